This design comes from an exercise in tuning for a short achievable clock period and few clock cycles on the open sky130 flow, not from production work. Only simulation tests tie the RTL to the original design; equivalence was not proved. Runs are listed by start time; runs that overlapped did not see each other's results, and the first one shown may already differ from the original design. Not every run is shown, and edits may drop behaviour that the tests do not exercise.

`flow/run.sh`:
```
#!/bin/bash
# synth_recipe.tcl (not shown) runs the flow's synth.tcl, then flattens the netlist and writes it again
# the make line also repeats each setting of config.mk as NAME=value (left out here)
make -C /OpenROAD-flow-scripts/flow DESIGN_CONFIG=/design/flow/config.mk WORK_HOME=/design/flow/orfs CLKGATE_MAP_FILE= SYNTH_SCRIPT=/design/flow/synth_recipe.tcl finish
```
`flow/config.mk`:
```
export PLATFORM = sky130hd
export DESIGN_NAME = Top
export DESIGN_NICKNAME = Top
export VERILOG_FILES = /design/flow/design.v
export SDC_FILE = /design/flow/constraint.sdc
export NUM_CORES = 4
export LEC_CHECK = 0
export CAP_MARGIN = 20
export CORE_MARGIN = 2
export CORE_UTILIZATION = 40
export PLACE_DENSITY = 0.6
export SLEW_MARGIN = 20
```
`flow/constraint.sdc`:
```
create_clock -name core_clock -period 8.5 [get_ports {clk}]
set_input_delay 1.7000 -clock core_clock [delete_from_list [all_inputs] [get_ports {clk}]]
set_output_delay 1.7000 -clock core_clock [all_outputs]
set_load 0.01 [all_outputs]
```
`flow/design.v`:
```
`timescale 1ns / 1ps
module ALU(R1, R2, R3, Opcode, ShouldClear);
input ShouldClear;
input [2:0] Opcode;
input [31:0] R2, R3;
output reg [31:0] R1;
always @ (*)
if (Opcode[2:0] == 3'h0) begin
	R1 = R2;
	end else if (Opcode[2:0] == 3'h1) begin
	R1 = ~R2;
	end else if (Opcode[2:0] == 3'h2) begin
	R1 = (R2 + R3);
	end else if (Opcode[2:0] == 3'h3) begin
	R1 = (R2 - R3);
	end else if (Opcode[2:0] == 3'h4) begin
	if (ShouldClear) begin
	R1 = ((R2 & 32'b0) | R3);
	end else begin
	R1 = (R2 | R3);
	end
	end else if (Opcode[2:0] == 3'h5) begin
	R1 = (R2 & R3);
	end else if (Opcode[2:0] == 3'h6) begin
	R1 = (R2^R3);
	end else begin
	R1 = (($signed(R2) < $signed(R3))? 1:0);	
end
endmodule
`timescale 1ns / 1ps
module ALUControl(Opcode, ALUOp, ALUCTLline);
input [5:0] Opcode;
input [1:0] ALUOp;
output reg [2:0] ALUCTLline;
always @ (*) begin
	if (ALUOp == 2'b00) begin
		ALUCTLline = 3'b010;
	end else if (ALUOp == 2'b01) begin
		if (Opcode[2:0] == 3'b011 || Opcode[2:0] == 3'b100) begin
		ALUCTLline = 3'b101;
		end else begin
		ALUCTLline = 3'b100;
		end
	end else if (ALUOp == 2'b10) begin  
		ALUCTLline = 3'b011;
	end else begin
		ALUCTLline = Opcode[2:0];
	end
end
endmodule
`timescale 1ns / 1ps
module ALUReg(ALUResult, ALUOut, clk, reset);
input clk, reset;
input [31:0] ALUResult;
output reg [31:0] ALUOut;
always @ (posedge clk or posedge reset) begin
	if (reset) begin
	ALUOut <= 0;
	end else begin
	ALUOut <= ALUResult;
	end
end
endmodule
`timescale 1ns / 1ps
module BranchLogic(ALUResult, OpCode, BranchCTL, BranchOut);
input BranchCTL;
input [5:0] OpCode;
input [31:0] ALUResult;
output reg BranchOut;
always @ (*) begin
	if (BranchCTL == 1'b1) begin
		if (ALUResult == 0 && OpCode == 6'b100000) begin  
			BranchOut = 1;
		end else if (ALUResult != 0 && OpCode == 6'b100001) begin  
			BranchOut = 1;
		end else if (ALUResult[31] == 1 && OpCode == 6'b100010) begin  
			BranchOut = 1;
		end else if ((ALUResult[31] == 1 || ALUResult == 0) && OpCode == 6'b100011) begin  
			BranchOut = 1;
		end else begin
			BranchOut = 0;
		end
	end else begin
		BranchOut = 0;
	end
end
endmodule
`timescale 1ns / 1ps
module BreakUpInstr(Instruction, DMemData, Instr31to26, Instr25to21, Instr20to16, Instr15to0, MemRegOut, IRWrite, clk);
input clk, IRWrite;
input [31:0] DMemData, Instruction;
output reg [31:0] MemRegOut;
output reg [4:0] Instr25to21, Instr20to16;
output reg [5:0] Instr31to26;
output reg [15:0] Instr15to0;
always @ (posedge clk) begin
MemRegOut <= DMemData;
if (IRWrite) begin
Instr31to26 <= Instruction[31:26];
Instr25to21 <= Instruction[25:21];
Instr20to16 <= Instruction[20:16];
Instr15to0 <= Instruction[15:0];
end
end
endmodule
`timescale 1ns / 1ps
module Controller(OpCode, FetchOpCode, clk, reset,
IRWrite, PCWrite, RegDst, RegWrite,
MemtoReg, PCWriteCond, MemWrite, ZeroExtendCTL, BranchCTL,
ALUSrcB, ALUOp, PCSource, ALUSrcA, ResultOrOut, ReadOther,
TypeOfMemAddress, ShouldClear, JALCTL, JCTL, Halted);
input [5:0] OpCode;        
input [5:0] FetchOpCode;   
input clk, reset;
output reg [1:0] ALUSrcB, ALUOp, PCSource;
output reg ALUSrcA, IRWrite, PCWrite, RegDst, RegWrite, MemtoReg, PCWriteCond,
MemWrite, ZeroExtendCTL, BranchCTL, ResultOrOut, ReadOther, TypeOfMemAddress,
ShouldClear, JALCTL, JCTL, Halted;
reg [4:0] state, next_state;
always @ (posedge clk or posedge reset)
	if (reset)
		state <= 5'd0;
	else
		state <= next_state;
always @ (*) begin
	ALUSrcA = 0;
	ALUSrcB = 0;
	ALUOp = 0;
	PCSource = 0;
	IRWrite = 0;
	PCWrite = 0;
	PCWriteCond = 0;
	RegDst = 0;
	RegWrite = 0;
	MemtoReg = 0;
	MemWrite = 0;
	ZeroExtendCTL = 0;
	BranchCTL = 0;
	ResultOrOut = 0;
	ReadOther = 0;
	TypeOfMemAddress = 0;
	ShouldClear = 0;
	JALCTL = 0;
	JCTL = 0;
	Halted = 0;
	next_state = state;
	case (state)
		0:  
		begin
			IRWrite = 1;
			ALUSrcB = 1;
			if (FetchOpCode == 6'b000000)  
				next_state = 22;
			else
				next_state = 1;
		end
		1:  
		begin
			ALUSrcB = 3;
			if (OpCode[5:3] == 3'b010) begin
				ReadOther = 1;
				next_state = 6;
			end else if (OpCode[5:3] == 3'b100) begin
				next_state = 8;
			end else if (OpCode == 6'b000010) begin  
				next_state = 20;
			end else if (OpCode == 6'b000001) begin  
				next_state = 9;
			end else if (OpCode[5:3] == 3'b110) begin
				ReadOther = 1;
				next_state = 13;
			end else if (OpCode == 6'b111110) begin  
				ReadOther = 1;
				next_state = 17;
			end else if (OpCode == 6'b111101) begin  
				ReadOther = 1;
				next_state = 18;
			end else if (OpCode == 6'b111001 || OpCode == 6'b111010 ||
			             OpCode == 6'b111011 || OpCode == 6'b111100) begin
				next_state = 2;
			end else begin
				next_state = 12;
			end
		end
		2:
		begin
			ALUSrcA = 1;
			ALUOp = 1;
			ALUSrcB = 3;
			if (OpCode == 6'b111011)  
				next_state = 3;
			else if (OpCode == 6'b111100)  
				next_state = 5;
			else  
				next_state = 11;
		end
		3:
		begin
			ALUSrcA = 1;
			ALUOp = 1;
			ALUSrcB = 3;
			next_state = 4;
		end
		4:
		begin
			RegWrite = 1;
			MemtoReg = 1;
			next_state = 12;
		end
		5:
		begin
			MemWrite = 1;
			next_state = 12;
		end
		6:
		begin
			ReadOther = 1;
			ALUSrcA = 1;
			ALUSrcB = 0;
			ALUOp = 3;
			next_state = 7;
		end
		7:
		begin
			ReadOther = 1;
			RegWrite = 1;
			next_state = 12;
		end
		8:
		begin
			ALUSrcA = 1;
			ALUSrcB = 0;
			ALUOp = 2;
			next_state = 15;
		end
		9:  
		begin
			PCWrite = 1;
			ALUSrcB = 3;
			JCTL = 1;
			next_state = 0;
		end
		11:  
		begin
			ALUSrcA = 1;
			ALUOp = 1;
			ALUSrcB = 3;
			ZeroExtendCTL = (OpCode == 6'b111010);
			ShouldClear = (OpCode == 6'b111001);
			RegWrite = 1;
			ResultOrOut = 1;
			next_state = 12;
		end
		12:  
		begin
			ALUSrcB = 1;
			PCWrite = 1;
			next_state = 0;
		end
		13:
		begin
			ReadOther = 1;
			ALUSrcA = 1;
			ALUSrcB = 3;
			ALUOp = 3;
			next_state = 14;
		end
		14:
		begin
			ReadOther = 1;
			RegWrite = 1;
			next_state = 12;
		end
		15:  
		begin
			ALUSrcB = 2;
			BranchCTL = 1;
			PCWriteCond = 1;
			next_state = 12;
		end
		17:  
		begin
			ReadOther = 1;
			ALUSrcA = 1;
			ALUSrcB = 3;
			TypeOfMemAddress = 1;
			MemWrite = 1;
			next_state = 12;
		end
		18:  
		begin
			ReadOther = 1;
			ALUSrcA = 1;
			ALUSrcB = 3;
			TypeOfMemAddress = 1;
			next_state = 19;
		end
		19:  
		begin
			ReadOther = 1;
			ALUSrcA = 1;
			ALUSrcB = 3;
			TypeOfMemAddress = 1;
			MemtoReg = 1;
			RegWrite = 1;
			next_state = 12;
		end
		20:  
		begin
			ALUSrcB = 1;
			next_state = 21;
		end
		21:
		begin
			ALUSrcB = 1;
			JALCTL = 1;
			RegWrite = 1;
			ResultOrOut = 1;
			next_state = 9;
		end
		22:  
		begin
			Halted = 1;
			next_state = 22;
		end
		default:
			next_state = 0;
	endcase
end
endmodule
`timescale 1ns / 1ps
module OneBitMux(Input0, Input1, Sel, Output);
parameter inputWidth = 32;
input Sel;
output reg [inputWidth-1:0] Output;
input [inputWidth-1:0] Input0, Input1;
always @ (*)
if (Sel == 1'b1) begin
	Output = Input1;
end else begin
	Output = Input0;
end
endmodule
`timescale 1ns / 1ps
module ProgramCounter(PCWriteCond, BranchOut, PCWrite, mux6out, PCAddress, clk, reset);
input [31:0] mux6out;
input PCWriteCond, BranchOut, PCWrite, clk, reset;
output reg [31:0] PCAddress;
wire and1out, or1out;
and (and1out, BranchOut, PCWriteCond);
or (or1out, and1out, PCWrite);
always @ (posedge clk or posedge reset) begin
	if (reset) begin
		PCAddress <= 0;
	end else begin
		if (or1out == 1'b1) begin
			PCAddress <= mux6out;
		end else begin
			PCAddress <= PCAddress;
		end
	end
end
endmodule
`timescale 1ns / 1ps
module RegFileOutAluInReg(A, B, Areg, Breg, clk, reset);
input clk, reset;
input [31:0] A, B;
output reg [31:0] Areg, Breg;
always @ (posedge clk or posedge reset) begin
	if (reset) begin
	Areg <= 0;
	Breg <= 0;
	end else begin
	Areg <= A;
	Breg <= B;
	end
end
endmodule
`timescale 1ns / 1ps
module SignExtendBlock(Imm16, Imm32);
input [15:0] Imm16;
output reg [31:0] Imm32;
always @ (*) begin
if (Imm16[15] == 1'b1) begin
Imm32 = {16'b1111111111111111, Imm16};
end else begin
Imm32 = {16'b0000000000000000, Imm16};
end
end
endmodule
`timescale 1ns / 1ps
module TwoBitMux(input0, input1, input2, input3, sel, out);
input [31:0] input0, input1, input2, input3;
input [1:0] sel;
output reg [31:0] out;
always @ (*) begin
	if (sel == 2'b00) begin
		out = input0;
	end else if (sel == 2'b01) begin
		out = input1;
	end else if (sel == 2'b10) begin
		out = input2;
	end else begin
		out = input3;
	end
end
endmodule
`timescale 1ns / 1ps
module ZeroExtendBlock(Imm16, Imm32, ZeroExtendCTL);
input [15:0] Imm16;
input ZeroExtendCTL;
output reg [31:0] Imm32;
always @ (*) begin
	if (ZeroExtendCTL == 1'b0) begin
		Imm32 = {16'b0000000000000000, Imm16};   
	end else begin
		Imm32 = {Imm16, 16'b0000000000000000};   
	end
end
endmodule
`timescale 1ns / 1ps
module add_one(in, out);
input [31:0] in;
output reg [31:0] out;
always @ (*) begin
out = in + 1;
end
endmodule
`timescale 1ns / 1ps
module new_nbit_register_file(write_data,
                          read_data_1, read_data_2,
                          read_sel_1, read_sel_2,
                          write_address, RegWrite, clk);
    parameter data_width = 32;
    parameter select_width = 5;
    input                                       clk, RegWrite;
    input           [data_width-1:0]            write_data;
    input           [4:0]                       read_sel_1, read_sel_2, write_address;
    output reg      [data_width-1:0]            read_data_1, read_data_2;
    reg             [data_width-1:0]            register_file [0:data_width-1];
    always @ (*) begin
        read_data_1 = register_file[read_sel_1];
        read_data_2 = register_file[read_sel_2];
    end
    always @ (posedge clk) begin
        if (RegWrite)
            register_file[write_address] <= write_data;
    end
endmodule
`timescale 1ns / 1ps
module Top(clk, reset, imem_addr, imem_data, dmem_addr, dmem_wdata, dmem_we,
dmem_rdata, halted);
input clk, reset;
output [31:0] imem_addr;
input [31:0] imem_data;
output [31:0] dmem_addr, dmem_wdata;
output dmem_we;
input [31:0] dmem_rdata;
output halted;
wire PCWriteCond, PCWrite, MemtoReg, IRWrite, ALUSrcA, MemWrite,
RegWrite, RegDst, BranchOut, ResultOrOut, ReadOther, TypeOfMemAddress, ShouldClear, JALCTL, JCTL,
ZeroExtendCTL, BranchCTL, Halted;
wire [1:0] ALUSrcB, PCSource, ALUOp;
wire [2:0] ALUCTLline;
wire [31:0] PCAddress, mux3out, mux5inZE, mux5inSE, ALUOut,
MemRegOut, A, B, Areg, Breg, ALUInA, ALUInB, ALUResult, mux6out, mux7out,
WriteMemAddress, AddOneOut, JALMuxOut;
wire [4:0] Instr25to21, Instr20to16, mux2out, mux8out, mux9out, mux_31_out;
wire [5:0] Instr31to26;
wire [15:0] Instr15to0;
assign imem_addr = PCAddress;
assign dmem_addr = WriteMemAddress;
assign dmem_wdata = Areg;
assign dmem_we = MemWrite;
assign halted = Halted;
ProgramCounter PC1(PCWriteCond, BranchOut, PCWrite, mux6out, PCAddress, clk, reset);
BreakUpInstr InstrReg(imem_data, dmem_rdata, Instr31to26, Instr25to21, Instr20to16,
								Instr15to0, MemRegOut, IRWrite, clk);  
OneBitMux mux10(mux5inZE, ALUResult, TypeOfMemAddress, WriteMemAddress);
OneBitMux #(5) mux8(Instr25to21, Instr20to16, ReadOther, mux8out);
OneBitMux #(5) mux9(Instr20to16, Instr15to0[15:11], ReadOther, mux9out);
Controller Control(Instr31to26, imem_data[31:26], clk, reset, IRWrite, PCWrite, RegDst, RegWrite,
MemtoReg, PCWriteCond, MemWrite, ZeroExtendCTL, BranchCTL, ALUSrcB, ALUOp, PCSource, ALUSrcA,
ResultOrOut, ReadOther, TypeOfMemAddress, ShouldClear, JALCTL, JCTL, Halted);
OneBitMux #(5) mux_31(Instr25to21, 5'b11111, JALCTL, mux_31_out);
OneBitMux #(5) mux2(mux_31_out, Instr15to0[15:11], RegDst, mux2out);
OneBitMux mux3(mux7out, MemRegOut, MemtoReg, mux3out);
new_nbit_register_file regFile(mux3out, A, B, mux8out, mux9out, mux2out, RegWrite, clk);
RegFileOutAluInReg regReg(A, B, Areg, Breg, clk, reset);  
ZeroExtendBlock zeroExtend(Instr15to0, mux5inZE, ZeroExtendCTL);
add_one Add0(mux5inZE, AddOneOut);
OneBitMux JALMux(mux5inZE, AddOneOut, JCTL, JALMuxOut);
SignExtendBlock signExtend(Instr15to0, mux5inSE);
OneBitMux mux4(PCAddress, Areg, ALUSrcA, ALUInA);
TwoBitMux mux5(Breg, 32'b00000000000000000000000000000001, mux5inSE, JALMuxOut, ALUSrcB, ALUInB);
ALUControl aluctl(Instr31to26, ALUOp, ALUCTLline);
ALU theALU(ALUResult, ALUInA, ALUInB, ALUCTLline, ShouldClear);
ALUReg ALUreg(ALUResult, ALUOut, clk, reset);  
OneBitMux mux7(ALUOut, ALUResult, ResultOrOut, mux7out);
TwoBitMux mux6(ALUResult, ALUOut, {Instr31to26, Instr25to21, Instr20to16, Instr15to0},
						32'b00000000000000000000000000000000, PCSource, mux6out);
BranchLogic branches(ALUOut, Instr31to26, BranchCTL, BranchOut);
endmodule
```
==> results of run 1 <==
-- registers in the layout (all words and copies together) (netlist names), 6 cells and up --
register,count
regReg.Breg,32
ALUreg.ALUOut,32
regFile.register_file,1024
InstrReg.Instr31to26,6
PC1.PCAddress,32
InstrReg.Instr15to0,16
InstrReg.MemRegOut,32
regReg.Areg,32
-- worst max-delay path, delay by kind of cell (launching register included) --
family	cells	cell delay, ns
DFF	1	0.39
AOI/OAI and AO/OA	7	1.67
and+or+nand+nor	7	2.45
adders and majority gates	1	0.27
buffers and inverters	3	1.01
-- layer usage --
metal / global-route usage [%] / vias up / wire (µm)
met3: 7.754 / 812 / 28090
li1: - / 21190 / -
met2: 47.78 / 3381 / 113300
met1: 40.40 / 25310 / 97710
met5: 0 / - / 27
met4: 18.68 / 4 / 17520
-- per-stage QoR --
stage          setup slack, ns  util (%)
6_report                0.2103     46.36
5_1_grt                -0.1406     46.35
4_1_cts              0.0002469     46.21
3_5_place_dp            0.3891     43.35
3_3_place_gp            0.4789     43.28
2_1_floorplan            1.578         -
-- cell families (layout without fill, tap and decap cells) --
logic type               count (synthesis)  after routing
XOR/XNOR                                55             55
flip-flops                            1221           1221
other                                    0              5
multiplexers                           608            608
buffers and inverters                  520            735
adder cells (fa/ha/maj)                 99             99
AND/OR/NAND/NOR                       2016           2016
AO/OA/AOI/OAI                          992            992
-- cell type report --
type	instances	area share, %
sequential	1221	49.38
multi-input combinational	3770	35.56
clock buffer	193	5.372
timing repair buffer	384	4.882
tap	2058	3.564
clock inverter	46	0.6338
inverter	112	0.5888
antenna	5	0.01732
-- final timing paths --
| kind | start | end | slack [ns] |
|---|---|---|---|
| hold / removal | PC1.PCAddress[12] | PC1.PCAddress[12] | 0.52 |
| setup reg to reg | Control.state[0] | regFile.register_file[7][30] | 2.26 |
| min in group asynchronous | reset | regReg.Areg[27] | 1.55 |
| setup / recovery | Control.state[0] | dmem_addr[26] | 0.21 |
| max in group asynchronous | reset | ALUreg.ALUOut[15] | 5.45 |
| hold reg to reg | PC1.PCAddress[12] | PC1.PCAddress[12] | 0.52 |
-- placed cells by master (no fill, tap or decap), types with 78 or more instances in the layout --
cell and count:
a21oi_1 140, ha_1 91, buf_4 202, o22ai_1 142, edfxtp_1 1056, nand3_1 527, nand2_1 970, clkbuf_16 139
dfrtp_1 132, mux2i_1 520, nand4_1 78, inv_1 110, o21ai_0 92, nor2_1 142, clkdlybuf4s50_1 162
-- what timing repair did --
action,in CTS,in global routing
cloned,0,0
resized for setup,19,37
setup buffers,5,3
hold endpoints to repair,0,0
endpoints found under the setup margin,18,19
pin swaps,3,6
==> qor.yml, run 1 <==
die_area_um2: 159600
fin_worst_hold_slack_ns: 0.5182
worst-path-max-fanout: 44
core_um2: 155800
clockBufferDepth: 3
fin_setup_tns_ns: 0
cp.arrival_ns: 6.59
initial_utilization_pct: 40.14
fill_cells: 14020
clk_latency_ns: 0.80
synthToLayoutAreaGrowth_pct: 15.50
cp_slowest_cell: "clkdlybuf4s50_1"
startpoint_type: "flop"
yosysMostFrequentCell: "edfxtp_1"
place_area_um2: 67560
vias: 50690
regArea_um2: 35680
report.final.hold_viol_count: 0
end_kind: "output pin"
io_buffer_count: 163
drtAntennaViolNets: 0
synthCells: 5511
synth_compound_area_share_pct: 11.23
rsz0062_at_grt: "true"
grt_overflow_total: 0
setup_viol: 0
relSlewSlack_pct: 21.02
dp_hpwl_um: 162800
grtUsageTotal_pct: 31.35
netlist_area_um2: 62560
synthFlopType: "edfxtp_1"
wl_per_cell_um: 32.95
maxSlewViolCount: 0
synth_fa_ha_area_share_pct: 2.004
synth-seq-cells: 1221
hold_depth: 2
status: "no timing/DRC/antenna violations"
fin_cells: 7789
reg2regPathDepth: 16
htree_levels: 4
grt_pass1_vias: 48090
grt_pass1_wl_um: 355300
path_clk_slew_ns: 0.06
num_rows: 145
clock_sinks: 1221
hold_buffers: 0
die_height_um: 399.5
synth_simple_gate_area_share_pct: 14.57
synth_top_family_by_area: "simple AND/OR/NAND/NOR gates"
yosysSeqAreaShare_pct: 57.04
drive_above_1_share_pct: 11.79
vias_per_cell: 6.508
hold_path.class: "reg2reg"
synthDistinctLibCells: 105
fin_crit_sh_pct: 97.53
num-nets-final: 5789
die_w_um: 399.5
gp_congestion: 1.027
drc: 0
grt_max_degree: 135
drt_iter0_drc: 7457
synth-xor-area-share_pct: 0.7700
fin_crit_ns: 8.290
path_class: "reg2out"
final.setup_skew_ns: 0.04155
wirelength_um: 256600
multi_input_area_um2: 25690
num_io_pins: 164
stdcell_area_um2: 72250
synth_top_area_cell: "edfxtp_1"
ys_async_sr_fraction_pct: 10.89
root_buffer: "clkbuf_16"
cp_cell_sequence: "buf_12, or3b_4, or3_1, or4_1, nand4_1, o211a_2, ha_1, or4_1, or3_1, a21oi_4, nor3_1, buf_4, o221a_2, o211ai_1, o2111ai_1, o211a_1, o21ai_0, clkdlybuf4s50_1"
dp_cells: 7535
syn-mean-instance-area_um2: 11.35
worstPathRequired_ns: 6.80
max_freq_mhz: 120.6
cts_tree: "built"
worst_pin_slew_ns: 1.185
grt_antenna_before_repair: 10
first_pass_iters: 6
synth_mux_area_share_pct: 11.05
cts_inserted_buffers: 135
synth_warnings: 15
synth_top_area_share_pct: 50.69
cp_slowest_stage_delay_ns: 0.59
synth_edf_count: 1056
synth_area_leaders: "edfxtp_1, mux2i_1, nand2_1, dfrtp_1, nand3_1"
cap_violations: 0
synth_common_cells: "edfxtp_1, nand2_1, nand3_1"
Testbench counts, summed over its fixed seeds: cycles 118,489.
Power of run 1 is not shown: the default activity estimate is doubtful for this run.
==> run 2: changes to the inputs <==
==> flow/design.v (replaced) <==
`timescale 1ns / 1ps
module Top(clk, reset, imem_addr, imem_data, dmem_addr, dmem_wdata, dmem_we,
dmem_rdata, halted);
input clk, reset;
output [31:0] imem_addr;
input [31:0] imem_data;
output [31:0] dmem_addr, dmem_wdata;
output dmem_we;
input [31:0] dmem_rdata;
output halted;
reg [31:0] pc;
reg        halted_q;
reg        d_v;
reg [31:0] d_ins, d_pc, d_pcp1, d_tgt;
reg        d_pred;
reg        e_v;
reg [31:0] e_A, e_B, e_base, e_imm, e_pc, e_alt;
reg        e_fwdA, e_fwdB, e_fwdBase;
reg [8:0]  e_fn;           
reg        e_br, e_pred, e_wr, e_load, e_store, e_noop;
reg [1:0]  e_bc;           
reg [4:0]  e_dst;
reg        m_wr, m_load, m_store;
reg [4:0]  m_dst;
reg [31:0] m_res, m_addr, m_wdata;
reg [31:0] rf [0:31];
assign imem_addr  = pc;
assign dmem_addr  = m_addr;
assign dmem_wdata = m_wdata;
assign dmem_we    = m_store;
assign halted     = halted_q;
wire [5:0] f_op = imem_data[31:26];
wire f_jump = (f_op == 6'b000001) | (f_op == 6'b000010);
wire f_isbr = (f_op[5:2] == 4'b1000);
wire f_pred = (f_op == 6'b100001) |
              (((f_op == 6'b100010) | (f_op == 6'b100011)) & imem_data[15]);
wire f_taken = f_jump | f_pred;
wire f_sx = f_isbr & imem_data[15];
wire [17:0] f_lo = {1'b0, pc[15:0], 1'b1} + {1'b0, imem_data[15:0], 1'b1};
wire [15:0] f_hi0 = pc[31:16];
wire [15:0] f_hip = pc[31:16] + 16'd1;
wire [15:0] f_him = pc[31:16] - 16'd1;
wire [15:0] f_hi = f_sx ? (f_lo[17] ? f_hi0 : f_him) : (f_lo[17] ? f_hip : f_hi0);
wire [31:0] f_tgt = {f_hi, f_lo[16:1]};
wire [31:0] f_pcp1 = pc + 32'd1;
wire [5:0] d_op = d_ins[31:26];
wire [4:0] d_a = d_ins[25:21];
wire [4:0] d_b = d_ins[20:16];
wire [4:0] d_c = d_ins[15:11];
wire [15:0] d_im = d_ins[15:0];
wire [31:0] d_ze = {16'h0, d_im};
wire d_alur = (d_op[5:3] == 3'b010);
wire d_alui = (d_op[5:3] == 3'b110);
wire d_br   = (d_op[5:2] == 4'b1000);
wire d_li   = (d_op == 6'b111001);
wire d_lui  = (d_op == 6'b111010);
wire d_lwi  = (d_op == 6'b111011);
wire d_swi  = (d_op == 6'b111100);
wire d_lw   = (d_op == 6'b111101);
wire d_sw   = (d_op == 6'b111110);
wire d_jal  = (d_op == 6'b000010);
wire d_noop = (d_op == 6'b000000);
wire [4:0] d_srcA = (d_lui | d_swi | d_br) ? d_a : d_b;
wire [4:0] d_srcB = d_br ? d_b : d_c;
wire d_useA = d_alur | d_alui | d_lui | d_swi | d_br | d_lw | d_sw;
wire d_useB = d_alur | d_br;
wire d_wr = d_alur | d_alui | d_li | d_lui | d_lwi | d_lw | d_jal;
wire [4:0] d_dst = d_jal ? 5'd31 : d_a;
wire [31:0] wb = m_load ? dmem_rdata : m_res;
wire [31:0] d_rA = (m_wr && m_dst == d_srcA) ? wb : rf[d_srcA];
wire [31:0] d_rB = (m_wr && m_dst == d_srcB) ? wb : rf[d_srcB];
wire d_hitA = e_v && e_wr && (e_dst == d_srcA);
wire d_hitB = e_v && e_wr && (e_dst == d_srcB);
wire stall = d_v && e_load && ((d_useA && d_hitA) || (d_useB && d_hitB));
reg [8:0] d_fn;
always @(*) begin
	d_fn = 9'b0;
	if (d_alur | d_alui)
		d_fn[d_op[2:0]] = 1'b1;
	else if (d_lui)
		d_fn[4] = 1'b1;
	else
		d_fn[8] = 1'b1;
end
wire [31:0] d_Bval = d_useB ? d_rB :
                     d_lui  ? {d_im, 16'h0} :
                     d_jal  ? d_pcp1 : d_ze;
wire [31:0] A = e_fwdA ? m_res : e_A;
wire [31:0] B = e_fwdB ? m_res : e_B;
wire [31:0] base = e_fwdBase ? m_res : e_base;
wire [31:0] sum = A + B;
wire [31:0] dif = A - B;
wire eq = (A == B);
wire lt = (A[31] ^ B[31]) ? A[31] : dif[31];
wire [31:0] res = ({32{e_fn[0]}} & A) |
                  ({32{e_fn[1]}} & ~A) |
                  ({32{e_fn[2]}} & sum) |
                  ({32{e_fn[3]}} & dif) |
                  ({32{e_fn[4]}} & (A | B)) |
                  ({32{e_fn[5]}} & (A & B)) |
                  ({32{e_fn[6]}} & (A ^ B)) |
                  ({32{e_fn[7]}} & {31'b0, lt}) |
                  ({32{e_fn[8]}} & B);
wire taken = (e_bc == 2'd0) ? eq :
             (e_bc == 2'd1) ? ~eq :
             (e_bc == 2'd2) ? dif[31] : (dif[31] | eq);
wire mispredict = e_v && e_br && (taken != e_pred);
wire halt_now = e_v && e_noop;
always @(posedge clk or posedge reset) begin
	if (reset) begin
		pc <= 32'd0;
		halted_q <= 1'b0;
		d_v <= 1'b0;
		e_v <= 1'b0;
		m_wr <= 1'b0;
		m_store <= 1'b0;
		m_load <= 1'b0;
	end else begin
		if (halted_q)
			pc <= pc;
		else if (halt_now)
			pc <= e_pc;
		else if (mispredict)
			pc <= e_alt;
		else if (stall)
			pc <= pc;
		else if (f_taken)
			pc <= f_tgt;
		else
			pc <= f_pcp1;
		if (halt_now)
			halted_q <= 1'b1;
		if (halted_q || halt_now || mispredict)
			d_v <= 1'b0;
		else if (!stall)
			d_v <= 1'b1;
		e_v <= d_v && !stall && !mispredict && !halt_now && !halted_q;
		m_wr <= e_v && e_wr;
		m_store <= e_v && e_store;
		m_load <= e_v && e_load;
	end
end
always @(posedge clk) begin
	if (!stall) begin
		d_ins <= imem_data;
		d_pc <= pc;
		d_pcp1 <= f_pcp1;
		d_tgt <= f_tgt;
		d_pred <= f_pred;
	end
	e_A <= d_rA;
	e_B <= d_Bval;
	e_base <= (d_lwi | d_swi) ? 32'd0 : d_rA;
	e_imm <= d_ze;
	e_fwdA <= d_useA && d_hitA;
	e_fwdB <= d_useB && d_hitB;
	e_fwdBase <= d_useA && d_hitA && !(d_lwi | d_swi);
	e_fn <= d_fn;
	e_br <= d_br;
	e_bc <= d_op[1:0];
	e_pred <= d_pred;
	e_wr <= d_wr;
	e_load <= d_lw | d_lwi;
	e_store <= d_sw | d_swi;
	e_noop <= d_noop;
	e_dst <= d_dst;
	e_pc <= d_pc;
	e_alt <= d_pred ? d_pcp1 : d_tgt;
	m_dst <= e_dst;
	m_res <= res;
	m_addr <= base + e_imm;
	m_wdata <= A;
	if (m_wr)
		rf[m_dst] <= wb;
end
endmodule
==> run 2 against run 1 <==
Cell area is 38% higher; wire length is 41% higher; core utilization is 1.5 points lower; synthesized area is 43% higher; global-route usage is 1.3 points lower; non-clock buffer count is 26 lower; synthesized cell count is 61% higher; clock-buffer cell count is 34 higher; register-to-register slack worse by 1.4 ns; first-iteration DRC count is 81% higher; critical path type is now reg2reg.
==> qor.yml, run 2 <==
status: "no timing/DRC/antenna violations"
synth_fa_ha_area_share_pct: 2.035
max_freq_mhz: 131.6
synthFlopType: "edfxtp_1"
synth_common_cells: "nand2_1, edfxtp_1, mux2i_1"
dp_hpwl_um: 206600
synthToLayoutAreaGrowth_pct: 11.32
grtUsageTotal_pct: 30.06
largest-register: "rf"
yosysMostFrequentCell: "nand2_1"
syn-mean-instance-area_um2: 10.10
worst-path-max-fanout: 31
drtAntennaViolNets: 0
cts_tree: "built"
wl_per_cell_um: 30.79
vias_per_cell: 6.861
layout_common_cells: "nand2_1, edfxtp_1, mux2i_1, nand3_1, o21ai_0"
grt_pass1_vias: 75630
fin_crit_sh_pct: 89.37
cp.arrival_ns: 8.36
synth_edf_count: 1153
rsz0062_at_grt: "false"
post-cts-setup-buffer-count: 0
vias: 80580
grt_pass1_wl_um: 518000
fin_crit_ns: 7.596
largest_reg_flops: 1024
end_kind: "flop"
synth_top_area_share_pct: 38.58
num_io_pins: 164
cp_slowest_cell: "dfxtp_1"
synth-xor-area-share_pct: 1.103
final.setup_skew_ns: 0.03410
synthDistinctLibCells: 101
die_height_um: 477.7
drive_above_1_share_pct: 9.502
final_common_cell: "nand2_1"
path_class: "reg2reg"
synth-seq-cells: 1493
synthCells: 8888
gp_congestion: 0.9313
ys_async_sr_fraction_pct: 2.545
synth_area_leaders: "edfxtp_1, mux2i_1, dfxtp_1, nand2_1, a222oi_1"
wirelength_um: 361600
clock_sinks: 1493
synth_warnings: 1
drc: 0
startpoint_type: "flop"
cp_cell_sequence: "mux2_2, inv_1, ha_1, nor4_1, a221o_1, a221o_1, a31oi_4, o211a_1, o41ai_1, a221oi_1, fa_1, and3_1, o22ai_1, o211ai_1, o311ai_4, buf_4, nand2_1, nor2_1, a221oi_1, o21ai_0"
grt_overflow_total: 0
root_buffer: "clkbuf_16"
htree_levels: 4
fill_cells: 20340
worstPathRequired_ns: 9.26
clockBufferDepth: 3
grt_antenna_before_repair: 16
num-nets-final: 8835
core_um2: 222700
grt_max_degree: 218
initial_utilization_pct: 40.29
synth_top_area_cell: "edfxtp_1"
num_rows: 173
cp_slowest_stage_delay_ns: 0.70
drt_iter0_drc: 13460
synth_mux_area_share_pct: 15.49
die_w_um: 477.7
die_area_um2: 228200
io_buffer_count: 163
cap_violations: 0
cts-resized-gates: 0
synth_compound_area_share_pct: 17.72
path_clk_slew_ns: 0.06
synth_simple_gate_area_share_pct: 12.84
maxSlewViolCount: 0
clk_latency_ns: 0.87
stdcell_area_um2: 99910
cts_inserted_buffers: 170
first_pass_iters: 13
post-route-util_pct: 44.86
relSlewSlack_pct: 19.36
fin_setup_tns_ns: 0
report.final.hold_viol_count: 0
yosysSeqAreaShare_pct: 46.37
hold_buffers: 0
worst_pin_slew_ns: 1.207
netlist_area_um2: 89750
setup_viol: 0
place_area_um2: 94360
synth_top_family_by_area: "compound AO/OA/AOI/OAI gates"
hold_path.class: "reg2reg"
## run 2: cell families after synthesis
family	after synthesis
and+or+nand+nor	2611
DFF	1493
AOI/OAI and AO/OA	2202
muxes	1359
xor gates and xnor gates	113
buffers and inverters	967
adders and majority gates	143
## run 2: path summary, 6_finish.rpt
check	startpoint	endpoint	slack (ns)	cells past startpoint
worst max-delay path	e_fwdB	pc[15]	0.90	20
worst min-delay path	d_pc[18]	e_pc[18]	0.34	0
worst max register to register	e_fwdB	pc[15]	0.90	20
worst min register to register	d_pc[18]	e_pc[18]	0.34	0
max in group asynchronous	reset	m_load	6.66	3
min in group asynchronous	reset	pc[2]	1.34	3
## run 2: worst max-delay path: cells and delay by family (launching register included)
kind                     cells  cell delay (ns)
AO/OA/AOI/OAI               11             3.21
AND/OR/NAND/NOR              4             1.60
adder cells (fa/ha/maj)      2             1.00
flip-flops                   1             0.70
multiplexers                 1             0.43
buffers and inverters        2             0.54
## run 2: metal layers
layer	routed length (µm)	GRT usage (%)	share of wire, %	vias to the layer above
li1	-	-	-	33800
met3	43670	6.262	12	1117
met5	13	0	0.0036	-
met1	140500	40.84	39	39810
met2	154200	43.99	43	5851
met4	23150	17.89	6.4	2
## run 2: area by class of cell
type,instances,area (µm²),area share (%)
well taps,2975,3722,3.726
inverters,175,671.9,0.6725
flip-flops and latches,1493,41620,41.66
diodes,3,7.507,0.007514
repair buffers,358,3528,3.532
multi-input cells,6428,44850,44.89
clock inverters,86,745.7,0.7464
clock buffers,227,4758,4.763
## run 2: through the flow
stage | cells | hold WS [ns] | setup WS [ns]
final | 11750 | 0.3366 | 0.9035
after global routing | 11740 | 0.3432 | 0.5011
after CTS | 11740 | 0.3345 | 1.084
after detailed placement | 11430 | 0.3269 | 1.115
after global placement | 11430 | 0.3244 | 1.274
after floorplan | 8888 | 0.3233 | 2.100
Testbench counts for the RTL of run 2, summed over its fixed seeds: cycles 26,695.
Power of run 2 is not shown: the default activity estimate is doubtful for this run.
==> run 3: changes to the inputs <==
==> flow/design.v (replaced) <==
`timescale 1ns / 1ps
module Top(clk, reset, imem_addr, imem_data, dmem_addr, dmem_wdata, dmem_we,
dmem_rdata, halted);
input clk, reset;
output [31:0] imem_addr;
input [31:0] imem_data;
output [31:0] dmem_addr, dmem_wdata;
output dmem_we;
input [31:0] dmem_rdata;
output halted;
reg [31:0] pc;
reg        halted_q;
reg        e_v;
reg [31:0] e_A, e_B, e_base, e_imm, e_alt;
reg        e_fwdA, e_fwdB, e_fwdBase;
reg [8:0]  e_fn;           
reg        e_br, e_pred, e_wr, e_load, e_store, e_noop;
reg [1:0]  e_bc;           
reg [4:0]  e_dst;
reg        m_wr, m_load, m_store;
reg [4:0]  m_dst;
reg [31:0] m_res, m_addr, m_wdata;
reg [31:0] rf [0:31];
assign imem_addr  = pc;
assign dmem_addr  = m_addr;
assign dmem_wdata = m_wdata;
assign dmem_we    = m_store;
assign halted     = halted_q;
wire [31:0] ins = imem_data;
wire [5:0] op = ins[31:26];
wire [4:0] fa = ins[25:21];
wire [4:0] fb = ins[20:16];
wire [4:0] fc = ins[15:11];
wire [15:0] im = ins[15:0];
wire [31:0] ze = {16'h0, im};
wire f_alur = (op[5:3] == 3'b010);
wire f_alui = (op[5:3] == 3'b110);
wire f_br   = (op[5:2] == 4'b1000);
wire f_li   = (op == 6'b111001);
wire f_lui  = (op == 6'b111010);
wire f_lwi  = (op == 6'b111011);
wire f_swi  = (op == 6'b111100);
wire f_lw   = (op == 6'b111101);
wire f_sw   = (op == 6'b111110);
wire f_j    = (op == 6'b000001);
wire f_jal  = (op == 6'b000010);
wire f_noop = (op == 6'b000000);
wire f_same = (fa == fb);
wire f_pred = f_same ? ((op == 6'b100000) | (op == 6'b100011)) :
              ((op == 6'b100001) |
               (((op == 6'b100010) | (op == 6'b100011)) & im[15]));
wire f_taken = f_j | f_jal | f_pred;
wire f_sx = f_br & im[15];
wire [17:0] f_lo = {1'b0, pc[15:0], 1'b1} + {1'b0, im, 1'b1};
wire [15:0] f_hi0 = pc[31:16];
wire [15:0] f_hip = pc[31:16] + 16'd1;
wire [15:0] f_him = pc[31:16] - 16'd1;
wire [15:0] f_hi = f_sx ? (f_lo[17] ? f_hi0 : f_him) : (f_lo[17] ? f_hip : f_hi0);
wire [31:0] f_tgt = {f_hi, f_lo[16:1]};
wire [31:0] f_pcp1 = pc + 32'd1;
wire selA_a = f_lui | f_swi | f_br;
wire useA = f_alur | f_alui | f_lui | f_swi | f_br | f_lw | f_sw;
wire useB = f_alur | f_br;
wire f_wr = f_alur | f_alui | f_li | f_lui | f_lwi | f_lw | f_jal;
wire [4:0] f_dst = f_jal ? 5'd31 : fa;
wire [31:0] wb = m_load ? dmem_rdata : m_res;
wire [31:0] rA = (m_wr && m_dst == fa) ? wb : rf[fa];
wire [31:0] rB = (m_wr && m_dst == fb) ? wb : rf[fb];
wire [31:0] rC = (m_wr && m_dst == fc) ? wb : rf[fc];
wire [31:0] opA = selA_a ? rA : rB;
wire [31:0] opB = f_br ? rB : rC;
wire e_wv = e_v && e_wr;
wire hit_a = e_wv && (e_dst == fa);
wire hit_b = e_wv && (e_dst == fb);
wire hit_c = e_wv && (e_dst == fc);
wire hitA = selA_a ? hit_a : hit_b;
wire hitB = f_br ? hit_b : hit_c;
wire stall = e_load && ((useA && hitA) || (useB && hitB));
reg [8:0] f_fn;
always @(*) begin
	f_fn = 9'b0;
	if (f_alur | f_alui)
		f_fn[op[2:0]] = 1'b1;
	else if (f_lui)
		f_fn[4] = 1'b1;
	else
		f_fn[8] = 1'b1;
end
wire [31:0] Bval = useB  ? opB :
                   f_lui ? {im, 16'h0} :
                   f_jal ? f_pcp1 : ze;
wire [31:0] A = e_fwdA ? m_res : e_A;
wire [31:0] B = e_fwdB ? m_res : e_B;
wire [31:0] base = e_fwdBase ? m_res : e_base;
wire [31:0] sum = A + B;
wire [31:0] dif = A - B;
wire eq = (A == B);
wire lt = (A[31] ^ B[31]) ? A[31] : dif[31];
wire [31:0] res = ({32{e_fn[0]}} & A) |
                  ({32{e_fn[1]}} & ~A) |
                  ({32{e_fn[2]}} & sum) |
                  ({32{e_fn[3]}} & dif) |
                  ({32{e_fn[4]}} & (A | B)) |
                  ({32{e_fn[5]}} & (A & B)) |
                  ({32{e_fn[6]}} & (A ^ B)) |
                  ({32{e_fn[7]}} & {31'b0, lt}) |
                  ({32{e_fn[8]}} & B);
wire taken = (e_bc == 2'd0) ? eq :
             (e_bc == 2'd1) ? ~eq :
             (e_bc == 2'd2) ? dif[31] : (dif[31] | eq);
wire redirect = e_v && (e_noop || (e_br && (taken != e_pred)));
always @(posedge clk or posedge reset) begin
	if (reset) begin
		pc <= 32'd0;
		halted_q <= 1'b0;
		e_v <= 1'b0;
		m_wr <= 1'b0;
		m_store <= 1'b0;
		m_load <= 1'b0;
	end else begin
		if (!halted_q) begin
			if (redirect)
				pc <= e_alt;
			else if (stall)
				pc <= pc;
			else if (f_taken)
				pc <= f_tgt;
			else
				pc <= f_pcp1;
		end
		if (e_v && e_noop)
			halted_q <= 1'b1;
		e_v <= !stall && !redirect && !halted_q;
		m_wr <= e_v && e_wr;
		m_store <= e_v && e_store;
		m_load <= e_v && e_load;
	end
end
always @(posedge clk) begin
	e_A <= opA;
	e_B <= Bval;
	e_base <= (f_lwi | f_swi) ? 32'd0 : opA;
	e_imm <= ze;
	e_fwdA <= useA && hitA;
	e_fwdB <= useB && hitB;
	e_fwdBase <= useA && hitA && !(f_lwi | f_swi);
	e_fn <= f_fn;
	e_br <= f_br;
	e_bc <= op[1:0];
	e_pred <= f_pred;
	e_wr <= f_wr;
	e_load <= f_lw | f_lwi;
	e_store <= f_sw | f_swi;
	e_noop <= f_noop;
	e_dst <= f_dst;
	e_alt <= f_noop ? pc : f_pred ? f_pcp1 : f_tgt;
	m_dst <= e_dst;
	m_res <= res;
	m_addr <= base + e_imm;
	m_wdata <= A;
	if (m_wr)
		rf[m_dst] <= wb;
end
endmodule
--- a/flow/config.mk
+++ b/flow/config.mk
@@ -6,7 +6,9 @@
 export NUM_CORES = 4
 export LEC_CHECK = 0
+export ABC_CLOCK_PERIOD_IN_PS = 500
 export CAP_MARGIN = 20
 export CORE_MARGIN = 2
 export CORE_UTILIZATION = 40
 export PLACE_DENSITY = 0.6
+export SETUP_SLACK_MARGIN = 5
 export SLEW_MARGIN = 20
==> run 3 against run 2 <==
Still clean; non-clock buffer count is 248 higher; register-to-register slack better by 2.0 ns; first-iteration DRC count is 45% lower; largest cell class unchanged.
==> qor.yml, run 3 <==
status: "no timing/DRC/antenna violations"
grt_pass1_wl_um: 396200
synthCells: 4996
grt_antenna_before_repair: 11
grt_pass1_vias: 51690
vias_per_cell: 6.694
hold_path.class: "reg2reg"
drive_above_1_share_pct: 41.84
fin_cells: 7967
synthDistinctLibCells: 94
synth_common_cells: "edfxtp_1, mux4_2, nand2_1"
synth_area_leaders: "edfxtp_1, mux4_2, dfxtp_1, ha_1, mux2i_1"
max_freq_mhz: 177.4
syn-mean-instance-area_um2: 15.10
setup_viol: 0
yosysMostFrequentCell: "edfxtp_1"
worst-path-max-fanout: 7
fin_crit_ns: 5.636
htree_levels: 4
relSlewSlack_pct: 21.14
end_kind: "flop"
path_class: "reg2reg"
startpoint_type: "flop"
grtUsageTotal_pct: 29.23
cts_inserted_buffers: 143
worst_pin_slew_ns: 1.182
netlist_area_um2: 75460
cts_tree: "built"
cap_violations: 0
root_buffer: "clkbuf_16"
num_io_pins: 164
yosysSeqAreaShare_pct: 49.14
drt_iter0_drc: 7347
gp_congestion: 0.9350
vias: 53330
wirelength_um: 287100
cp.arrival_ns: 6.29
wl_per_cell_um: 36.04
drtAntennaViolNets: 0
synth_warnings: 1
synth-seq-cells: 1331
num_rows: 159
fill_cells: 15440
grt_overflow_total: 0
dp_cells: 7359
grt_max_degree: 72
die_height_um: 438.3
clock_sinks: 1331
synth_top_area_share_pct: 40.75
die_area_um2: 192100
rsz0062_at_grt: "true"
synthToLayoutAreaGrowth_pct: 23.19
drc: 0
layout_common_cells: "edfxtp_1, mux4_2, nand2_1, dfxtp_1, buf_4"
clk_latency_ns: 0.82
fin_crit_sh_pct: 66.31
die_w_um: 438.3
maxSlewViolCount: 0
largest_reg_flops: 1024
core_um2: 187600
dp_hpwl_um: 164000
synth_edf_count: 1024
io_buffer_count: 163
largest-register: "rf"
regArea_um2: 37140
ys_async_sr_fraction_pct: 2.780
worstPathRequired_ns: 9.16
hold_buffers: 0
clockBufferDepth: 3
report.final.hold_viol_count: 0
num-nets-final: 5568
first_pass_iters: 9
initial_utilization_pct: 40.22
multi_input_area_um2: 39870
synthFlopType: "edfxtp_1"
path_clk_slew_ns: 0.06
final.setup_skew_ns: 0.03271
final_common_cell: "edfxtp_1"
synth_top_area_cell: "edfxtp_1"
fin_setup_tns_ns: 0
[run 3: final timing paths]
path / to / slack [ns] / cells after the start / from
min in group asynchronous: pc[29] / 1.50 / 2 / reset
max in group asynchronous: pc[8] / 6.32 / 2 / reset
max reg2reg: pc[17] / 2.86 / 27 / e_fwdA
min reg2reg: m_dst[4] / 0.43 / 0 / e_dst[4]
max: pc[17] / 2.86 / 27 / e_fwdA
min: m_dst[4] / 0.43 / 0 / e_dst[4]
[run 3: cell families (layout without fill, tap and decap cells)]
family / Yosys count / after routing / synth area share, %
buffers and inverters: 529 / 991 / 2.766
xor gates and xnor gates: 127 / 127 / 1.474
DFF: 1331 / 1331 / 49.14
and+or+nand+nor: 856 / 866 / 5.293
adders and majority gates: 143 / 143 / 2.421
other: 0 / 4 / 0
AOI/OAI and AO/OA: 802 / 802 / 6.835
muxes: 1208 / 1208 / 32.07
[run 3: per-layer routing]
| metal | global-route usage, % | vias up | share of wire (%) |
|---|---|---|---|
| met2 | 46.65 | 3511 | 47 |
| met5 | 0 | - | 0.017 |
| li1 | - | 21240 | - |
| met3 | 6.770 | 791 | 11 |
| met4 | 17.29 | 8 | 7.3 |
| met1 | 36.40 | 27780 | 35 |
[run 3: what timing repair did]
| item | in CTS | in global routing |
|---|---|---|
| setup buffers | 177 | 104 |
| cloned | 55 | 14 |
| pin swaps | 137 | 124 |
| setup endpoints to repair | 245 | 516 |
| resized for setup | 668 | 235 |
[run 3: area by class of cell]
class	instances	share of cell area, %
multi-input combinational	3146	42.89
sequential	1331	39.95
timing repair buffer	606	8.136
clock buffer	186	4.303
tap	2495	3.358
clock inverter	68	0.7739
inverter	131	0.5761
antenna	4	0.01077
[run 3: through the flow]
stage	hold slack [ns]	setup WS (ns)	util, %	cell area, µm²
after floorplan	0.3963	3.425	-	77270
after global placement	0.4228	1.539	42.81	80310
after detailed placement	0.4237	1.493	42.82	80320
after CTS	0.4327	2.866	48.37	90740
after global routing	0.4380	2.758	49.55	92950
final	0.4315	2.864	49.55	92960
[run 3: critical path, stage by stage (launching register included)]
cell and delay (ns):
dfxtp_4 0.47, buf_12 0.15, mux2i_4 0.24, inv_2 0.08, ha_4 0.16, nand2b_4 0.14, a221oi_4 0.26, a311oi_2 0.06
buf_4 0.17, a31oi_4 0.20, o211ai_4 0.12, a21oi_2 0.17, and3_4 0.21, o31a_1 0.17, nand2_2 0.08, a311oi_4 0.35
fa_2 0.58, buf_6 0.16, nand2_4 0.06, o2111ai_4 0.11, mux2i_2 0.22, o41ai_4 0.08, buf_4 0.16, or3_4 0.44
buf_4 0.17, buf_4 0.13, o32ai_2 0.24, a221oi_1 0.08
Testbench counts for the RTL of run 3, summed over its fixed seeds: cycles 25,238.
Power of run 3 is not shown: the default activity estimate is doubtful for this run.
==> run 4: changes to the inputs <==
--- a/flow/design.v
+++ b/flow/design.v
@@ -12,11 +12,12 @@
 reg        halted_q;
 reg        e_v;
-reg [31:0] e_A, e_B, e_base, e_imm, e_alt;
-reg        e_fwdA, e_fwdB, e_fwdBase;
+reg [31:0] e_A, e_B, e_imm, e_alt;
+reg        e_abs;
 reg [8:0]  e_fn;           
 reg        e_br, e_pred, e_wr, e_load, e_store, e_noop;
 reg [1:0]  e_bc;           
 reg [4:0]  e_dst;
-reg        m_wr, m_load, m_store;
+reg        m_wr, m_load, m_store, m_redir;
+reg [31:0] m_alt;
 reg [4:0]  m_dst;
 reg [31:0] m_res, m_addr, m_wdata;
@@ -70,5 +71,5 @@
 wire [31:0] opA = selA_a ? rA : rB;
 wire [31:0] opB = f_br ? rB : rC;
-wire e_wv = e_v && e_wr;
+wire e_wv = e_v && e_wr;   
 wire hit_a = e_wv && (e_dst == fa);
 wire hit_b = e_wv && (e_dst == fb);
@@ -90,24 +91,36 @@
                    f_lui ? {im, 16'h0} :
                    f_jal ? f_pcp1 : ze;
-wire [31:0] A = e_fwdA ? m_res : e_A;
-wire [31:0] B = e_fwdB ? m_res : e_B;
-wire [31:0] base = e_fwdBase ? m_res : e_base;
-wire [31:0] sum = A + B;
-wire [31:0] dif = A - B;
-wire eq = (A == B);
-wire lt = (A[31] ^ B[31]) ? A[31] : dif[31];
-wire [31:0] res = ({32{e_fn[0]}} & A) |
-                  ({32{e_fn[1]}} & ~A) |
-                  ({32{e_fn[2]}} & sum) |
+wire [31:0] A = e_A;
+wire [31:0] B = e_B;
+wire [31:0] sum, dif, addr;
+wire dif_c31;
+ks_add32 add_s(.a(A), .b(B), .cin(1'b0), .s(sum), .c31());
+ks_add32 add_d(.a(A), .b(~B), .cin(1'b1), .s(dif), .c31(dif_c31));
+ks_add32 add_a(.a(A), .b(e_imm), .cin(1'b0), .s(addr), .c31());
+wire eq = ~|(A ^ B);
+wire d31 = A[31] ^ ~B[31] ^ dif_c31;
+wire lt = (A[31] ^ B[31]) ? A[31] : d31;
+wire [31:0] res_early = ({32{e_fn[0]}} & A) |
+                        ({32{e_fn[1]}} & ~A) |
+                        ({32{e_fn[4]}} & (A | B)) |
+                        ({32{e_fn[5]}} & (A & B)) |
+                        ({32{e_fn[6]}} & (A ^ B)) |
+                        ({32{e_fn[8]}} & B);
+wire [31:0] res = ({32{e_fn[2]}} & sum) |
                   ({32{e_fn[3]}} & dif) |
-                  ({32{e_fn[4]}} & (A | B)) |
-                  ({32{e_fn[5]}} & (A & B)) |
-                  ({32{e_fn[6]}} & (A ^ B)) |
-                  ({32{e_fn[7]}} & {31'b0, lt}) |
-                  ({32{e_fn[8]}} & B);
-wire taken = (e_bc == 2'd0) ? eq :
-             (e_bc == 2'd1) ? ~eq :
-             (e_bc == 2'd2) ? dif[31] : (dif[31] | eq);
-wire redirect = e_v && (e_noop || (e_br && (taken != e_pred)));
+                  {31'b0, e_fn[7] & lt} |
+                  res_early;
+wire e_ok = e_v && !m_redir;
+wire e_beq = e_br && !e_bc[1];
+wire redir_t = e_ok && (e_noop || (e_beq && !e_pred));
+wire redir_n = e_ok && (e_noop || (e_beq && e_pred));
+wire taken_eq = e_bc[0] ? ~eq : eq;
+wire redirect = taken_eq ? redir_t : redir_n;
+wire taken_lt = e_bc[0] ? (d31 | eq) : d31;
+wire mis_lt = e_ok && e_br && e_bc[1] && (taken_lt != e_pred);
+wire [31:0] f_next = stall ? pc : f_taken ? f_tgt : f_pcp1;
+wire [31:0] pc_t = redir_t ? e_alt : f_next;
+wire [31:0] pc_n = redir_n ? e_alt : f_next;
+wire [31:0] pc_next = m_redir ? m_alt : taken_eq ? pc_t : pc_n;
 always @(posedge clk or posedge reset) begin
 	if (reset) begin
@@ -118,31 +131,23 @@
 		m_store <= 1'b0;
 		m_load <= 1'b0;
+		m_redir <= 1'b0;
 	end else begin
 		if (!halted_q) begin
-			if (redirect)
-				pc <= e_alt;
-			else if (stall)
-				pc <= pc;
-			else if (f_taken)
-				pc <= f_tgt;
-			else
-				pc <= f_pcp1;
+			pc <= pc_next;
 		end
-		if (e_v && e_noop)
+		if (e_ok && e_noop)
 			halted_q <= 1'b1;
-		e_v <= !stall && !redirect && !halted_q;
-		m_wr <= e_v && e_wr;
-		m_store <= e_v && e_store;
-		m_load <= e_v && e_load;
+		e_v <= !stall && !redirect && !m_redir && !halted_q;
+		m_wr <= e_ok && e_wr;
+		m_store <= e_ok && e_store;
+		m_load <= e_ok && e_load;
+		m_redir <= mis_lt;
 	end
 end
 always @(posedge clk) begin
-	e_A <= opA;
-	e_B <= Bval;
-	e_base <= (f_lwi | f_swi) ? 32'd0 : opA;
+	e_A <= (useA && hitA) ? res : opA;
+	e_B <= (useB && hitB) ? res : Bval;
+	e_abs <= f_lwi | f_swi;
 	e_imm <= ze;
-	e_fwdA <= useA && hitA;
-	e_fwdB <= useB && hitB;
-	e_fwdBase <= useA && hitA && !(f_lwi | f_swi);
 	e_fn <= f_fn;
 	e_br <= f_br;
@@ -156,6 +161,7 @@
 	e_alt <= f_noop ? pc : f_pred ? f_pcp1 : f_tgt;
 	m_dst <= e_dst;
+	m_alt <= e_alt;
 	m_res <= res;
-	m_addr <= base + e_imm;
+	m_addr <= e_abs ? e_imm : addr;    
 	m_wdata <= A;
 	if (m_wr)
@@ -163,2 +169,11 @@
 end
 endmodule
+module ks_add32(a, b, cin, s, c31);
+input [31:0] a, b;
+input cin;
+output [31:0] s;
+output c31;
+wire [32:0] t = {1'b0, a} + {1'b0, b} + {32'b0, cin};
+assign s = t[31:0];
+assign c31 = s[31] ^ a[31] ^ b[31];
+endmodule
==> run 4 against run 3 <==
Still clean; sequential share of layout area grew 0.44 points; register-to-register slack better by 2.0 ns; clock-buffer cell count shrank 10; wire length rose by 2.0%; first-iteration DRC count is 17% higher; synthesized cell count is 0.68% higher; non-clock buffer count is 32 lower; core utilization is 0.38 points lower; maximum frequency increased by 42%; via count increased by 2.7%; cell count shrank 0.10%; cell area is 0.88% lower; critical path type is now in2reg.
==> qor.yml, run 4 <==
fin_crit_ns: 3.975
num_rows: 159
drtAntennaViolNets: 0
netlist_area_um2: 75250
wl_per_cell_um: 36.81
drc: 0
fill_cells: 15530
rsz0062_at_grt: "true"
core_um2: 187400
gp_congestion: 0.9435
vias: 54770
r2r_slack_ns: 4.88
synthDistinctLibCells: 92
die_w_um: 437.7
num-nets-final: 5549
relSlewSlack_pct: 23.15
grt_max_degree: 64
drt_iter0_drc: 8613
final_common_cell: "edfxtp_1"
die_height_um: 437.7
report.final.hold_viol_count: 0
r2r_start: "m_wr"
setup_viol: 0
critPathLaunch: "imem_data[0]"
synth_top_area_share_pct: 40.87
clk_latency_ns: 0.82
synth-seq-cells: 1330
worst-path-max-fanout: 4
maxSlewViolCount: 0
place_area_um2: 79870
drive_above_1_share_pct: 39.21
wirelength_um: 293000
initial_utilization_pct: 40.15
final.setup_skew_ns: 0.03082
num_io_pins: 164
die_area_um2: 191600
yosysSeqAreaShare_pct: 49.26
synth_area_leaders: "edfxtp_1, mux4_2, dfxtp_1, ha_1, mux2i_1"
largest_reg_flops: 1024
worst_pin_slew_ns: 1.150
root_buffer: "clkbuf_16"
ys_async_sr_fraction_pct: 2.857
synth_warnings: 1
hold_start: "e_alt[11]"
fin_setup_tns_ns: 0
cts_inserted_buffers: 144
clockBufferDepth: 3
layout_common_cells: "edfxtp_1, mux4_2, nor2_1, nand2_1, buf_4"
synth_edf_count: 1024
stdcell_area_um2: 92140
vias_per_cell: 6.882
synthToLayoutAreaGrowth_pct: 22.46
dp_hpwl_um: 155700
synthFlopType: "edfxtp_1"
cap_violations: 0
end_kind: "flop"
grt_pass1_vias: 51760
startpoint_type: "primary input"
syn-mean-instance-area_um2: 14.96
fin_crit_sh_pct: 46.76
grtUsageTotal_pct: 29.48
max_freq_mhz: 251.6
yosysMostFrequentCell: "edfxtp_1"
status: "no timing/DRC/antenna violations"
largest-register: "rf"
synth_common_cells: "edfxtp_1, mux4_2, nor2_1"
path_clk_slew_ns: 0.06
first_pass_iters: 7
worstPathRequired_ns: 9.18
synth_top_area_cell: "edfxtp_1"
grt_pass1_wl_um: 399700
cts_tree: "built"
clock_sinks: 1330
io_buffer_count: 163
cp.arrival_ns: 4.66
synthCells: 5030
grt_antenna_before_repair: 10
hold_path.class: "reg2reg"
path_class: "in2reg"
htree_levels: 4
grt_overflow_total: 0
==> run 4: changes by cell type in the layout (fill, tap and decap cells not counted), moves of 26 or more <==
| cell | change |
|---|---|
| xnor2_1 | +26 |
| a22oi_1 | +27 |
| mux2_2 | -35 |
| mux2i_4 | -27 |
| dfxtp_1 | -38 |
| nand2_1 | -47 |
| inv_1 | +41 |
| a221oi_1 | +32 |
| a211oi_1 | +26 |
| nor2_1 | +69 |
| buf_6 | -33 |
==> run 4: cell type report <==
cell class / count / area [µm²] / area share, %
antenna: 6 / 15.01 / 0.01629
clock buffer: 176 / 3913 / 4.246
clock inverter: 84 / 1106 / 1.200
inverter: 159 / 655.6 / 0.7115
multi-input combinational: 3132 / 38580 / 41.87
sequential: 1330 / 37220 / 40.39
tap: 2495 / 3122 / 3.388
timing repair buffer: 574 / 7513 / 8.154
timing repair inverter: 3 / 22.52 / 0.02444
==> run 4: worst max-delay path: stages <==
cell	delay, ns
buf_12	0.11
inv_12	0.04
ha_4	0.12
inv_2	0.03
fa_2	0.36
a211oi_4	0.25
o21ai_2	0.12
a2111oi_4	0.35
or3_1	0.19
a41oi_2	0.15
buf_12	0.18
buf_12	0.12
nand3b_1	0.19
buf_4	0.18
o21ai_4	0.07
mux2_4	0.32
a21oi_2	0.11
o21ai_1	0.06
==> run 4: path summary, 6_finish.rpt <==
path,end,cells after the start
setup reg to reg,rf[4][30],3
hold / removal,m_alt[11],0
min in group asynchronous,pc[30],2
setup / recovery,pc[29],18
max in group asynchronous,pc[17],2
hold reg to reg,m_alt[11],0
==> run 4: cell families (layout without fill, tap and decap cells) <==
group / Yosys count / count (layout) / synth area share [%]
AOI/OAI and AO/OA: 880 / 881 / 7.676
DFF: 1330 / 1330 / 49.26
xor gates and xnor gates: 149 / 149 / 1.744
buffers and inverters: 577 / 996 / 3.006
other: 0 / 6 / 0
and+or+nand+nor: 825 / 833 / 5.003
muxes: 1130 / 1130 / 30.96
adders and majority gates: 139 / 139 / 2.351
==> run 4: per-stage QoR <==
step                util [%]  setup slack [ns]  cells  hold slack [ns]
floorplan                  -             4.138   5030           0.3259
global placement       42.62             2.852   7366           0.3302
detailed placement     42.62             2.794   7367           0.3376
CTS                    47.61             4.668   7796           0.3426
global route           49.16             4.421   7953           0.3526
finish                 49.17             4.525   7959           0.3480
==> run 4: repair_timing <==
item	4_1_cts	5_1_grt
gates cloned	65	27
hold endpoints to repair	0	0
endpoints found under the setup margin	191	305
buffers inserted	104	130
hold buffers	0	0
pin swaps	53	101
resized for setup	505	281
==> run 4: metal layers <==
layer,global-route usage (%),share of wire [%],vias up
met1,38.45,36,28200
met4,16.15,6.2,10
met3,7.476,13,877
met5,0,0.023,-
met2,45.23,45,4385
li1,-,-,21300
Testbench counts for the RTL of run 4, summed over its fixed seeds: cycles 25,441.
Power of run 4 is not shown: the default activity estimate is doubtful for this run.
==> run 5: changes to the inputs <==
--- a/flow/design.v
+++ b/flow/design.v
@@ -53,11 +53,15 @@
 wire f_taken = f_j | f_jal | f_pred;
 wire f_sx = f_br & im[15];
-wire [17:0] f_lo = {1'b0, pc[15:0], 1'b1} + {1'b0, im, 1'b1};
+wire [15:0] f_lo;
+wire f_c16;
+ks_add #(16) add_t(.a(pc[15:0]), .b(im), .cin(1'b1), .s(f_lo), .cout(f_c16));
 wire [15:0] f_hi0 = pc[31:16];
-wire [15:0] f_hip = pc[31:16] + 16'd1;
-wire [15:0] f_him = pc[31:16] - 16'd1;
-wire [15:0] f_hi = f_sx ? (f_lo[17] ? f_hi0 : f_him) : (f_lo[17] ? f_hip : f_hi0);
-wire [31:0] f_tgt = {f_hi, f_lo[16:1]};
-wire [31:0] f_pcp1 = pc + 32'd1;
+wire [15:0] f_hip, f_him;
+inc16 inc_h(.a(pc[31:16]), .y(f_hip));
+dec16 dec_h(.a(pc[31:16]), .y(f_him));
+wire [15:0] f_hi = f_sx ? (f_c16 ? f_hi0 : f_him) : (f_c16 ? f_hip : f_hi0);
+wire [31:0] f_tgt = {f_hi, f_lo};
+wire [31:0] f_pcp1;
+inc32 inc_p(.a(pc), .y(f_pcp1));
 wire selA_a = f_lui | f_swi | f_br;
 wire useA = f_alur | f_alui | f_lui | f_swi | f_br | f_lw | f_sw;
@@ -95,8 +99,9 @@
 wire [31:0] sum, dif, addr;
 wire dif_c31;
-ks_add32 add_s(.a(A), .b(B), .cin(1'b0), .s(sum), .c31());
-ks_add32 add_d(.a(A), .b(~B), .cin(1'b1), .s(dif), .c31(dif_c31));
-ks_add32 add_a(.a(A), .b(e_imm), .cin(1'b0), .s(addr), .c31());
-wire eq = ~|(A ^ B);
+ks_add #(32) add_s(.a(A), .b(B), .cin(1'b0), .s(sum), .c31(), .cout());
+ks_add #(32) add_d(.a(A), .b(~B), .cin(1'b1), .s(dif), .c31(dif_c31), .cout());
+ks_add #(32) add_a(.a(A), .b(e_imm), .cin(1'b0), .s(addr), .c31(), .cout());
+wire eq;
+eq32 cmp(.a(A), .b(B), .eq(eq));
 wire d31 = A[31] ^ ~B[31] ^ dif_c31;
 wire lt = (A[31] ^ B[31]) ? A[31] : d31;
@@ -169,11 +174,68 @@
 end
 endmodule
-module ks_add32(a, b, cin, s, c31);
+module ks_add(a, b, cin, s, c31, cout);
+parameter W = 32;
+input [W-1:0] a, b;
+input cin;
+output [W-1:0] s;
+output c31, cout;
+wire [W-1:0] p0, g0, g1, p1, g2, p2, g3, p3, g4, p4, g5, p5;
+ks_pg #(W) pg(.a(a), .b(b), .cin(cin), .p(p0), .g(g0));
+ks_lvl #(W, 1) l1(.gi(g0), .pi(p0), .go(g1), .po(p1));
+ks_lvl #(W, 2) l2(.gi(g1), .pi(p1), .go(g2), .po(p2));
+ks_lvl #(W, 4) l3(.gi(g2), .pi(p2), .go(g3), .po(p3));
+ks_lvl #(W, 8) l4(.gi(g3), .pi(p3), .go(g4), .po(p4));
+generate
+	if (W > 16) begin : top
+		ks_lvl #(W, 16) l5(.gi(g4), .pi(p4), .go(g5), .po(p5));
+	end else begin : notop
+		assign g5 = g4;
+		assign p5 = p4;
+	end
+endgenerate
+ks_sum #(W) sm(.p(p0), .c({g5[W-2:0], cin}), .s(s));
+assign c31 = g5[W-2];
+assign cout = g5[W-1];
+endmodule
+module ks_pg(a, b, cin, p, g);
+parameter W = 32;
+input [W-1:0] a, b;
+input cin;
+output [W-1:0] p, g;
+assign p = a ^ b;
+assign g = (a & b) | {{(W-1){1'b0}}, (a[0] ^ b[0]) & cin};
+endmodule
+module ks_lvl(gi, pi, go, po);
+parameter W = 32;
+parameter D = 1;
+input [W-1:0] gi, pi;
+output [W-1:0] go, po;
+assign go = gi | (pi & {gi[W-1-D:0], {D{1'b0}}});
+assign po = pi & {pi[W-1-D:0], {D{1'b1}}};
+endmodule
+module ks_sum(p, c, s);
+parameter W = 32;
+input [W-1:0] p, c;
+output [W-1:0] s;
+assign s = p ^ c;
+endmodule
+module inc32(a, y);
+input [31:0] a;
+output [31:0] y;
+assign y = a + 32'd1;
+endmodule
+module inc16(a, y);
+input [15:0] a;
+output [15:0] y;
+assign y = a + 16'd1;
+endmodule
+module dec16(a, y);
+input [15:0] a;
+output [15:0] y;
+assign y = a - 16'd1;
+endmodule
+module eq32(a, b, eq);
 input [31:0] a, b;
-input cin;
-output [31:0] s;
-output c31;
-wire [32:0] t = {1'b0, a} + {1'b0, b} + {32'b0, cin};
-assign s = t[31:0];
-assign c31 = s[31] ^ a[31] ^ b[31];
-endmodule
+output eq;
+assign eq = (a == b);
+endmodule
--- a/flow/config.mk
+++ b/flow/config.mk
@@ -6,9 +6,9 @@
 export NUM_CORES = 4
 export LEC_CHECK = 0
-export ABC_CLOCK_PERIOD_IN_PS = 500
 export CAP_MARGIN = 20
 export CORE_MARGIN = 2
-export CORE_UTILIZATION = 40
-export PLACE_DENSITY = 0.6
+export CORE_UTILIZATION = 55
+export PLACE_DENSITY = 0.7
 export SETUP_SLACK_MARGIN = 5
 export SLEW_MARGIN = 20
+export SYNTH_HIERARCHICAL = 1
==> run 5 against run 4 <==
Still clean; synthesized area is 7.0% higher; first-iteration DRC count is 18% higher; critical path depth decreased by 9; setup slack improved by 0.42 ns; global-route usage is 9.3 points higher; synthesized cell count increased by 11%; flip-flop and latch count unchanged; critical path type unchanged; largest cell class unchanged.
==> qor.yml, run 5 <==
wl_per_cell_um: 38.52
die_height_um: 386.7
clockBufferDepth: 3
report.final.hold_viol_count: 0
grtUsageTotal_pct: 38.76
met2_usage_pct: 56.88
cts_inserted_buffers: 140
num_rows: 140
drc: 0
first_pass_iters: 12
fin_setup_tns_ns: 0
syn-mean-instance-area_um2: 14.44
relSlewSlack_pct: 18.97
drtAntennaViolNets: 0
use_met3_pct: 13.71
post-route-util_pct: 62.51
num-nets-final: 5890
vias_per_cell: 7.509
worst-path-max-fanout: 15
dp_hpwl_um: 176700
fill_cells: 10570
io_buffer_count: 163
synthToLayoutAreaGrowth_pct: 12.98
grtUsageMet1_pct: 49.63
vias: 57610
status: "no timing/DRC/antenna violations"
die_w_um: 386.7
fin_crit_sh_pct: 41.78
hold_depth: 0
cp.arrival_ns: 4.24
gp_congestion: 1.049
final_common_cell: "edfxtp_1"
r2r_slack_ns: 5.01
wirelength_um: 295500
synthCells: 5578
final.setup_skew_ns: 0.02563
htree_levels: 4
end_kind: "flop"
setup_viol: 0
drive_above_1_share_pct: 29.36
maxSlewViolCount: 0
top_usage_layer: "met2"
hold_path.class: "reg2reg"
netlist_area_um2: 80540
cap_violations: 0
largest-register: "rf"
drt_iter0_drc: 10150
hold_buffers: 0
grt_pass1_wl_um: 413000
core_um2: 145600
layout_common_cells: "edfxtp_1, mux4_2, a21o_1, and2_1, dfxtp_1"
worstPathRequired_ns: 9.19
num_io_pins: 164
clock_sinks: 1330
rsz0062_at_grt: "true"
cp_slowest_stage_delay_ns: 0.49
min_to: "m_alt[23]"
grt_pass1_vias: 56340
critPathLaunch: "imem_data[27]"
hold_start: "e_alt[23]"
worst_pin_slew_ns: 1.214
die_area_um2: 149500
reg2regPathDepth: 12
grt_max_degree: 102
r2r_end: "e_A[22]"
cts_tree: "built"
path_clk_slew_ns: 0.06
r2r_start: "e_B[17]"
clk_latency_ns: 0.81
path_class: "in2reg"
grt_overflow_total: 0
fin_crit_ns: 3.551
synth_warnings: 7
grt_antenna_before_repair: 18
cp_cell_sequence: "dlygate4sd2_1, inv_1, ha_4, mux2_2, a41o_2, and3_4, nor2_4, o22ai_1, nor4_1"
cp_slowest_cell: "nor2_4"
root_buffer: "clkbuf_16"
max_freq_mhz: 281.6
largest_reg_flops: 1024
startpoint_type: "primary input"
initial_utilization_pct: 55.33
run 5: worst max path at each step:
stage | endpoint | slack (ns) | cells after the start
4_1_cts | e_B[20] | 4.97 | 8
5_1_grt | e_B[7] | 4.88 | 8
3_3_place_gp | e_A[19] | 2.93 | 9
2_1_floorplan | e_B[28] | 4.76 | 10
6_report | e_A[15] | 4.95 | 9
3_5_place_dp | pc[16] | 3.04 | 7
run 5: per-layer routing:
metal | up-vias | part of all wire [%]
met5 | - | 0.022
met4 | 12 | 7.6
met3 | 1082 | 15
met2 | 4992 | 44
met1 | 28870 | 34
li1 | 22650 | -
run 5: critical path, delay by kind of cell:
family | cells | cell delay [ns]
compound gates | 2 | 0.46
simple gates | 3 | 1.00
fa+ha+maj | 1 | 0.25
mux | 1 | 0.32
buf+inv | 2 | 0.50
run 5: repair_timing:
action                                  4_1_cts  5_1_grt
pin swaps                                    21       22
endpoints found under the setup margin      167      122
resized for setup                           264       98
cloned                                       25       10
buffers inserted                             68       16
run 5: cell type report:
class | instances | area, µm² | area share, %
inverters | 111 | 426.7 | 0.4689
repair buffers | 384 | 4508 | 4.954
flip-flops and latches | 1330 | 37150 | 40.83
diodes | 6 | 15.01 | 0.01650
multi-input cells | 3673 | 42010 | 46.17
clock inverters | 79 | 757.0 | 0.8319
clock buffers | 172 | 3726 | 4.095
well taps | 1917 | 2399 | 2.636
run 5: per-stage QoR:
stage	area, µm²	hold slack (ns)	worst slack, ns	instances
after floorplan	81570	0.3306	4.758	5600
final	90990	0.3499	4.949	7672
after global placement	83740	0.3328	2.933	7291
after global routing	90980	0.3531	4.875	7666
after detailed placement	83830	0.3368	3.041	7295
after CTS	90280	0.3493	4.969	7639
Testbench counts for the RTL of run 5, summed over its fixed seeds: cycles 25,441.
Power of run 5 is not shown: the default activity estimate is doubtful for this run.
==> run 6: changes to the inputs <==
--- a/flow/design.v
+++ b/flow/design.v
@@ -60,5 +60,8 @@
 inc16 inc_h(.a(pc[31:16]), .y(f_hip));
 dec16 dec_h(.a(pc[31:16]), .y(f_him));
-wire [15:0] f_hi = f_sx ? (f_c16 ? f_hi0 : f_him) : (f_c16 ? f_hip : f_hi0);
+wire [15:0] f_hi_c1 = f_sx ? f_hi0 : f_hip;
+wire [15:0] f_hi_c0 = f_sx ? f_him : f_hi0;
+wire [15:0] f_hi;
+mux #(16) mx_hi(.s(f_c16), .a(f_hi_c1), .b(f_hi_c0), .y(f_hi));
 wire [31:0] f_tgt = {f_hi, f_lo};
 wire [31:0] f_pcp1;
@@ -70,7 +73,18 @@
 wire [4:0] f_dst = f_jal ? 5'd31 : fa;
 wire [31:0] wb = m_load ? dmem_rdata : m_res;
-wire [31:0] rA = (m_wr && m_dst == fa) ? wb : rf[fa];
-wire [31:0] rB = (m_wr && m_dst == fb) ? wb : rf[fb];
-wire [31:0] rC = (m_wr && m_dst == fc) ? wb : rf[fc];
+wire [1023:0] rf_all;
+genvar gi;
+generate
+	for (gi = 0; gi < 32; gi = gi + 1) begin : rfa
+		assign rf_all[32*gi +: 32] = rf[gi];
+	end
+endgenerate
+wire [31:0] rfA, rfB, rfC;
+rf_mux rd_a(.d(rf_all), .sel(fa), .q(rfA));
+rf_mux rd_b(.d(rf_all), .sel(fb), .q(rfB));
+rf_mux rd_c(.d(rf_all), .sel(fc), .q(rfC));
+wire [31:0] rA = (m_wr && m_dst == fa) ? wb : rfA;
+wire [31:0] rB = (m_wr && m_dst == fb) ? wb : rfB;
+wire [31:0] rC = (m_wr && m_dst == fc) ? wb : rfC;
 wire [31:0] opA = selA_a ? rA : rB;
 wire [31:0] opB = f_br ? rB : rC;
@@ -81,5 +95,6 @@
 wire hitA = selA_a ? hit_a : hit_b;
 wire hitB = f_br ? hit_b : hit_c;
-wire stall = e_load && ((useA && hitA) || (useB && hitB));
+wire stall;
+load_use lu(.op(op), .fa(fa), .fb(fb), .fc(fc), .dst(e_dst), .lv(e_v && e_wr && e_load), .stall(stall));
 reg [8:0] f_fn;
 always @(*) begin
@@ -118,14 +133,21 @@
 wire e_ok = e_v && !m_redir;
 wire e_beq = e_br && !e_bc[1];
-wire redir_t = e_ok && (e_noop || (e_beq && !e_pred));
-wire redir_n = e_ok && (e_noop || (e_beq && e_pred));
-wire taken_eq = e_bc[0] ? ~eq : eq;
-wire redirect = taken_eq ? redir_t : redir_n;
+wire r_eq1 = m_redir || (e_ok && (e_noop || (e_beq && (e_bc[0] ? e_pred : !e_pred))));
+wire r_eq0 = m_redir || (e_ok && (e_noop || (e_beq && (e_bc[0] ? !e_pred : e_pred))));
+wire redir_any;
+mux #(1) mx_red(.s(eq), .a(r_eq1), .b(r_eq0), .y(redir_any));
 wire taken_lt = e_bc[0] ? (d31 | eq) : d31;
 wire mis_lt = e_ok && e_br && e_bc[1] && (taken_lt != e_pred);
-wire [31:0] f_next = stall ? pc : f_taken ? f_tgt : f_pcp1;
-wire [31:0] pc_t = redir_t ? e_alt : f_next;
-wire [31:0] pc_n = redir_n ? e_alt : f_next;
-wire [31:0] pc_next = m_redir ? m_alt : taken_eq ? pc_t : pc_n;
+wire [31:0] e_target = m_redir ? m_alt : e_alt;
+wire [31:0] o_s, o_ns, oth;
+mux #(32) mx_os(.s(redir_any), .a(e_target), .b(pc), .y(o_s));
+mux #(32) mx_ons(.s(redir_any), .a(e_target), .b(f_pcp1), .y(o_ns));
+wire hold = stall || halted_q;
+mux #(32) mx_oth(.s(hold), .a(o_s), .b(o_ns), .y(oth));
+wire go_tgt = !redir_any && !hold && f_taken;
+wire [31:0] pc_next;
+mux #(32) mx_pc(.s(go_tgt), .a(f_tgt), .b(oth), .y(pc_next));
+wire [31:0] e_alt_next;
+mux #(32) mx_alt(.s(!f_noop && !f_pred), .a(f_tgt), .b(f_noop ? pc : f_pcp1), .y(e_alt_next));
 always @(posedge clk or posedge reset) begin
 	if (reset) begin
@@ -138,10 +160,8 @@
 		m_redir <= 1'b0;
 	end else begin
-		if (!halted_q) begin
-			pc <= pc_next;
-		end
+		pc <= pc_next;    
 		if (e_ok && e_noop)
 			halted_q <= 1'b1;
-		e_v <= !stall && !redirect && !m_redir && !halted_q;
+		e_v <= !stall && !redir_any && !halted_q;
 		m_wr <= e_ok && e_wr;
 		m_store <= e_ok && e_store;
@@ -164,5 +184,5 @@
 	e_noop <= f_noop;
 	e_dst <= f_dst;
-	e_alt <= f_noop ? pc : f_pred ? f_pcp1 : f_tgt;
+	e_alt <= e_alt_next;
 	m_dst <= e_dst;
 	m_alt <= e_alt;
@@ -182,19 +202,21 @@
 wire [W-1:0] p0, g0, g1, p1, g2, p2, g3, p3, g4, p4, g5, p5;
 ks_pg #(W) pg(.a(a), .b(b), .cin(cin), .p(p0), .g(g0));
-ks_lvl #(W, 1) l1(.gi(g0), .pi(p0), .go(g1), .po(p1));
-ks_lvl #(W, 2) l2(.gi(g1), .pi(p1), .go(g2), .po(p2));
-ks_lvl #(W, 4) l3(.gi(g2), .pi(p2), .go(g3), .po(p3));
-ks_lvl #(W, 8) l4(.gi(g3), .pi(p3), .go(g4), .po(p4));
+ks_lvl #(W, 1, 0) l1(.gi(g0), .pi(p0), .go(g1), .po(p1));    
+ks_lvl #(W, 2, 1) l2(.gi(g1), .pi(p1), .go(g2), .po(p2));    
+ks_lvl #(W, 4, 0) l3(.gi(g2), .pi(p2), .go(g3), .po(p3));    
+ks_lvl #(W, 8, 1) l4(.gi(g3), .pi(p3), .go(g4), .po(p4));    
+wire [W-1:0] gc;    
 generate
 	if (W > 16) begin : top
-		ks_lvl #(W, 16) l5(.gi(g4), .pi(p4), .go(g5), .po(p5));
+		ks_lvl #(W, 16, 0) l5(.gi(g4), .pi(p4), .go(g5), .po(p5));    
+		ks_sum #(W, 1) sm(.p(p0), .c({g5[W-2:0], ~cin}), .s(s));
+		assign gc = ~g5;
 	end else begin : notop
-		assign g5 = g4;
-		assign p5 = p4;
+		ks_sum #(W, 0) sm(.p(p0), .c({g4[W-2:0], cin}), .s(s));
+		assign gc = g4;
 	end
 endgenerate
-ks_sum #(W) sm(.p(p0), .c({g5[W-2:0], cin}), .s(s));
-assign c31 = g5[W-2];
-assign cout = g5[W-1];
+assign c31 = gc[W-2];
+assign cout = gc[W-1];
 endmodule
 module ks_pg(a, b, cin, p, g);
@@ -209,14 +231,33 @@
 parameter W = 32;
 parameter D = 1;
+parameter NEG = 0;
 input [W-1:0] gi, pi;
 output [W-1:0] go, po;
-assign go = gi | (pi & {gi[W-1-D:0], {D{1'b0}}});
-assign po = pi & {pi[W-1-D:0], {D{1'b1}}};
+generate
+	if (NEG == 0) begin : t
+		wire [W-1:0] gj = {gi[W-1-D:0], {D{1'b0}}};
+		wire [W-1:0] pj = {pi[W-1-D:0], {D{1'b1}}};
+		assign go = ~(gi | (pi & gj));
+		assign po = ~(pi & pj);
+	end else begin : n
+		wire [W-1:0] gj = {gi[W-1-D:0], {D{1'b1}}};
+		wire [W-1:0] pj = {pi[W-1-D:0], {D{1'b0}}};
+		assign go = ~(gi & (pi | gj));
+		assign po = ~(pi | pj);
+	end
+endgenerate
 endmodule
 module ks_sum(p, c, s);
 parameter W = 32;
+parameter NEG = 0;
 input [W-1:0] p, c;
 output [W-1:0] s;
-assign s = p ^ c;
+generate
+	if (NEG == 0) begin : t
+		assign s = p ^ c;
+	end else begin : n
+		assign s = ~(p ^ c);
+	end
+endgenerate
 endmodule
 module inc32(a, y);
@@ -240,2 +281,32 @@
 assign eq = (a == b);
 endmodule
+module rf_mux(d, sel, q);
+input [1023:0] d;
+input [4:0] sel;
+output [31:0] q;
+assign q = d[32*sel +: 32];
+endmodule
+module mux(s, a, b, y);
+parameter W = 32;
+input s;
+input [W-1:0] a, b;
+output [W-1:0] y;
+assign y = s ? a : b;
+endmodule
+module load_use(op, fa, fb, fc, dst, lv, stall);
+input [5:0] op;
+input [4:0] fa, fb, fc, dst;
+input lv;
+output stall;
+wire alur = (op[5:3] == 3'b010);
+wire alui = (op[5:3] == 3'b110);
+wire br   = (op[5:2] == 4'b1000);
+wire lui  = (op == 6'b111010);
+wire swi  = (op == 6'b111100);
+wire lw   = (op == 6'b111101);
+wire sw   = (op == 6'b111110);
+wire use_a = lui | swi | br;
+wire use_b = alur | alui | lw | sw | br;
+wire use_c = alur;
+assign stall = lv & ((use_a & (fa == dst)) | (use_b & (fb == dst)) | (use_c & (fc == dst)));
+endmodule
==> run 6 against run 5 <==
First-iteration DRC count grew 5.5%; wire length grew 16%; flip-flop and latch count is the same; critical endpoint is now e_B[12]; largest cell class unchanged.
==> qor.yml, run 6 <==
status: "no timing/DRC/antenna violations"
fill_cells: 12060
grt_pass1_vias: 67930
num_io_pins: 164
layout_common_cells: "mux2i_1, edfxtp_1, a21oi_1, nand2_1, nand3_1"
setup_viol: 0
grtUsageTotal_pct: 41.69
die_w_um: 394.8
synthToLayoutAreaGrowth_pct: 13.02
drtAntennaViolNets: 0
hold_buffers: 0
worst_slack_ns: 4.854
root_buffer: "clkbuf_16"
initial_utilization_pct: 55.37
dp_cells: 9494
end_kind: "flop"
worst_pin_slew_ns: 1.128
path_class: "in2reg"
wl_per_cell_um: 34.46
clockBufferDepth: 3
largest-register: "rf"
dp_hpwl_um: 200500
synth_warnings: 7
relSlewSlack_pct: 24.34
drc: 0
post-route-util_pct: 62.58
htree_levels: 4
grt_pass1_wl_um: 475800
max_freq_mhz: 274.3
startpoint_type: "primary input"
cts_tree: "built"
cap_violations: 0
place_ws_ns: 3.084
largest_reg_flops: 1024
first_pass_iters: 9
fin_crit_sh_pct: 42.90
die_height_um: 394.8
synthCells: 7660
gp_congestion: 1.003
die_area_um2: 155900
worstPathRequired_ns: 9.20
grt_max_degree: 116
cp.arrival_ns: 4.34
num_rows: 143
vias_per_cell: 7.125
path_clk_slew_ns: 0.07
io_buffer_count: 163
multi_input_area_um2: 44010
cts_inserted_buffers: 151
num-nets-final: 8008
regArea_um2: 37180
grt_antenna_before_repair: 23
drt_iter0_drc: 10710
grt_overflow_total: 0
syn-mean-instance-area_um2: 10.97
maxSlewViolCount: 0
final_common_cell: "mux2i_1"
fin_cells: 9922
final.setup_skew_ns: 0.04719
drive_above_1_share_pct: 15.07
hold_path.class: "reg2reg"
clock_sinks: 1330
rsz0062_at_grt: "true"
vias: 70690
clk_latency_ns: 0.85
worst-path-max-fanout: 10
report.final.hold_viol_count: 0
netlist_area_um2: 84010
core_um2: 151700
fin_setup_tns_ns: 0
fin_crit_ns: 3.646
wirelength_um: 341900
-- run 6: cell count changes in the layout (fill, tap and decap cells not counted), moves of 308 or more --
| cell | previous run | this run |
|---|---|---|
| a21o_1 | 425 | 16 |
| a21oi_1 | 29 | 573 |
| and2_1 | 321 | 4 |
| mux2i_1 | 198 | 1557 |
| mux4_2 | 903 | 0 |
| nand2_1 | 191 | 563 |
| nand3_1 | 45 | 353 |
-- run 6: worst paths after layout --
kind | slack [ns] | end | start | cells past startpoint
max | 4.85 | e_B[12] | imem_data[15] | 11
min | 0.35 | m_alt[8] | e_alt[8] | 0
max reg2reg | 5.04 | pc[16] | e_A[18] | 12
min reg2reg | 0.35 | m_alt[8] | e_alt[8] | 0
max in group asynchronous | 6.53 | pc[23] | reset | 2
min in group asynchronous | 1.34 | pc[18] | reset | 2
-- run 6: repair_timing --
| action | CTS | global route |
|---|---|---|
| gates resized for setup | 300 | 125 |
| endpoints found under the setup margin | 197 | 130 |
| pin swaps | 20 | 18 |
| buffers inserted | 74 | 26 |
| gates cloned | 28 | 13 |
-- run 6: layout make-up --
type,count,area share (%)
Antenna cell,9,0.02372
Timing Repair Buffer,450,5.773
Clock inverter,88,0.9408
Tap cell,2030,2.675
Timing Repair inverter,2,0.01054
Multi-Input combinational cell,5614,46.35
Inverter,209,0.8512
Sequential cell,1330,39.16
Clock buffer,190,4.221
-- run 6: routing by layer --
metal | part of all wire (%) | vias up | track usage (%)
met4 | 7.2 | 24 | 25.63
met2 | 43 | 5600 | 62.03
met3 | 14 | 1349 | 13.17
met5 | 0.067 | - | 0
met1 | 36 | 34430 | 52.83
li1 | - | 29280 | -
-- run 6: critical path, cell delays in order --
cell             delay, ns
clkdlybuf4s50_1       0.51
buf_12                0.14
buf_4                 0.19
or2_2                 0.54
nor3_1                0.17
a31oi_1               0.22
nand3_1               0.22
nand2_1               0.15
a21oi_1               0.05
a311oi_1              0.29
a31oi_1               0.13
-- run 6: stage by stage --
step                      cell area (µm²)  hold WS [ns]
after global routing                94930        0.3506
after detailed placement            86860        0.3350
after global placement              86840        0.3291
final                               94950        0.3468
after CTS                           93930        0.3486
after floorplan                     84120        0.3272
Testbench counts for the RTL of run 6, summed over its fixed seeds: cycles 25,441.
Power of run 6 is not shown: the default activity estimate is doubtful for this run.
==> run 7: changes to the inputs <==
--- a/flow/design.v
+++ b/flow/design.v
@@ -10,4 +10,5 @@
 output halted;
 reg [31:0] pc;
+reg [31:0] pc_o;    
 reg        halted_q;
 reg        e_v;
@@ -23,5 +24,5 @@
 reg [31:0] m_res, m_addr, m_wdata;
 reg [31:0] rf [0:31];
-assign imem_addr  = pc;
+assign imem_addr  = pc_o;
 assign dmem_addr  = m_addr;
 assign dmem_wdata = m_wdata;
@@ -145,7 +146,11 @@
 wire hold = stall || halted_q;
 mux #(32) mx_oth(.s(hold), .a(o_s), .b(o_ns), .y(oth));
-wire go_tgt = !redir_any && !hold && f_taken;
-wire [31:0] pc_next;
+wire go1 = !r_eq1 && !hold && f_taken;
+wire go0 = !r_eq0 && !hold && f_taken;
+wire go_tgt;
+mux #(1) mx_go(.s(eq), .a(go1), .b(go0), .y(go_tgt));
+wire [31:0] pc_next, pc_o_next;
 mux #(32) mx_pc(.s(go_tgt), .a(f_tgt), .b(oth), .y(pc_next));
+mux #(32) mx_pco(.s(go_tgt), .a(f_tgt), .b(oth), .y(pc_o_next));
 wire [31:0] e_alt_next;
 mux #(32) mx_alt(.s(!f_noop && !f_pred), .a(f_tgt), .b(f_noop ? pc : f_pcp1), .y(e_alt_next));
@@ -153,4 +158,5 @@
 	if (reset) begin
 		pc <= 32'd0;
+		pc_o <= 32'd0;
 		halted_q <= 1'b0;
 		e_v <= 1'b0;
@@ -161,4 +167,5 @@
 	end else begin
 		pc <= pc_next;    
+		pc_o <= pc_o_next;
 		if (e_ok && e_noop)
 			halted_q <= 1'b1;
==> flow/flow/run.sh (new file) <==
#!/bin/bash
set -euo pipefail
cd "$(dirname "$0")/.."
bash standard.sh SETUP_SLACK_MARGIN=6.5 finish > standard_make.log 2>&1
==> flow/standard.sh (new file) <==
#!/bin/bash
# synth_recipe.tcl (not shown) runs the flow's synth.tcl, then flattens the netlist and writes it again
# the make line also repeats each setting of config.mk as NAME=value (left out here)
make -C /OpenROAD-flow-scripts/flow DESIGN_CONFIG=/design/flow/config.mk WORK_HOME=/design/flow/orfs CLKGATE_MAP_FILE= SYNTH_SCRIPT=/design/flow/synth_recipe.tcl "${@:-finish}"
removed: flow/run.sh
==> run 7 against run 6 <==
Critical path depth increased by 1; clock-buffer cell count increased by 1; non-clock buffer count increased by 705; still clean on timing, DRC and antenna; cell count increased by 8.2%; sequential share of layout area decreased by 5.9 points; synthesized area increased by 1.3%; wire length increased by 25%; register-to-register slack improved by 0.32 ns; cell area increased by 21%; core utilization increased by 12 points.
==> qor.yml, run 7 <==
status: "no timing/DRC/antenna violations"
rsz0062_at_grt: "true"
clk_latency_ns: 0.87
synthToLayoutAreaGrowth_pct: 35.12
die_height_um: 397.3
relSlewSlack_pct: 17.57
die_w_um: 397.3
cp_common_cell: "buf_12"
drt_iter0_drc: 16700
cts_tree: "built"
cp_slowest_stage_delay_ns: 0.57
io_buffer_count: 163
num-nets-final: 8761
htree_levels: 4
cp_cell_sequence: "buf_12, buf_12, buf_4, nor2_4, buf_12, buf_16, a22o_1, nor3_2, a31oi_1, nand3_2, a311oi_4, a31oi_1"
clockBufferDepth: 3
worst_pin_slew_ns: 1.235
synth_warnings: 7
netlist_area_um2: 85080
end_kind: "flop"
vias: 82700
setup_viol: 0
fin_cells: 10730
hold_path.class: "reg2reg"
place_ws_ns: 2.629
worst_slack_ns: 5.136
startpoint_type: "primary input"
drc: 0
first_pass_iters: 14
num_rows: 144
core_um2: 153900
cts_inserted_buffers: 149
place_area_um2: 89230
layout_common_cells: "mux2i_1, edfxtp_1, nand2_1, a21oi_1, buf_4"
wirelength_um: 429000
dp_cells: 9517
final.setup_skew_ns: 0.05616
synthCells: 7695
fin_crit_ns: 3.364
worst-path-max-fanout: 10
report.final.hold_viol_count: 0
cp_slowest_cell: "a311oi_4"
path_clk_slew_ns: 0.07
syn-mean-instance-area_um2: 11.06
final_common_cell: "mux2i_1"
maxSlewViolCount: 0
grt_pass1_wl_um: 553600
worstPathRequired_ns: 9.20
dp_hpwl_um: 192400
clock_sinks: 1362
fin_crit_sh_pct: 39.57
num_io_pins: 164
fin_setup_tns_ns: 0
cap_violations: 0
max_freq_mhz: 297.3
largest_reg_flops: 1024
cp.buffers_inverters: 5
largest-register: "rf"
stdcell_area_um2: 115000
initial_utilization_pct: 55.30
die_area_um2: 157900
drive_above_1_share_pct: 35.53
vias_per_cell: 7.705
grtUsageTotal_pct: 49.28
hold_buffers: 0
grt_pass1_vias: 75630
gp_congestion: 1.034
critPathTopFamily: "compound AO/OA/AOI/OAI gates"
wl_per_cell_um: 39.97
drtAntennaViolNets: 0
root_buffer: "clkbuf_16"
fill_cells: 9196
path_class: "in2reg"
cp.arrival_ns: 4.06
grt_max_degree: 71
grt_overflow_total: 0
grt_antenna_before_repair: 56
-- run 7: metal layers --
metal / global-route usage (%) / wire length [µm] / vias to the layer above / share of wire [%]
li1: - / - / 31020 / -
met1: 55.83 / 135200 / 39230 / 32
met2: 68.38 / 166400 / 9040 / 39
met3: 24.95 / 75870 / 3351 / 18
met4: 41.78 / 49650 / 61 / 12
met5: 2.482 / 1980 / - / 0.46
-- run 7: per-stage QoR --
| stage | utilization [%] | hold slack, ns |
|---|---|---|
| 6_report | 74.72 | 0.3484 |
| 5_1_grt | 74.64 | 0.3558 |
| 4_1_cts | 71.15 | 0.3461 |
| 3_5_place_dp | 57.99 | 0.3342 |
| 3_3_place_gp | 57.99 | 0.3296 |
| 2_1_floorplan | - | 0.3272 |
-- run 7: worst paths after layout --
| check | to | depth (start not counted) | slack (ns) | startpoint |
|---|---|---|---|---|
| max | e_B[0] | 12 | 5.14 | imem_data[11] |
| max in group asynchronous | pc[1] | 3 | 6.59 | reset |
| min in group asynchronous | pc[22] | 3 | 1.42 | reset |
| min | m_alt[31] | 0 | 0.35 | e_alt[31] |
| max reg2reg | e_B[20] | 8 | 5.36 | pc[0] |
| min reg2reg | m_alt[31] | 0 | 0.35 | e_alt[31] |
-- run 7: layout make-up --
type,count,area [µm²],area share [%]
repair buffers,1155,16940,14.73
well taps,2044,2557,2.225
diodes,57,142.6,0.1241
multi-input cells,5605,51020,44.38
flip-flops and latches,1362,38220,33.24
clock buffers,191,3956,3.441
clock inverters,82,893.4,0.7771
repair inverters,7,46.29,0.04027
inverters,231,1195,1.039
-- run 7: what timing repair did --
action,4_1_cts,5_1_grt
setup buffers,478,207
resized for setup,2133,582
setup endpoints to repair,2437,1215
cloned,165,34
pin swaps,511,475
hold endpoints to repair,0,0
Testbench counts for the RTL of run 7, summed over its fixed seeds: cycles 25,441.
Power of run 7 is not shown: the default activity estimate is doubtful for this run.
==> run 8: changes to the inputs <==
--- a/flow/design.v
+++ b/flow/design.v
@@ -85,9 +85,9 @@
 rf_mux rd_b(.d(rf_all), .sel(fb), .q(rfB));
 rf_mux rd_c(.d(rf_all), .sel(fc), .q(rfC));
-wire [31:0] rA = (m_wr && m_dst == fa) ? wb : rfA;
-wire [31:0] rB = (m_wr && m_dst == fb) ? wb : rfB;
-wire [31:0] rC = (m_wr && m_dst == fc) ? wb : rfC;
-wire [31:0] opA = selA_a ? rA : rB;
-wire [31:0] opB = f_br ? rB : rC;
+wire by_a = m_wr && (m_dst == fa);
+wire by_b = m_wr && (m_dst == fb);
+wire by_c = m_wr && (m_dst == fc);
+wire byA = selA_a ? by_a : by_b;
+wire byB = f_br ? by_b : by_c;
 wire e_wv = e_v && e_wr;   
 wire hit_a = e_wv && (e_dst == fa);
@@ -108,7 +108,14 @@
 		f_fn[8] = 1'b1;
 end
-wire [31:0] Bval = useB  ? opB :
-                   f_lui ? {im, 16'h0} :
-                   f_jal ? f_pcp1 : ze;
+wire sA_res = useA && hitA;
+wire sA_wb = !sA_res && byA;
+wire sA_ra = !sA_res && !byA && selA_a;
+wire sA_rb = !sA_res && !byA && !selA_a;
+wire sB_res = useB && hitB;
+wire sB_wb = useB && !hitB && byB;
+wire sB_rb = useB && !hitB && !byB && f_br;
+wire sB_rc = useB && !hitB && !byB && !f_br;
+wire sB_k = !useB;
+wire [31:0] kB = f_lui ? {im, 16'h0} : f_jal ? f_pcp1 : ze;
 wire [31:0] A = e_A;
 wire [31:0] B = e_B;
@@ -146,8 +153,8 @@
 wire hold = stall || halted_q;
 mux #(32) mx_oth(.s(hold), .a(o_s), .b(o_ns), .y(oth));
-wire go1 = !r_eq1 && !hold && f_taken;
-wire go0 = !r_eq0 && !hold && f_taken;
+wire nored;
+mux #(1) mx_go(.s(eq), .a(!r_eq1), .b(!r_eq0), .y(nored));
 wire go_tgt;
-mux #(1) mx_go(.s(eq), .a(go1), .b(go0), .y(go_tgt));
+and3 a_go(.a(f_taken), .b(!hold), .c(nored), .y(go_tgt));
 wire [31:0] pc_next, pc_o_next;
 mux #(32) mx_pc(.s(go_tgt), .a(f_tgt), .b(oth), .y(pc_next));
@@ -155,4 +162,7 @@
 wire [31:0] e_alt_next;
 mux #(32) mx_alt(.s(!f_noop && !f_pred), .a(f_tgt), .b(f_noop ? pc : f_pcp1), .y(e_alt_next));
+wire [31:0] e_A_next, e_B_next;
+opsel sel_a(.s({1'b0, sA_rb, sA_ra, sA_wb, sA_res}), .d0(res), .d1(wb), .d2(rfA), .d3(rfB), .d4(32'b0), .y(e_A_next));
+opsel sel_b(.s({sB_k, sB_rc, sB_rb, sB_wb, sB_res}), .d0(res), .d1(wb), .d2(rfB), .d3(rfC), .d4(kB), .y(e_B_next));
 always @(posedge clk or posedge reset) begin
 	if (reset) begin
@@ -178,6 +188,6 @@
 end
 always @(posedge clk) begin
-	e_A <= (useA && hitA) ? res : opA;
-	e_B <= (useB && hitB) ? res : Bval;
+	e_A <= e_A_next;
+	e_B <= e_B_next;
 	e_abs <= f_lwi | f_swi;
 	e_imm <= ze;
@@ -318,2 +328,14 @@
 assign stall = lv & ((use_a & (fa == dst)) | (use_b & (fb == dst)) | (use_c & (fc == dst)));
 endmodule
+module opsel(s, d0, d1, d2, d3, d4, y);
+input [4:0] s;
+input [31:0] d0, d1, d2, d3, d4;
+output [31:0] y;
+assign y = ({32{s[0]}} & d0) | ({32{s[1]}} & d1) | ({32{s[2]}} & d2) |
+           ({32{s[3]}} & d3) | ({32{s[4]}} & d4);
+endmodule
+module and3(a, b, c, y);
+input a, b, c;
+output y;
+assign y = a & b & c;
+endmodule
==> flow/flow/run.sh (replaced) <==
#!/bin/bash
set -euo pipefail
cd "$(dirname "$0")/.."
bash standard.sh SETUP_SLACK_MARGIN=5.8 finish > standard_make.log 2>&1
--- a/flow/config.mk
+++ b/flow/config.mk
@@ -8,6 +8,6 @@
 export CAP_MARGIN = 20
 export CORE_MARGIN = 2
-export CORE_UTILIZATION = 55
-export PLACE_DENSITY = 0.7
+export CORE_UTILIZATION = 45
+export PLACE_DENSITY = 0.65
 export SETUP_SLACK_MARGIN = 5
 export SLEW_MARGIN = 20
==> run 8 against run 7 <==
Flip-flop and latch count unchanged; still clean; setup slack better by 0.16 ns; cell count up 0.26%; wire length down 3.7%; synthesized cell count down 3.3%; global-route usage down 8.0 points; largest cell class unchanged.
==> qor.yml, run 8 <==
status: "no timing/DRC/antenna violations"
final_common_cell: "mux2i_1"
gp_congestion: 0.9491
netlist_area_um2: 83980
cp_common_cell: "mux2_4"
fin_crit_sh_pct: 37.71
num-nets-final: 8370
first_pass_iters: 15
syn-mean-instance-area_um2: 11.29
multi_input_area_um2: 47730
worstPathRequired_ns: 9.23
core_um2: 185400
dp_cells: 9776
r2r_slack_ns: 5.29
hold_start: "e_alt[12]"
layout_common_cells: "mux2i_1, edfxtp_1, nand2_1, a21oi_1, buf_4"
initial_utilization_pct: 45.29
cts_tree: "built"
cp.arrival_ns: 3.94
grt_pass1_wl_um: 556600
hold_buffers: 0
root_buffer: "clkbuf_16"
grt_antenna_before_repair: 27
dp_hpwl_um: 196600
die_w_um: 436.0
grt_max_degree: 71
r2r_end: "pc[8]"
path_clk_slew_ns: 0.07
grt_overflow_total: 0
vias_per_cell: 7.112
cp_slowest_stage_delay_ns: 0.43
cap_violations: 0
num_io_pins: 164
startpoint_type: "flop"
hold_depth: 0
worst-path-max-fanout: 7
largest-register: "rf"
max_freq_mhz: 312.0
hold_path.class: "reg2reg"
grt_pass1_vias: 72340
fin_cells: 10760
drc: 0
drt_iter0_drc: 14460
cp_cell_sequence: "xor2_2, nor4_4, nand4_1, nor2_4, buf_12, mux2_4, buf_12, buf_16, mux2_4, mux2_4, mux2_4"
place_area_um2: 87870
vias: 76540
synth_warnings: 7
io_buffer_count: 163
report.final.hold_viol_count: 0
clock_sinks: 1362
synthCells: 7441
htree_levels: 4
drive_above_1_share_pct: 29.60
final.setup_skew_ns: 0.05635
r2r_start: "e_B[12]"
stdcell_area_um2: 109100
fin_setup_tns_ns: 0
path_class: "reg2reg"
grtUsageTotal_pct: 41.30
end_kind: "flop"
min_to: "m_alt[12]"
maxSlewViolCount: 0
critPathLaunch: "e_B[12]"
largest_reg_flops: 1024
clk_latency_ns: 0.87
rsz0062_at_grt: "true"
num_rows: 158
reg2regPathDepth: 11
fill_cells: 14340
cts_inserted_buffers: 149
wl_per_cell_um: 38.39
setup_viol: 0
synthToLayoutAreaGrowth_pct: 29.91
regArea_um2: 38120
worst_pin_slew_ns: 1.254
wirelength_um: 413100
die_area_um2: 190100
cp_slowest_cell: "mux2_4"
relSlewSlack_pct: 16.41
fin_crit_ns: 3.205
drtAntennaViolNets: 0
clockBufferDepth: 3
die_height_um: 436.0
## run 8: worst max path at each step
stage,slack [ns],endpoint
after floorplan,5.05,pc[0]
after global placement,2.85,pc_o[5]
after detailed placement,2.78,pc[21]
after CTS,5.33,imem_addr[13]
after global routing,5.27,e_A[20]
final,5.29,pc[8]
## run 8: worst max-delay path: cells and delay by family, from the launching register on
kind | cells | cell delay, ns
XOR/XNOR | 1 | 0.21
AND/OR/NAND/NOR | 3 | 0.67
multiplexers | 4 | 1.28
buffers and inverters | 3 | 0.46
flip-flops | 1 | 0.42
## run 8: cell type report
class,instances,share of cell area [%]
antenna,36,0.08258
clock buffer,198,3.919
clock inverter,79,0.7535
inverter,199,0.7374
multi-input combinational,5455,43.75
sequential,1362,34.94
tap,2480,2.844
timing repair buffer,953,12.97
## run 8: layer usage
metal / GRT usage, % / vias up / share of wire (%)
met4: 33.99 / 26 / 10
met5: 2.067 / - / 0.13
met3: 19.54 / 2487 / 16
met2: 56.89 / 7311 / 40
met1: 48.34 / 36980 / 34
li1: - / 29740 / -
## run 8: timing repair
item | in CTS | in global routing
pin swaps | 355 | 253
gates cloned | 171 | 7
setup buffers | 401 | 94
gates resized for setup | 1781 | 276
setup endpoints to repair | 773 | 602
## run 8: metrics by stage
stage / hold slack [ns] / util, % / worst slack [ns]
6_report: 0.3320 / 58.83 / 5.295
5_1_grt: 0.3493 / 58.79 / 5.268
4_1_cts: 0.3439 / 57.52 / 5.327
3_5_place_dp: 0.3343 / 47.38 / 2.783
3_3_place_gp: 0.3283 / 47.38 / 2.855
2_1_floorplan: 0.3272 / - / 5.054
Testbench counts for the RTL of run 8, summed over its fixed seeds: cycles 25,441.
Power of run 8 is not shown: the default activity estimate is doubtful for this run.

## separate check: timing with driven ports
In the flow no input, the clock included, has a driving cell. The finished layouts below were timed again as built, in two steps. Step 1, drivers: a clkbuf_16 drives clk and a buf_2 each remaining input, both assumed. Step 2 also shifts input and output timing later by t, the mid clock arrival at the registers, as if the neighbouring blocks saw the same clock. Slacks: no drivers / after step 1 / after step 2; pairs: no drivers / after step 1.
run | t, ns | setup slack, ns | hold WS [ns] | worst setup path at the end | latest minus earliest clock arrival (ns)
run 1 | 0.862 | 0.210 / 0.124 / 0.986 | 0.518 / 0.518 / 0.518 | register to output | 0.042 / 0.042
run 2 | 0.935 | 0.904 / 0.904 / 0.904 | 0.337 / 0.337 / 0.337 | register to register | 0.042 / 0.043
run 3 | 0.890 | 2.864 / 2.864 / 2.589 | 0.432 / 0.432 / 0.432 | input to register | 0.038 / 0.038
run 4 | 0.895 | 4.525 / 4.530 / 3.636 | 0.348 / 0.348 / 0.348 | input to register | 0.034 / 0.033
run 5 | 0.890 | 4.949 / 4.647 / 3.757 | 0.350 / 0.350 / 0.350 | input to register | 0.034 / 0.034
run 6 | 0.903 | 4.854 / 4.810 / 3.907 | 0.347 / 0.347 / 0.347 | input to register | 0.051 / 0.052
run 7 | 0.927 | 5.136 / 4.903 / 3.976 | 0.348 / 0.348 / 0.348 | input to register | 0.061 / 0.061
run 8 | 0.932 | 5.295 / 5.207 / 4.274 | 0.332 / 0.332 / 0.332 | input to register | 0.059 / 0.059
After both steps every run listed still meets setup and hold. The setup slack of run 5, which loses most, moves by -0.302 ns with the drivers and by -1.192 ns with both steps.
